This design comes from an exercise in tuning for small area on the open sky130 flow, not from production work. RTL that was checked went through simulation tests only; none was proved equivalent to the original. Order is by start time. A run may have started before the one above it ended, and the first run may already hold edits. The series may have gaps, and a smaller design here may also do less where the tests do not look. The RTL of runs 2 to 6 was laid out without a check of its function. Power figures rest on the tool's default switching activity, not on a simulated workload.

<file path="flow/config.mk">
export PLATFORM = sky130hd
export DESIGN_NAME = dino_game_top
export DESIGN_NICKNAME = dino_game_top
export VERILOG_FILES = /design/flow/design.v
export SDC_FILE = /design/flow/constraint.sdc
export NUM_CORES = 4
export LEC_CHECK = 0
export CAP_MARGIN = 20
export CORE_MARGIN = 2
export CORE_UTILIZATION = 40
export SLEW_MARGIN = 20
</file>
<file path="flow/constraint.sdc">
create_clock -name core_clock -period 10.0 [get_ports {clk}]
set_input_delay 2.0000 -clock core_clock [delete_from_list [all_inputs] [get_ports {clk}]]
set_output_delay 2.0000 -clock core_clock [all_outputs]
set_load 0.01 [all_outputs]
</file>
<file path="flow/design.v">
module dino_game_top(
    input clk, rst,
    input jump, crouch,
    output [7:0] dinor,
    output [15:0] outc,
    output [6:0] HEX0, HEX1, HEX2, HEX3, HEX4, HEX5
);
    wire clkdiv, clkdis;
    wire endiv, endis;
    wire [2:0] dinonow;
    wire [4:0] xcoor;
    wire state, shape;
    wire [1:0] game_state;
    freqdiv_gen f1(.clk(clk), .rst(rst), .exp(32'd31), .out(clkdiv), .rise(endiv));
    freqdiv_gen f2(.clk(clk), .rst(rst), .exp(32'd3), .out(clkdis), .rise(endis));
    dinologic_core d1(.clk(clk), .en(endiv), .rst(rst), .jump(jump), .crouch(crouch), .sprite_id(dinonow));
    random_gen r1(.clk(clk), .en(endiv), .rst(rst), .out(state));
    obstacle_move m1(.clk(clk), .en(endiv), .rst(rst), .state(state), .game_state(game_state), .xcoor(xcoor), .shape(shape));
    display_combined display_unit(
        .clk(clk), .en(endis), .rst(rst),
        .crouch(crouch), .jump(jump),
        .dinonow(dinonow),
        .shape(shape),
        .xcoor(xcoor),
        .dinor(dinor),
        .outc(outc),
        .game_state(game_state)
    );
    score_counter my_score(
        .clk(clk),
        .rst(rst),
        .game_state(game_state),
        .jump(jump), .crouch(crouch),
        .hex0(HEX0), .hex1(HEX1), .hex2(HEX2), .hex3(HEX3), .hex4(HEX4), .hex5(HEX5)
    );
endmodule
module display_combined(
    input clk, en, rst, shape,
    input jump,
    input crouch,
    input [2:0] dinonow,
    input [4:0] xcoor,
    output reg [7:0] dinor,
    output reg [15:0] outc,
    output reg [1:0] game_state
);
    reg [2:0] row_idx;
    reg [15:0] dino_row_data;
    reg [15:0] obs_raw_data;
    reg [31:0] obs_shifted;
    wire [2:0] next_row = row_idx + 1;
    reg [23:0] blink_counter;
    reg blink_state;
    function [15:0] start_pattern;
        input [2:0] r;
        begin
            case (r)
                3'd1: start_pattern = 16'b0000000010000000;
                3'd2: start_pattern = 16'b0000000011000000;
                3'd3: start_pattern = 16'b0000000011100000;
                3'd4: start_pattern = 16'b0000000011000000;
                3'd5: start_pattern = 16'b0000000010000000;
                default: start_pattern = 16'b0000000000000000;
            endcase
        end
    endfunction
    function [15:0] end_pattern;
        input [2:0] r;
        begin
            case (r)
                3'd2: end_pattern = 16'b1110100010110000;
                3'd3: end_pattern = 16'b1000100110101000;
                3'd4: end_pattern = 16'b1110101010100100;
                3'd5: end_pattern = 16'b1000110010101000;
                3'd6: end_pattern = 16'b1110100010110000;
                default: end_pattern = 16'b0000000000000000;
            endcase
        end
    endfunction
    always @(*) begin
        case (dinonow)
            3'd0: case(next_row)
                3'd5: dino_row_data=16'b0001100000000000;
                3'd4: dino_row_data=16'b0001010000000000;
                3'd3: dino_row_data=16'b0101100000000000;
                3'd2: dino_row_data=16'b0111100000000000;
                3'd1: dino_row_data=16'b0011000000000000;
                3'd0: dino_row_data=16'b0010100000000000;
                default: dino_row_data=0; endcase
            3'd1: case(next_row)
                3'd5: dino_row_data=16'b0001100000000000;
                3'd4: dino_row_data=16'b0001010000000000;
                3'd3: dino_row_data=16'b0101100000000000;
                3'd2: dino_row_data=16'b0111100000000000;
                3'd1: dino_row_data=16'b0011000000000000;
                3'd0: dino_row_data=16'b0101000000000000;
                default: dino_row_data=0; endcase
            3'd2: case(next_row)
                3'd7: dino_row_data=16'b0100000000000000;
                3'd6: dino_row_data=16'b0010011000000000;
                3'd5: dino_row_data=16'b0011110100000000;
                3'd4: dino_row_data=16'b0001111000000000;
                3'd3: dino_row_data=16'b0001010000000000;
                default: dino_row_data=0; endcase
            3'd3: case(next_row)
                3'd7: dino_row_data=16'b0100000000000000;
                3'd6: dino_row_data=16'b0010011000000000;
                3'd5: dino_row_data=16'b0011110100000000;
                3'd4: dino_row_data=16'b0001111000000000;
                3'd3: dino_row_data=16'b0010001000000000;
                default: dino_row_data=0; endcase
            3'd4: case(next_row)
                3'd3: dino_row_data=16'b0100110000000000;
                3'd2: dino_row_data=16'b0111111000000000;
                3'd1: dino_row_data=16'b0011100000000000;
                3'd0: dino_row_data=16'b0010010000000000;
                default: dino_row_data=0; endcase
            3'd5: case(next_row)
                3'd3: dino_row_data=16'b0100110000000000;
                3'd2: dino_row_data=16'b0111111000000000;
                3'd1: dino_row_data=16'b0011100000000000;
                3'd0: dino_row_data=16'b0100100000000000;
                default: dino_row_data=0; endcase
            default: dino_row_data = 0;
        endcase
    end
    always @(*) begin
        if (shape == 0) begin  
            case (next_row)
                3'd2: obs_raw_data=16'b0000000000000101;
                3'd1: obs_raw_data=16'b0000000000001011;
                3'd0: obs_raw_data=16'b0000000000001001;
                default: obs_raw_data=0; endcase
        end else begin  
            case (next_row)
                3'd7: obs_raw_data=16'b0000000000000010;
                3'd6: obs_raw_data=16'b0000000000000110;
                3'd5: obs_raw_data=16'b0000000000010111;
                3'd4: obs_raw_data=16'b0000000000001110;
                default: obs_raw_data=0; endcase
        end
        obs_shifted = {16'b0, obs_raw_data} << xcoor;
    end
    always @(posedge clk or negedge rst) begin
        if (!rst) begin
            row_idx <= 0;
            dinor <= 8'hFE;
            outc <= 0;
            game_state <= 0;
            blink_counter <= 0;
            blink_state <= 0;
        end
        else if (en) begin
            row_idx <= next_row;
            dinor <= ~(8'b00000001 << next_row);
            if (blink_counter >= 40) begin
                blink_counter <= 0;
                blink_state <= ~blink_state;
            end
            else begin
                blink_counter <= blink_counter + 1;
            end
            case (game_state)
                2'd0: begin  
                    outc <= 16'b0;
                    if (!jump||!crouch) begin   
                        game_state <= 1;
                    end
                    else begin
                        if (blink_state) begin
                            outc <= start_pattern(row_idx);
                        end
                        else begin
                            outc <= 16'b0;
                        end
                    end
                end
                2'd1: begin  
                    if (dino_row_data & obs_shifted[31:16]) begin
                        game_state <= 2;  
                        outc <= dino_row_data | obs_shifted[31:16];
                    end else begin
                        outc <= dino_row_data | obs_shifted[31:16];
                    end
                end
                2'd2: begin  
                    outc <= 16'b0;
                    if (!jump||!crouch) begin   
                        game_state <= 0;
                    end
                    else begin
                        if (blink_state) begin
                            outc <= end_pattern(row_idx);
                        end
                        else begin
                            outc <= 16'b0;
                        end
                    end
                end
                default: begin
                    game_state <= 0;
                    outc <= 0;
                end
            endcase
        end
    end
endmodule
module freqdiv_gen(input clk, rst, input [31:0] exp, output reg out, output rise);
    reg [31:0] count;
    assign rise = (count == exp) && !out;
    always @(posedge clk or negedge rst) begin
        if (!rst)
            {count, out} <= 0;
        else if (count == exp) begin
            count <= 0; out <= ~out;
        end else
            count <= count + 1;
    end
endmodule
module dinologic_core(input clk, en, rst, jump, crouch, output reg [2:0] sprite_id);
    parameter RUN = 2'b00, JUMP = 2'b01, CROUCH = 2'b10;
    reg [1:0] state;
    reg anim_toggle;
    reg [6:0] holdt;
    reg [3:0] anim_cnt;
    always @(posedge clk or negedge rst) begin
        if (!rst) begin
            state <= RUN; anim_toggle <= 0; holdt <= 0; anim_cnt <= 0;
        end else if (en) begin
            if (anim_cnt < 4'd10) begin  
                anim_cnt <= anim_cnt + 1;
            end else begin
                anim_cnt <= 0;
                anim_toggle <= ~anim_toggle;
            end
            case (state)
                RUN: if (!jump)
                        state <= JUMP;
                    else if (!crouch)
                        state <= CROUCH;
                JUMP: if (holdt < 60)
                        holdt <= holdt + 1;
                    else begin
                        holdt <= 0; state <= RUN;
                    end
                CROUCH: if (crouch)
                        state <= RUN;
            endcase
        end
    end
    always @(*) begin
        case (state)
            RUN:    sprite_id = anim_toggle ? 3'd1 : 3'd0;
            JUMP:   sprite_id = anim_toggle ? 3'd3 : 3'd2;
            CROUCH: sprite_id = anim_toggle ? 3'd5 : 3'd4;
            default: sprite_id = 3'd0;
        endcase
    end
endmodule
module random_gen(input clk, en, rst, output reg out);
    reg [15:0] lfsr;
    wire feedback = lfsr[15] ^ lfsr[13] ^ lfsr[12] ^ lfsr[10];
    always @(posedge clk or negedge rst) begin
        if (!rst) begin
            lfsr <= 16'hACE1; out <= 0;
        end else if (en) begin
            lfsr <= {lfsr[14:0], feedback}; out <= lfsr[15];
        end
    end
endmodule
module obstacle_move(
    input clk, en, rst,
    input [1:0] game_state,
    input state,
    output reg [4:0] xcoor,
    output reg shape
);
    reg [2:0] delay;
    reg [31:0] start_delay_counter;
    reg delay_complete;
    always @(posedge clk or negedge rst) begin
        if (!rst) begin
            xcoor <= 0;
            shape <= 0;
            delay <= 0;
            start_delay_counter <= 0;
            delay_complete <= 0;
        end
        else if (en) begin
            case (game_state)
                2'd0: begin  
                    xcoor <= 0;
                    shape <= 0;
                    delay <= 0;
                    start_delay_counter <= 0;
                    delay_complete <= 0;
                end
                2'd1: begin  
                    if (!delay_complete) begin
                        if (start_delay_counter < 32'd120) begin
                            start_delay_counter <= start_delay_counter + 1;
                        end
                        else begin
                            delay_complete <= 1;
                            start_delay_counter <= 0;
                        end
                    end
                    else begin
                        if (delay < 3'd5)
                            delay <= delay + 1;
                        else begin
                            delay <= 0;
                            if (xcoor == 31) begin
                                xcoor <= 0;
                                shape <= state;
                            end else xcoor <= xcoor + 1;
                        end
                    end
                end
                2'd2: begin  
                    xcoor <= 0;
                end
                default: begin
                    xcoor <= 0;
                    shape <= 0;
                    delay <= 0;
                    start_delay_counter <= 0;
                    delay_complete <= 0;
                end
            endcase
        end
    end
endmodule
module score_counter(
    input clk,
    input rst, jump, crouch,
    input [1:0] game_state,  
    output [6:0] hex0,
    output [6:0] hex1,
    output [6:0] hex2,
    output [6:0] hex3,
    output [6:0] hex4,
    output [6:0] hex5
);
    parameter SCORE_SPEED = 9;
    reg [31:0] time_cnt;
    wire tick_score;
    always @(posedge clk or negedge rst) begin
        if(!rst) begin
            time_cnt <= 0;
        end
        else if (game_state == 2'd1) begin
            if(time_cnt >= SCORE_SPEED)
                time_cnt <= 0;
            else
                time_cnt <= time_cnt + 1;
        end
        else begin
            time_cnt <= 0;
        end
    end
    assign tick_score = (time_cnt == SCORE_SPEED);
    reg [3:0] digit0, digit1, digit2, digit3, digit4, digit5;
    always @(posedge clk or negedge rst) begin
        if(!rst) begin
            digit0 <= 0; digit1 <= 0; digit2 <= 0;
            digit3 <= 0; digit4 <= 0; digit5 <= 0;
        end
        else if (tick_score && (game_state == 2'd1)) begin
            if(digit0 == 4'd9) begin
                digit0 <= 0;
                if(digit1 == 4'd9) begin
                    digit1 <= 0;
                    if(digit2 == 4'd9) begin
                        digit2 <= 0;
                        if(digit3 == 4'd9) begin
                            digit3 <= 0;
                            if(digit4 == 4'd9) begin
                                digit4 <= 0;
                                if(digit5 == 4'd9) digit5 <= 0;
                                else digit5 <= digit5 + 1;
                            end else digit4 <= digit4 + 1;
                        end else digit3 <= digit3 + 1;
                    end else digit2 <= digit2 + 1;
                end else digit1 <= digit1 + 1;
            end else digit0 <= digit0 + 1;
        end
        else if ((game_state == 2'd0)||(game_state == 2'd2)) begin
            if(!jump||!crouch) begin
                digit0 <= 0; digit1 <= 0; digit2 <= 0;
                digit3 <= 0; digit4 <= 0; digit5 <= 0;
            end
        end
    end
    function [6:0] seg7_decoder;
        input [3:0] num;
        begin
            case(num)
                4'h0: seg7_decoder = 7'b1000000;
                4'h1: seg7_decoder = 7'b1111001;
                4'h2: seg7_decoder = 7'b0100100;
                4'h3: seg7_decoder = 7'b0110000;
                4'h4: seg7_decoder = 7'b0011001;
                4'h5: seg7_decoder = 7'b0010010;
                4'h6: seg7_decoder = 7'b0000010;
                4'h7: seg7_decoder = 7'b1111000;
                4'h8: seg7_decoder = 7'b0000000;
                4'h9: seg7_decoder = 7'b0010000;
                default: seg7_decoder = 7'b1111111;
            endcase
        end
    endfunction
    assign hex0 = seg7_decoder(digit0);
    assign hex1 = seg7_decoder(digit1);
    assign hex2 = seg7_decoder(digit2);
    assign hex3 = seg7_decoder(digit3);
    assign hex4 = seg7_decoder(digit4);
    assign hex5 = seg7_decoder(digit5);
endmodule
</file>
<file path="flow/run.sh">
#!/bin/bash
# synth_recipe.tcl (not shown) runs the flow's synth.tcl, then flattens the netlist and writes it again
# the make line also repeats each setting of config.mk as NAME=value (left out here)
make -C /OpenROAD-flow-scripts/flow DESIGN_CONFIG=/design/flow/config.mk WORK_HOME=/design/flow/orfs CLKGATE_MAP_FILE= SYNTH_SCRIPT=/design/flow/synth_recipe.tcl finish
</file>
==> Flow_metrics.wiki, run 1 <==
{| class="wikitable"
! Metric !! Value
|-
| Worst Hold Depth || 2
|-
| Total of max-cap violations || 0
|-
| Final number of hold-violating endpoints || 0
|-
| Number of synthesized flops with an enable pin || 0
|-
| Die area || 33900 um2
|-
| WHS Endpoint || r1.lfsr[6]
|-
| Total power after layout || 2.11 mW
|-
| Setup Fix Bufs, Post-CTS || 0
|-
| Fmax achieved || 0.228 GHz
|-
| Count leader, synth || dfrtp_1
|-
| Global routing usage summed across all routing layers || 16.3%
|-
| CTS tree || done
|-
| Flop and latch count out of synthesis || 249
|-
| Period utilisation layout || 43.8%
|-
| Setup Total Neg Slack || 0 ns
|-
| Vias in the first global route || 9561
|-
| Transition time at the pin with the least slew margin || 0.952 ns
|-
| Biggest area consumer among synthesized cells || dfrtp_1
|-
| Floorplan Core Area || 31700 um2
|-
| Per-cell via count in the routed design || 5.32
|-
| Netlist area before placement || 13000 um2
|-
| Horizontal die dimension || 184 um
|-
| Starting density of the core || 40.9%
|-
| Max H-tree Level || 1
|-
| Unrepaired setup endpoints after global routing || no
|-
| Cell count after placement || 1875
|-
| Peak fanout along the critical path || 7
|-
| Sum of overflow across all layers after global routing || 0
|-
| Final ANT Viol Nets || 0
|-
| HPWL reported at the end of detailed placement || 18.9 mm
|-
| Setup violations, final || 0
|-
| Async S/R FF share, synth || 100%
|-
| Share of Yosys cell area claimed by the top area cell type || 45.1%
|-
| Class of the most critical hold timing path || reg2reg
|-
| Final weighted congestion in routability-driven placement || 0.848
|-
| Clk sinks || 249
|-
| Initial antenna violation count || 0
|-
| Master cell of the clock root buffer || clkbuf_16
|-
| First-pass GRT wire length || 46.7 mm
|-
| Count of cell types in the netlist || 73
|-
| Remaining routing DRC violations || 0
|-
| Final period demand of the worst path || 4.38 ns
|-
| Max-Slew Margin vs Limit || 36.5%
|-
| Critical path data arrival time || 2.38 ns
|-
| Clk pin slew, worst setup/hold paths || 0.06 ns
|-
| Number of pins exceeding their max-slew limit in the final report || 0
|-
| Setup crit start kind || register
|-
| Average instance area after synthesis || 9.12 um2
|-
| Routed wire length || 27.3 mm
|-
| Path type of the worst setup path || reg2out
|-
| Finished Cell Area || 15100 um2
|-
| Antenna diode count || 0
|-
| Placement-stage cell area || 14100 um2
|-
| # nets final || 1563
|-
| Path depth of the worst reg2reg path || 9
|-
| Fraction of final layout cells with drive strength greater than 1 || 6.17%
|-
| Min-Delay Startpoint || r1.lfsr[5]
|-
| Total number of vias || 10200
|-
| Vertical extent of the die || 184 um
|-
| Cells after Synth || 1423
|-
| Result of the run || complete, no violations
|-
| Data required time of the critical path || 8.00 ns
|-
| Input/output buffers || 69
|-
| Fin cells || 1925
|-
| Starting DRC count in detailed routing || 668
|-
| Gates resized, CTS repair || 0
|-
| Area growth, synth to finish || 16.3%
|-
| Critical register-to-register path endpoint || display_unit.outc[15]
|-
| Peak ir drop on the vdd network || 0.118 mV
|-
| Element type at the critical path end || output port
|-
| Most used standard cells in the synthesized netlist || 234 x dfrtp_1, 193 x nand2_1, 174 x nor2_1
|-
| Power density cells || 140 nW/um2
|-
| Cts-stage hold buffer count || 0
|-
| Ys flop type || dfrtp_1
|-
| DR pass1 iterations || 5
|-
| Number of I/O pins || 70
|-
| Sequential cell area fraction in the yosys report || 48.2%
|-
| Clock buffers created by TritonCTS || 27
|-
| Launch instance of the worst register-to-register path || display_unit.row_idx[0]
|-
| WL/cell || 14.2 um
|-
| Register-to-register setup slack || 6.41 ns
|-
| Clock network latency to the later pin of the worst-skew pair || 0.55 ns
|-
| Ranking of synthesized cells by area || dfrtp_1 45%, nand2_1 5.6%, ha_1 5.5%
|-
| Count of yosys warnings during synthesis || 6
|-
| Maximum number of pins on one net before global-route repair || 171
|-
| Clock tree skew after final layout || 0.0152 ns
|-
| Row count || 65
|-
| Number of buffers on the longest clock path || 3
|-
| Leakage power || 6.79 nW
|}
-- power breakdown --
| group | switching [mW] | total (mW) | internal, mW |
|---|---|---|---|
| clock network | 0.405 | 1.04 | 0.632 |
| logic | 0.0339 | 0.0482 | 0.0143 |
| registers | 0.00396 | 1.02 | 1.02 |
| total | 0.443 | 2.11 | 1.66 |
-- worst max path at each step --
stage                                   from                  to  slack (ns)  depth (start not counted)
after floorplan                         jump  my_score.digit5[3]        6.40                          8
after global placement                  jump  my_score.digit5[3]        5.85                          8
after detailed placement                jump  my_score.digit5[3]        5.81                          8
after CTS                 my_score.digit4[1]             HEX4[3]        5.60                          6
after global routing      my_score.digit1[1]             HEX1[3]        5.46                          6
final                     my_score.digit4[1]             HEX4[3]        5.62                          6
-- flip-flops by register name, indices dropped and copies added, names as in the netlist, 3 cells and up --
register                    flops
f1.count                       32
f2.count                       32
m1.start_delay_counter         32
my_score.time_cnt              32
display_unit.blink_counter     24
display_unit.outc              16
r1.lfsr                        16
display_unit.dinor              8
d1.holdt                        7
m1.xcoor                        5
d1.anim_cnt                     4
my_score.digit0                 4
my_score.digit1                 4
my_score.digit2                 4
my_score.digit3                 4
my_score.digit4                 4
my_score.digit5                 4
display_unit.row_idx            3
m1.delay                        3
-- metal layers --
layer,track usage [%],routed length (um),vias up
met2,26.1,12200,217
met1,23.7,13400,4839
met5,0,0,-
li1,-,-,5137
met3,2.00,1160,46
met4,3.94,527,0
-- cell type report --
cell class	instances	area, um2
flip-flops and latches	249	6250
fillers	3036	16600
well taps	402	503
clock inverters	8	111
inverters	53	199
clock buffers	42	842
repair buffers	77	768
multi-input cells	1094	6410
-- cell usage in the layout, fill, tap and decap left out, drive strengths merged, types with 5 or more instances in the layout --
cell type	n
dfrtp	234
nand2	193
nor2	174
o21ai	96
a21oi	76
clkdlybuf4s50	68
ha	57
nand3	54
inv	54
xnor2	46
clkbuf	42
nor4	39
a31oi	35
xor2	30
nor3	29
conb	28
nand4	26
and3	20
nand2b	17
dfstp	15
nor2b	14
and2	13
o31ai	13
or2	13
buf	9
a41oi	8
o211ai	8
a22oi	7
and4	7
mux2i	6
or4	6
a21o	6
or3	5
a211oi	5
o21a	5
-- metrics by stage --
| step | hold slack (ns) | worst slack, ns | util (%) |
|---|---|---|---|
| after global routing | 0.481 | 5.46 | 47.6 |
| after CTS | 0.457 | 5.60 | 47.6 |
| after floorplan | 0.424 | 6.40 | - |
| after global placement | 0.439 | 5.85 | 44.5 |
| final | 0.451 | 5.62 | 47.6 |
| after detailed placement | 0.449 | 5.81 | 44.5 |
-- worst max-delay path, stage by stage (launching register included) --
cell	delay, ns
dfrtp_1	0.46
inv_1	0.15
ha_1	0.22
or2_2	0.27
a21oi_1	0.19
a31oi_1	0.06
clkdlybuf4s50_1	0.49
-- kinds of logic (layout without fill, tap and decap cells) --
| logic type | count (synthesis) | count (layout) | synth area share (%) |
|---|---|---|---|
| flops | 249 | 249 | 48.2 |
| simple gates | 626 | 626 | 22.9 |
| compound gates | 299 | 299 | 14.3 |
| xor+xnor | 76 | 76 | 5.13 |
| other cells | 1 | 28 | 0.0289 |
| mux | 8 | 8 | 0.637 |
| buf+inv | 107 | 180 | 3.31 |
| fa+ha+maj | 57 | 57 | 5.50 |
==> inputs of run 2 (changes only) <==
==> flow/design.v (replaced) <==
module dino_game_top(
    input clk, rst,
    input jump, crouch,
    output [7:0] dinor,
    output [15:0] outc,
    output [6:0] HEX0, HEX1, HEX2, HEX3, HEX4, HEX5
);
    reg [5:0] u;
    wire [2:0] row = u[5:3];
    wire scan  = (u[2:0] == 3'd7);      
    wire gsamp = (u == 6'd35);          
    wire gtick = (u == 6'd39);          
    always @(posedge clk or negedge rst)
        if (!rst) u <= 6'd4;
        else u <= u + 6'd1;
    assign dinor = ~(8'b00000001 << row);
    wire button = !jump || !crouch;
    reg [5:0] blink_cnt;
    reg blink;
    always @(posedge clk or negedge rst) begin
        if (!rst) begin
            blink_cnt <= 0; blink <= 0;
        end else if (scan) begin
            if (blink_cnt == 6'd40) begin
                blink_cnt <= 0; blink <= ~blink;
            end else
                blink_cnt <= blink_cnt + 6'd1;
        end
    end
    reg [5:0] h;
    reg [3:0] anim_cnt;
    reg anim;
    reg jp, cp;             
    wire notjump = &h[5:1];
    wire crouching = notjump & h[0];
    wire running = notjump & ~h[0];
    always @(posedge clk or negedge rst) begin
        if (!rst) begin
            jp <= 0; cp <= 0;
        end else if (gsamp) begin
            jp <= !jump; cp <= !crouch;
        end
    end
    always @(posedge clk or negedge rst) begin
        if (!rst) begin
            h <= 6'd62; anim_cnt <= 0; anim <= 0;
        end else if (gtick) begin
            if (anim_cnt == 4'd10) begin
                anim_cnt <= 0; anim <= ~anim;
            end else
                anim_cnt <= anim_cnt + 4'd1;
            if (running) begin
                if (jp) h <= 6'd0;
                else if (cp) h <= 6'd63;
            end else if (crouching) begin
                if (!cp) h <= 6'd62;
            end else begin
                if (h == 6'd60) h <= 6'd62;
                else h <= h + 6'd1;
            end
        end
    end
    reg [15:0] p;
    always @(posedge clk or negedge rst)
        if (!rst) p <= 16'h62B5;
        else p <= {p[14:0], p[15] ^ p[13] ^ p[12] ^ p[10]};
    reg [1:0] gsr;
    reg pat;
    reg [4:0] x;
    reg [2:0] d;
    reg f;
    reg shape;
    reg [15:0] dino_row;
    always @(*) begin
        case ({crouching, ~notjump, anim})
            3'b000: case (row)
                3'd5: dino_row=16'b0001100000000000;
                3'd4: dino_row=16'b0001010000000000;
                3'd3: dino_row=16'b0101100000000000;
                3'd2: dino_row=16'b0111100000000000;
                3'd1: dino_row=16'b0011000000000000;
                3'd0: dino_row=16'b0010100000000000;
                default: dino_row=0; endcase
            3'b001: case (row)
                3'd5: dino_row=16'b0001100000000000;
                3'd4: dino_row=16'b0001010000000000;
                3'd3: dino_row=16'b0101100000000000;
                3'd2: dino_row=16'b0111100000000000;
                3'd1: dino_row=16'b0011000000000000;
                3'd0: dino_row=16'b0101000000000000;
                default: dino_row=0; endcase
            3'b010: case (row)
                3'd7: dino_row=16'b0100000000000000;
                3'd6: dino_row=16'b0010011000000000;
                3'd5: dino_row=16'b0011110100000000;
                3'd4: dino_row=16'b0001111000000000;
                3'd3: dino_row=16'b0001010000000000;
                default: dino_row=0; endcase
            3'b011: case (row)
                3'd7: dino_row=16'b0100000000000000;
                3'd6: dino_row=16'b0010011000000000;
                3'd5: dino_row=16'b0011110100000000;
                3'd4: dino_row=16'b0001111000000000;
                3'd3: dino_row=16'b0010001000000000;
                default: dino_row=0; endcase
            3'b100: case (row)
                3'd3: dino_row=16'b0100110000000000;
                3'd2: dino_row=16'b0111111000000000;
                3'd1: dino_row=16'b0011100000000000;
                3'd0: dino_row=16'b0010010000000000;
                default: dino_row=0; endcase
            default: case (row)
                3'd3: dino_row=16'b0100110000000000;
                3'd2: dino_row=16'b0111111000000000;
                3'd1: dino_row=16'b0011100000000000;
                3'd0: dino_row=16'b0100100000000000;
                default: dino_row=0; endcase
        endcase
    end
    reg [4:0] obs_raw;
    always @(*) begin
        if (!f) obs_raw = 0;
        else if (shape == 0) begin  
            case (row)
                3'd2: obs_raw=5'b00101;
                3'd1: obs_raw=5'b01011;
                3'd0: obs_raw=5'b01001;
                default: obs_raw=0; endcase
        end else begin  
            case (row)
                3'd7: obs_raw=5'b00010;
                3'd6: obs_raw=5'b00110;
                3'd5: obs_raw=5'b10111;
                3'd4: obs_raw=5'b01110;
                default: obs_raw=0; endcase
        end
    end
    wire [31:0] obs_wide = {27'b0, obs_raw} << x;
    wire [15:0] obs_row = obs_wide[31:16];
    wire [15:0] game_row = dino_row | obs_row;
    wire coll = |(dino_row & obs_row);
    reg [15:0] start_row, end_row;
    always @(*) begin
        case (row)
            3'd2: start_row = 16'b0000000010000000;
            3'd3: start_row = 16'b0000000011000000;
            3'd4: start_row = 16'b0000000011100000;
            3'd5: start_row = 16'b0000000011000000;
            3'd6: start_row = 16'b0000000010000000;
            default: start_row = 16'b0000000000000000;
        endcase
        case (row)
            3'd3: end_row = 16'b1110100010110000;
            3'd4: end_row = 16'b1000100110101000;
            3'd5: end_row = 16'b1110101010100100;
            3'd6: end_row = 16'b1000110010101000;
            3'd7: end_row = 16'b1110100010110000;
            default: end_row = 16'b0000000000000000;
        endcase
    end
    assign outc = !pat ? 16'b0 :
                  gsr[1] ? end_row :
                  gsr[0] ? game_row : start_row;
    wire [1:0] gs = (gsr == 2'd1 && pat && coll) ? 2'd2 : gsr;
    wire gs_run = (gs == 2'd1);
    always @(posedge clk or negedge rst) begin
        if (!rst) begin
            gsr <= 0; pat <= 0;
        end else if (scan) begin
            case (gs)
                2'd1: begin gsr <= 2'd1; pat <= 1'b1; end
                2'd0: if (button) begin gsr <= 2'd1; pat <= 1'b0; end
                      else begin gsr <= 2'd0; pat <= blink; end
                default: if (button) begin gsr <= 2'd0; pat <= 1'b0; end
                      else begin gsr <= 2'd2; pat <= blink; end
            endcase
        end
    end
    always @(posedge clk or negedge rst) begin
        if (!rst) begin
            x <= 5'd11; d <= 3'd5; f <= 0; shape <= 0;
        end else if (gtick) begin
            case (gs)
                2'd0: begin
                    x <= 5'd11; d <= 3'd5; f <= 0; shape <= 0;
                end
                2'd1: begin
                    if (d != 3'd5)
                        d <= d + 3'd1;
                    else begin
                        d <= 0;
                        x <= x + 5'd1;
                        if (x == 5'd31) begin
                            f <= 1'b1;
                            if (f) shape <= p[15];
                        end
                    end
                end
                default: x <= 0;
            endcase
        end
    end
    reg [3:0] tc;
    always @(posedge clk or negedge rst) begin
        if (!rst) tc <= 0;
        else if (gs_run && tc != 4'd9) tc <= tc + 4'd1;
        else tc <= 0;
    end
    reg [3:0] digit0, digit1, digit2, digit3, digit4, digit5;
    always @(posedge clk or negedge rst) begin
        if (!rst) begin
            digit0 <= 0; digit1 <= 0; digit2 <= 0;
            digit3 <= 0; digit4 <= 0; digit5 <= 0;
        end else if (gs_run) begin
            if (tc == 4'd9) begin
                if (digit0 == 4'd9) begin
                    digit0 <= 0;
                    if (digit1 == 4'd9) begin
                        digit1 <= 0;
                        if (digit2 == 4'd9) begin
                            digit2 <= 0;
                            if (digit3 == 4'd9) begin
                                digit3 <= 0;
                                if (digit4 == 4'd9) begin
                                    digit4 <= 0;
                                    if (digit5 == 4'd9) digit5 <= 0;
                                    else digit5 <= digit5 + 4'd1;
                                end else digit4 <= digit4 + 4'd1;
                            end else digit3 <= digit3 + 4'd1;
                        end else digit2 <= digit2 + 4'd1;
                    end else digit1 <= digit1 + 4'd1;
                end else digit0 <= digit0 + 4'd1;
            end
        end else if (button) begin
            digit0 <= 0; digit1 <= 0; digit2 <= 0;
            digit3 <= 0; digit4 <= 0; digit5 <= 0;
        end
    end
    function [6:0] seg7;
        input [3:0] n;
        begin
            case (n)
                4'h0: seg7 = 7'b1000000;
                4'h1: seg7 = 7'b1111001;
                4'h2: seg7 = 7'b0100100;
                4'h3: seg7 = 7'b0110000;
                4'h4: seg7 = 7'b0011001;
                4'h5: seg7 = 7'b0010010;
                4'h6: seg7 = 7'b0000010;
                4'h7: seg7 = 7'b1111000;
                4'h8: seg7 = 7'b0000000;
                4'h9: seg7 = 7'b0010000;
                default: seg7 = 7'b1111111;
            endcase
        end
    endfunction
    assign HEX0 = seg7(digit0);
    assign HEX1 = seg7(digit1);
    assign HEX2 = seg7(digit2);
    assign HEX3 = seg7(digit3);
    assign HEX4 = seg7(digit4);
    assign HEX5 = seg7(digit5);
endmodule
==> Flow_metrics.wiki, run 2 <==
{| class="wikitable"
! Metric !! Value
|-
| Die area || 16900 um2 (-50%)
|-
| Ranking of synthesized cells by area || dfrtp_1 25%, ha_1 7.9%, dfstp_2 7.9%
|-
| Peak fanout along the critical path || 31 (+24)
|-
| Area growth, synth to finish || 17.0%
|-
| Row count || 46 (-29%)
|-
| Initial antenna violation count || 0 (unchanged)
|-
| Routed wire length || 17.0 mm (-38%)
|-
| Worst setup path startpoint || u[4]
|-
| Flop and latch count out of synthesis || 83 (-67%)
|-
| Setup Fix Bufs, Post-CTS || 0 (unchanged)
|-
| DR pass1 iterations || 5 (unchanged)
|-
| Netlist area before placement || 6350 um2 (-51%)
|-
| Remaining routing DRC violations || 0 (unchanged)
|-
| Most common cell after layout, fill and taps aside || nor2_1
|-
| Final number of hold-violating endpoints || 0 (unchanged)
|-
| Cts-stage hold buffer count || 0 (unchanged)
|-
| Horizontal die dimension || 130 um (-29%)
|-
| Ys flop type || dfrtp_1
|-
| Clk pin slew, worst setup/hold paths || 0.07 ns (about the same)
|-
| Area of combinational cells with multiple inputs || 3870 um2 (-40%)
|-
| Fmax achieved || 0.182 GHz (-20%)
|-
| Maximum number of pins on one net before global-route repair || 84 (-51%)
|-
| Class of the most critical hold timing path || reg2reg
|-
| Clk sinks || 83 (-67%)
|-
| Finished Cell Area || 7430 um2 (-51%)
|-
| Power density cells || 116 nW/um2 (-17%)
|-
| CTS tree || done
|-
| Sum of overflow across all layers after global routing || 0 (unchanged)
|-
| Biggest area consumer among synthesized cells || dfrtp_1
|-
| Vias in the first global route || 5512 (-42%)
|-
| Async S/R FF share, synth || 100% (unchanged)
|-
| # nets final || 879 (-44%)
|-
| Cells after Synth || 796 (-44%)
|-
| Fraction of final layout cells with drive strength greater than 1 || 7.74% (+1.6 points)
|-
| Setup violations, final || 0 (unchanged)
|-
| Critical register-to-register path endpoint || digit5[3]
|-
| Result of the run || complete, no violations
|-
| Main combinational cell family by area after synthesis || simple AND/OR/NAND/NOR gates
|-
| Path type of the worst setup path || reg2out
|-
| Global routing usage summed across all routing layers || 20.5% (+4.1 points)
|-
| Element type at the critical path end || output port
|-
| Count leader, synth || nor2_1
|-
| HPWL reported at the end of detailed placement || 12.6 mm (-33%)
|-
| Number of I/O pins || 70 (unchanged)
|-
| Final ANT Viol Nets || 0 (unchanged)
|-
| Peak ir drop on the vdd network || 0.0959 mV (-19%)
|-
| Vertical extent of the die || 130 um (-29%)
|-
| Final weighted congestion in routability-driven placement || 0.938 (+11%)
|-
| Reg with most FFs || p
|-
| Area occupied by registers || 2100 um2 (-66%)
|-
| Count of yosys warnings during synthesis || 1 (-5)
|-
| Leakage power || 3.02 nW (-56%)
|-
| Number of synthesized flops with an enable pin || 0 (unchanged)
|-
| Number of flip-flops in the largest register || 16
|-
| Starting DRC count in detailed routing || 475 (-29%)
|-
| Simple-gate share of the synthesized area || 25.3% (+2.3 points)
|-
| Max H-tree Level || 3 (+2)
|-
| Total number of vias || 5916 (-42%)
|-
| Fillcell total || 1499 (-51%)
|-
| Most frequent cells in the layout || 99 x nor2_1, 83 x nand2_1, 68 x clkdlybuf4s50_1, 66 x a21oi_1, 64 x dfrtp_1
|-
| Clock buffers created by TritonCTS || 9 (-67%)
|-
| Period utilisation layout || 55.0% (+11 points)
|-
| Compound-gate portion of the synthesized area || 24.3% (+10 points)
|-
| Clock tree skew after final layout || 0.0130 ns (-0.00220 ns)
|-
| Setup Total Neg Slack || 0 ns (unchanged)
|-
| Share of Yosys cell area claimed by the top area cell type || 25.2% (-20 points)
|-
| WL/cell || 16.1 um (+14%)
|-
| Gates resized, CTS repair || 0 (unchanged)
|-
| Master cell of the clock root buffer || clkbuf_16
|-
| Most used standard cells in the synthesized netlist || 99 x nor2_1, 83 x nand2_1, 66 x a21oi_1
|-
| Final period demand of the worst path || 5.50 ns (+1.12 ns)
|-
| Per-cell via count in the routed design || 5.60 (+5.3%)
|-
| Register-to-register setup slack || 5.94 ns (-0.47 ns)
|-
| Floorplan Core Area || 15700 um2 (-50%)
|-
| Total of max-cap violations || 0 (unchanged)
|-
| Arithmetic-cell share of the synthesized area counting full adders, half adders and majority gates || 7.89% (+2.4 points)
|-
| Xor and xnor fraction of the mapped netlist area || 2.48% (-2.6 points)
|-
| Critical path data arrival time || 3.50 ns (+1.12 ns)
|-
| Starting density of the core || 40.4% (-0.51 points)
|-
| Average instance area after synthesis || 7.97 um2 (-13%)
|-
| Last element of the critical path || outc[15]
|-
| Multiplexer share of the synthesized area || 0.986% (+0.35 points)
|-
| Input/output buffers || 69 (unchanged)
|-
| Number of pins exceeding their max-slew limit in the final report || 0 (unchanged)
|-
| Launch instance of the worst register-to-register path || u[5]
|-
| Sequential cell area fraction in the yosys report || 33.1% (-15 points)
|-
| Transition time at the pin with the least slew margin || 1.01 ns (+0.0594 ns)
|-
| Data required time of the critical path || 8.00 ns (about the same)
|-
| Placement-stage cell area || 7100 um2 (-50%)
|-
| Antenna diode count || 0 (unchanged)
|-
| Path depth of the worst reg2reg path || 10 (+1)
|-
| Max-Slew Margin vs Limit || 32.6% (-4.0 points)
|-
| Unrepaired setup endpoints after global routing || no
|-
| Setup crit start kind || register
|-
| Count of cell types in the netlist || 82 (+12%)
|-
| First-pass GRT wire length || 27.5 mm (-41%)
|-
| Clock network latency to the later pin of the worst-skew pair || 0.35 ns (-0.20 ns)
|-
| Number of buffers on the longest clock path || 2 (-1)
|}
run 2: cell count changes after synthesis, sizes merged, moves of 30 or more:
| cell | before | now |
|---|---|---|
| dfrtp | 234 | 64 |
| nand2 | 193 | 84 |
| nor2 | 174 | 99 |
| nor4 | 39 | 4 |
| o21ai | 96 | 66 |
| xnor2 | 46 | 9 |
run 2: power breakdown:
part / switching (mW) / total [mW] / internal [mW]
registers: 0.0204 / 0.371 / 0.351
clock network: 0.135 / 0.351 / 0.216
logic: 0.0680 / 0.137 / 0.0690
total: 0.224 / 0.859 / 0.636
run 2: per-stage QoR:
stage / cells / worst slack, ns / util [%] / total power [mW] / hold WS [ns]
after floorplan: 796 / 5.81 / - / 0.451 / 0.331
after global placement: 1040 / 4.98 / 45.2 / 0.510 / 0.337
after detailed placement: 1040 / 4.94 / 45.2 / 0.515 / 0.341
after CTS: 1056 / 4.55 / 47.2 / 0.871 / 0.356
after global routing: 1056 / 4.21 / 47.3 / 0.907 / 0.362
final: 1056 / 4.50 / 47.3 / 0.859 / 0.355
run 2: critical path, stage by stage, from the launching register on:
cell,delay (ns)
dfrtp_1,0.90
nor2b_1,0.33
a21oi_1,0.11
o22ai_1,0.40
o211ai_1,0.18
o22ai_1,0.18
and2_1,0.21
nand3_1,0.11
a21oi_1,0.17
clkdlybuf4s50_1,0.55
run 2: cell type report:
class | count | area share, %
tap | 216 | 3.64
timing repair buffer | 70 | 9.42
multi-input combinational | 627 | 52.1
inverter | 44 | 2.22
clock inverter | 4 | 0.741
sequential | 83 | 28.3
clock buffer | 12 | 3.59
run 2: cells by family (layout without fill, tap and decap cells):
family          Yosys count  count (layout)
compound gates          237             237
flops                    83              83
fa+ha+maj                40              40
buf+inv                  86             130
mux                       6               6
xor+xnor                 18              18
simple gates            326             326
run 2: metal layers:
metal	global-route usage [%]	vias to the layer above	wire [um]
li1	-	2906	-
met1	28.2	2791	7830
met2	32.4	186	7910
met5	0	-	0
met4	8.29	0	452
met3	3.12	33	788
run 2: worst min-delay path by stage:
stage / from / end / cells after the start
CTS: p[8] / p[9] / 0
global route: p[8] / p[9] / 0
floorplan: p[11] / p[12] / 0
global placement: p[11] / p[12] / 0
finish: p[8] / p[9] / 0
detailed placement: p[8] / p[9] / 0
==> inputs of run 3 (changes only) <==
--- a/flow/config.mk
+++ b/flow/config.mk
@@ -5,6 +5,7 @@
 export SDC_FILE = /design/flow/constraint.sdc
 export NUM_CORES = 4
 export LEC_CHECK = 0
+export ABC_AREA = 1
 export CAP_MARGIN = 20
 export CORE_MARGIN = 2
 export CORE_UTILIZATION = 40
==> Flow_metrics.wiki, run 3 <==
{| class="wikitable"
! Metric !! Value
|-
| Max-Slew Margin vs Limit || 50.8% (+18 points)
|-
| Power density cells || 150 nW/um2 (+30%)
|-
| Sequential cell area fraction in the yosys report || 34.4% (+1.3 points)
|-
| Cell seen most often among critical-path stages || inv_1
|-
| Most common cell after layout, fill and taps aside || nand2_1
|-
| Clock tree skew after final layout || 0.00689 ns (-0.00612 ns)
|-
| Critical path buffers and inverters || 4 (+3)
|-
| Async S/R FF share, synth || 100% (unchanged)
|-
| Gates resized, CTS repair || 0 (unchanged)
|-
| Count of yosys warnings during synthesis || 1 (unchanged)
|-
| Class of the most critical hold timing path || reg2reg
|-
| Number of flip-flops in the largest register || 16 (unchanged)
|-
| Fmax achieved || 0.209 GHz (+15%)
|-
| Sum of overflow across all layers after global routing || 0 (unchanged)
|-
| HPWL reported at the end of detailed placement || 11.2 mm (-11%)
|-
| Total number of vias || 5750 (-2.8%)
|-
| Peak fanout along the critical path || 5 (-84%)
|-
| Kind of cell with the highest combined delay on the critical path || buffers and inverters
|-
| Ranking of synthesized cells by area || dfrtp_1 26%, nand2_1 12%, ha_1 8.2%
|-
| Clk network pwr share || 30.9% (-9.9 points)
|-
| Setup Total Neg Slack || 0 ns (unchanged)
|-
| Number of pins exceeding their max-slew limit in the final report || 0 (unchanged)
|-
| Slowest cell on the critical path || clkdlybuf4s50_1
|-
| Count leader, synth || nand2_1
|-
| Data required time of the critical path || 8.00 ns (about the same)
|-
| Final period demand of the worst path || 4.79 ns (-0.709 ns)
|-
| # nets final || 948 (+7.8%)
|-
| Number of I/O pins || 70 (unchanged)
|-
| Cts-stage hold buffer count || 0 (unchanged)
|-
| Clk pin slew, worst setup/hold paths || 0.06 ns (about the same)
|-
| Clock buffers created by TritonCTS || 9 (unchanged)
|-
| Maximum number of pins on one net before global-route repair || 58 (-31%)
|-
| Metal2 WL || 6.89 mm (-13%)
|-
| Fraction of final layout cells with drive strength greater than 1 || 8.91% (+1.2 points)
|-
| Vertical extent of the die || 128 um (-1.8%)
|-
| Number of buffers on the longest clock path || 2 (unchanged)
|-
| Result of the run || complete, no violations
|-
| Count of cell types in the netlist || 49 (-40%)
|-
| Reg with most FFs || p
|-
| Remaining routing DRC violations || 0 (unchanged)
|-
| Routed wire length || 14.9 mm (-12%)
|-
| Biggest area consumer among synthesized cells || dfrtp_1
|-
| Internal power consumption || 0.743 mW (+17%)
|-
| Highest signal layer in the routed design || met4
|-
| Longest individual stage delay on the worst path || 0.61 ns (-0.29 ns)
|-
| Final ANT Viol Nets || 0 (unchanged)
|-
| Most used standard cells in the synthesized netlist || 192 x nand2_1, 92 x inv_1, 86 x nor2_1
|-
| Floorplan Core Area || 15100 um2 (-4.0%)
|-
| Path type of the worst setup path || reg2out
|-
| Peak ir drop on the vdd network || 0.153 mV (+59%)
|-
| Clk sinks || 83 (unchanged)
|-
| Reg power frac || 37.1% (-6.1 points)
|-
| Ys flop type || dfrtp_1
|-
| Routed length on met1 || 7.16 mm (-8.5%)
|-
| Antenna diode count || 0 (unchanged)
|-
| Post-Place Worst Slack || 5.56 ns (+0.616 ns)
|-
| Placement-stage cell area || 6930 um2 (-2.4%)
|-
| First-pass GRT wire length || 24.7 mm (-10%)
|-
| Finished Cell Area || 7230 um2 (-2.6%)
|-
| Setup Fix Bufs, Post-CTS || 0 (unchanged)
|-
| Element type at the critical path end || output port
|-
| Max H-tree Level || 3 (unchanged)
|-
| WL/cell || 13.5 um (-16%)
|-
| Vias in the first global route || 5105 (-7.4%)
|-
| Horizontal die dimension || 128 um (-1.8%)
|-
| Clock network latency to the later pin of the worst-skew pair || 0.34 ns (about the same)
|-
| Switching Fraction || 31.6% (+5.5 points)
|-
| Input/output buffers || 69 (unchanged)
|-
| Die area || 16300 um2 (-3.6%)
|-
| Unrepaired setup endpoints after global routing || no
|-
| Final weighted congestion in routability-driven placement || 0.924 (-1.5%)
|-
| Netlist area before placement || 6110 um2 (-3.7%)
|-
| CTS tree || done
|-
| Area growth, synth to finish || 18.3%
|-
| Final number of hold-violating endpoints || 0 (unchanged)
|-
| Setup crit start kind || register
|-
| Share of Yosys cell area claimed by the top area cell type || 26.2% (+0.97 points)
|-
| Transition time at the pin with the least slew margin || 0.738 ns (-0.273 ns)
|-
| Cells after Synth || 846 (+6.3%)
|-
| Per-cell via count in the routed design || 5.24 (-6.4%)
|-
| Critical path data arrival time || 2.79 ns (-0.71 ns)
|-
| Total of max-cap violations || 0 (unchanged)
|-
| Setup violations, final || 0 (unchanged)
|-
| Flop and latch count out of synthesis || 83 (unchanged)
|-
| Number of synthesized flops with an enable pin || 0 (unchanged)
|-
| Worst setup margin || 5.21 ns (+0.709 ns)
|-
| Global routing usage summed across all routing layers || 18.5% (-2.0 points)
|-
| Starting density of the core || 40.5% (+0.12 points)
|-
| Period utilisation layout || 47.9% (-7.1 points)
|-
| Average instance area after synthesis || 7.22 um2 (-9.4%)
|-
| Routed wire length on met3 || 649 um (-18%)
|-
| Relative contribution of combinational cells to total power || 32.0% (+16 points)
|-
| Row count || 45 (-2.2%)
|-
| Leakage power || 3.47 nW (+15%)
|-
| Most frequent cells in the layout || 192 x nand2_1, 92 x inv_1, 86 x nor2_1, 70 x o21ai_0, 68 x clkdlybuf4s50_1
|-
| Total power after layout || 1.09 mW (+26%)
|-
| DR pass1 iterations || 6 (+1)
|-
| Starting DRC count in detailed routing || 444 (-6.5%)
|-
| Master cell of the clock root buffer || clkbuf_16
|-
| Ordered list of cells on the worst path || inv_1 -> nor2_1 -> inv_1 -> nor2_1 -> inv_1 -> a2111oi_0 -> clkdlybuf4s50_1
|-
| Initial antenna violation count || 0 (unchanged)
|-
| Switching power of the nets || 0.343 mW (+53%)
|}
[run 3: final cells by class]
cell class	instances	area, um2
Sequential cell	83	2100
Clock inverter	4	51.3
Tap cell	188	235
Inverter	103	387
Fill cell	1511	7860
Clock buffer	12	246
Timing Repair Buffer	71	703
Multi-Input combinational cell	636	3510
[run 3: final timing paths]
kind	start	to	slack, ns	cells after the start
setup / recovery	gsr[0]	outc[0]	5.21	7
setup reg to reg	u[4]	digit2[3]	6.87	17
hold reg to reg	p[8]	p[9]	0.35	0
max in group asynchronous	rst	digit5[2]	7.39	2
hold / removal	p[8]	p[9]	0.35	0
min in group asynchronous	rst	h[0]	1.56	1
[run 3: routing by layer]
layer / up-vias / global-route usage (%)
met5: - / 0
met3: 15 / 3.18
li1: 2926 / -
met2: 139 / 29.7
met1: 2670 / 26.2
met4: 0 / 4.46
[run 3: kinds of logic after synthesis]
| group | synth area share [%] |
|---|---|
| buffers and inverters | 8.27 |
| flip-flops | 34.4 |
| XOR/XNOR | 2.72 |
| adder cells (fa/ha/maj) | 8.19 |
| AO/OA/AOI/OAI | 15.8 |
| AND/OR/NAND/NOR | 30.6 |
[run 3: metrics by stage]
stage                     std cells  util, %  hold slack [ns]
after floorplan                 846        -            0.331
after global placement         1081     45.9            0.333
after detailed placement       1081     45.9            0.343
after CTS                      1097     47.9            0.354
after global routing           1097     47.9            0.355
final                          1097     47.9            0.347
[run 3: power by group through the flow]
| stage | sequential [mW] | clock [mW] | combinational [mW] |
|---|---|---|---|
| after CTS | 0.401 | 0.346 | 0.352 |
| after global placement | 0.407 | 0 | 0.348 |
| final | 0.402 | 0.336 | 0.347 |
| after floorplan | 0.392 | 0 | 0.206 |
| after global routing | 0.407 | 0.360 | 0.393 |
| after detailed placement | 0.407 | 0 | 0.351 |
==> inputs of run 4 (changes only) <==
--- a/flow/config.mk
+++ b/flow/config.mk
@@ -6,7 +6,8 @@
 export NUM_CORES = 4
 export LEC_CHECK = 0
 export ABC_AREA = 1
+export ABC_CLOCK_PERIOD_IN_PS = 10000
 export CAP_MARGIN = 20
 export CORE_MARGIN = 2
-export CORE_UTILIZATION = 40
+export CORE_UTILIZATION = 50
 export SLEW_MARGIN = 20
==> Flow_metrics.wiki, run 4 <==
{| class="wikitable"
! Metric !! Value
|-
| Metal2 WL || 7.07 mm (+2.6%)
|-
| Starting density of the core || 51.1% (+11 points)
|-
| Finished Cell Area || 7180 um2 (-0.67%)
|-
| Die area || 13100 um2 (-19%)
|-
| First-pass GRT wire length || 24.9 mm (+0.64%)
|-
| Most common cell after layout, fill and taps aside || nand2_1
|-
| Path type of the worst setup path || reg2out
|-
| Power density cells || 153 nW/um2 (+1.7%)
|-
| Data required time of the critical path || 8.00 ns (about the same)
|-
| Final weighted congestion in routability-driven placement || 0.988 (+6.9%)
|-
| CTS tree || done
|-
| Max-Slew Margin vs Limit || 29.0% (-22 points)
|-
| Share of Yosys cell area claimed by the top area cell type || 26.2% (unchanged)
|-
| Total number of vias || 5877 (+2.2%)
|-
| Sequential cell area fraction in the yosys report || 34.4% (unchanged)
|-
| Leakage power || 3.47 nW (about the same)
|-
| Row count || 40 (-11%)
|-
| Total of max-cap violations || 0 (unchanged)
|-
| HPWL reported at the end of detailed placement || 11.3 mm (+1.0%)
|-
| Reg with most FFs || p
|-
| Number of flip-flops in the largest register || 16 (unchanged)
|-
| # nets final || 947 (-0.11%)
|-
| Biggest area consumer among synthesized cells || dfrtp_1
|-
| Number of buffers on the longest clock path || 2 (unchanged)
|-
| Max H-tree Level || 3 (unchanged)
|-
| Ys flop type || dfrtp_1
|-
| Result of the run || complete, no violations
|-
| Switching power of the nets || 0.358 mW (+4.4%)
|-
| Input/output buffers || 69 (unchanged)
|-
| Worst setup path startpoint || gsr[0]
|-
| Peak fanout along the critical path || 12 (+7)
|-
| Count of cell types in the netlist || 49 (unchanged)
|-
| Class of the most critical hold timing path || reg2reg
|-
| Routed length on met1 || 6.79 mm (-5.3%)
|-
| Setup crit start kind || register
|-
| Area growth, synth to finish || 17.5%
|-
| Flop and latch count out of synthesis || 83 (unchanged)
|-
| Gates resized, CTS repair || 0 (unchanged)
|-
| WL/cell || 14.2 um (+4.6%)
|-
| Number of synthesized flops with an enable pin || 0 (unchanged)
|-
| Clock buffers created by TritonCTS || 9 (unchanged)
|-
| Final period demand of the worst path || 5.58 ns (+0.787 ns)
|-
| Horizontal die dimension || 115 um (-10%)
|-
| Min-Delay Startpoint || p[3]
|-
| Launch instance of the worst register-to-register path || u[5]
|-
| Transition time at the pin with the least slew margin || 1.06 ns (+0.323 ns)
|-
| Slowest cell on the critical path || nor2_1
|-
| Setup violations, final || 0 (unchanged)
|-
| Setup Fix Bufs, Post-CTS || 0 (unchanged)
|-
| Cell seen most often among critical-path stages || inv_1
|-
| Most used standard cells in the synthesized netlist || 192 x nand2_1, 92 x inv_1, 86 x nor2_1
|-
| Routed wire length || 15.0 mm (+0.62%)
|-
| Sum of overflow across all layers after global routing || 0 (unchanged)
|-
| Unrepaired setup endpoints after global routing || no
|-
| Critical path data arrival time || 3.58 ns (+0.79 ns)
|-
| Average instance area after synthesis || 7.22 um2 (unchanged)
|-
| Reg power frac || 36.7% (-0.4 points)
|-
| Vertical extent of the die || 115 um (-10%)
|-
| Setup Total Neg Slack || 0 ns (unchanged)
|-
| Clock tree skew after final layout || 0.00551 ns (-0.00138 ns)
|-
| Vias in the first global route || 5302 (+3.9%)
|-
| Longest individual stage delay on the worst path || 0.81 ns (+0.20 ns)
|-
| Count of yosys warnings during synthesis || 1 (unchanged)
|-
| Remaining routing DRC violations || 0 (unchanged)
|-
| Final number of hold-violating endpoints || 0 (unchanged)
|-
| Clock network latency to the later pin of the worst-skew pair || 0.35 ns (about the same)
|-
| Final ANT Viol Nets || 0 (unchanged)
|-
| Fmax achieved || 0.179 GHz (-14%)
|-
| Clk sinks || 83 (unchanged)
|-
| Count leader, synth || nand2_1
|-
| Per-cell via count in the routed design || 5.57 (+6.3%)
|-
| Floorplan Core Area || 12000 um2 (-21%)
|-
| Global routing usage summed across all routing layers || 23.5% (+5.0 points)
|-
| Ordered list of cells on the worst path || inv_1 -> nor2_1 -> inv_1 -> nor2_1 -> inv_1 -> a2111oi_0 -> clkdlybuf4s50_1
|-
| Peak ir drop on the vdd network || 0.120 mV (-22%)
|-
| Clk pin slew, worst setup/hold paths || 0.07 ns (about the same)
|-
| Number of pins exceeding their max-slew limit in the final report || 0 (unchanged)
|-
| Switching Fraction || 32.6% (+1.0 points)
|-
| Cts-stage hold buffer count || 0 (unchanged)
|-
| Routed wire length on met3 || 716 um (+10%)
|-
| Highest signal layer in the routed design || met4
|-
| Most frequent cells in the layout || 192 x nand2_1, 92 x inv_1, 86 x nor2_1, 70 x o21ai_0, 68 x clkdlybuf4s50_1
|-
| Starting DRC count in detailed routing || 476 (+7.2%)
|-
| Maximum number of pins on one net before global-route repair || 53 (-8.6%)
|-
| Number of I/O pins || 70 (unchanged)
|-
| Initial antenna violation count || 0 (unchanged)
|-
| Internal power consumption || 0.739 mW (-0.50%)
|-
| Placement-stage cell area || 6870 um2 (-0.85%)
|-
| Element type at the critical path end || output port
|-
| Fraction of final layout cells with drive strength greater than 1 || 9.03% (+0.12 points)
|-
| Ranking of synthesized cells by area || dfrtp_1 26%, nand2_1 12%, ha_1 8.2%
|-
| Cells after Synth || 846 (unchanged)
|-
| Netlist area before placement || 6110 um2 (unchanged)
|-
| Relative contribution of combinational cells to total power || 31.8% (-0.2 points)
|-
| DR pass1 iterations || 5 (-1)
|-
| Async S/R FF share, synth || 100% (unchanged)
|-
| Master cell of the clock root buffer || clkbuf_16
|-
| Period utilisation layout || 55.8% (+7.9 points)
|-
| Clk network pwr share || 31.5% (+0.6 points)
|-
| Antenna diode count || 0 (unchanged)
|}
run 4: cell counts after synthesis:
No cell type changed its count.
run 4: worst max-delay path, delay by kind of cell, from the launching register on:
family	cells	cell delay, ns
flip-flops	1	0.42
AND/OR/NAND/NOR	2	1.31
buffers and inverters	4	1.11
AO/OA/AOI/OAI	1	0.38
run 4: power by group through the flow:
stage	logic, mW	registers, mW	clock network (mW)
2_1_floorplan	0.206	0.392	0
3_3_place_gp	0.344	0.405	0
3_5_place_dp	0.352	0.407	0
4_1_cts	0.353	0.402	0.352
5_1_grt	0.392	0.408	0.366
6_report	0.348	0.402	0.346
run 4: final timing paths:
| check | cells past startpoint | slack, ns | to |
|---|---|---|---|
| setup / recovery | 7 | 4.42 | outc[0] |
| hold / removal | 0 | 0.36 | p[4] |
| setup reg to reg | 17 | 6.80 | digit2[2] |
| hold reg to reg | 0 | 0.36 | p[4] |
| max in group asynchronous | 2 | 7.40 | blink_cnt[3] |
| min in group asynchronous | 1 | 1.59 | digit2[3] |
run 4: cells by family after synthesis:
logic type               share of synthesized area, %
XOR/XNOR                                         2.72
AO/OA/AOI/OAI                                    15.8
buffers and inverters                            8.27
AND/OR/NAND/NOR                                  30.6
flip-flops                                       34.4
adder cells (fa/ha/maj)                          8.19
run 4: area by class of cell:
cell class | instances | area, um2
Clock buffer | 9 | 225
Clock inverter | 7 | 82.6
Fill cell | 1058 | 4780
Inverter | 103 | 387
Multi-Input combinational cell | 636 | 3510
Sequential cell | 83 | 2100
Tap cell | 147 | 184
Timing Repair Buffer | 70 | 696
run 4: metal layers:
metal  GRT usage [%]  up-vias
met2            38.2      169
met3            4.92       31
met1            30.9     2772
li1                -     2905
met5               0        -
met4            8.86        0
run 4: through the flow:
| stage | power [mW] | setup WS (ns) | hold slack [ns] | utilization [%] | instances |
|---|---|---|---|---|---|
| floorplan | 0.598 | 5.78 | 0.331 | - | 846 |
| global placement | 0.750 | 4.85 | 0.342 | 57.5 | 1039 |
| detailed placement | 0.759 | 4.82 | 0.338 | 57.5 | 1039 |
| CTS | 1.11 | 4.44 | 0.360 | 60.0 | 1055 |
| global route | 1.17 | 4.21 | 0.361 | 60.0 | 1055 |
| finish | 1.10 | 4.42 | 0.358 | 60.0 | 1055 |
==> inputs of run 5 (changes only) <==
==> flow/flow/run.sh (new file) <==
#!/bin/bash
# Own flow: the standard ORFS layout (standard.sh), with these changes:
#  - no half/full-adder cell mapping in synthesis (abc maps the adders as gates);
#  - the port buffers are buf_1 cells;
#  - CTS uses clkbuf_8 buffers, larger sink clusters and no dummy loads.
set -euo pipefail
export ADDER_MAP_FILE=
export BUFFER_PORTS_ARGS="-buffer_cell sky130_fd_sc_hd__buf_1"
export CTS_ARGS="-sink_clustering_enable -repair_clock_nets -buf_list sky130_fd_sc_hd__clkbuf_8 -sink_clustering_size 25 -sink_clustering_max_diameter 60 -dont_use_dummy_load"
bash standard.sh > standard_flow.log 2>&1
==> flow/standard.sh (new file) <==
#!/bin/bash
# synth_recipe.tcl (not shown) runs the flow's synth.tcl, then flattens the netlist and writes it again
# the make line also repeats each setting of config.mk as NAME=value (left out here)
make -C /OpenROAD-flow-scripts/flow DESIGN_CONFIG=/design/flow/config.mk WORK_HOME=/design/flow/orfs CLKGATE_MAP_FILE= SYNTH_SCRIPT=/design/flow/synth_recipe.tcl "${@:-finish}"
--- a/flow/config.mk
+++ b/flow/config.mk
@@ -6,7 +6,6 @@
 export NUM_CORES = 4
 export LEC_CHECK = 0
 export ABC_AREA = 1
-export ABC_CLOCK_PERIOD_IN_PS = 10000
 export CAP_MARGIN = 20
 export CORE_MARGIN = 2
 export CORE_UTILIZATION = 50
removed: flow/run.sh
==> Flow_metrics.wiki, run 5 <==
{| class="wikitable"
! Metric !! Value
|-
| Remaining routing DRC violations || 0 (unchanged)
|-
| Most frequent cells in the layout || 184 x nand2_1, 103 x inv_1, 95 x nor2_1, 68 x buf_1
|-
| Critical path data arrival time || 2.90 ns (-0.68 ns)
|-
| Transition time at the pin with the least slew margin || 0.948 ns (-0.114 ns)
|-
| Switching Fraction || 35.4% (+2.8 points)
|-
| Routed wire length || 14.0 mm (-6.3%)
|-
| Switching power of the nets || 0.285 mW (-20%)
|-
| Clock network latency to the later pin of the worst-skew pair || 0.37 ns (+0.02 ns)
|-
| Critical register-to-register path endpoint || digit5[1]
|-
| Min-Delay Startpoint || p[1]
|-
| Setup violations, final || 0 (unchanged)
|-
| Max H-tree Level || 3 (unchanged)
|-
| Cell count after placement || 993 (-4.4%)
|-
| Input/output buffers || 69 (unchanged)
|-
| Setup crit start kind || register
|-
| Starting density of the core || 51.6% (+0.48 points)
|-
| # nets final || 868 (-8.3%)
|-
| Vias in the first global route || 4912 (-7.4%)
|-
| Horizontal die dimension || 110 um (-4.0%)
|-
| Maximum number of pins on one net before global-route repair || 75 (+42%)
|-
| Most used standard cells in the synthesized netlist || 184 x nand2_1, 103 x inv_1, 95 x nor2_1
|-
| Async S/R FF share, synth || 100% (unchanged)
|-
| Clk network pwr share || 23.3% (-8.2 points)
|-
| Total power after layout || 0.806 mW (-26%)
|-
| Fillcell total || 1089 (+2.9%)
|-
| Final number of hold-violating endpoints || 0 (unchanged)
|-
| Row count || 38 (-5.0%)
|-
| Setup Fix Bufs, Post-CTS || 0 (unchanged)
|-
| Number of buffers on the longest clock path || 2 (unchanged)
|-
| Average instance area after synthesis || 7.01 um2 (-3.0%)
|-
| Met2 demand-to-capacity share in global routing || 41.1% (+2.9 points)
|-
| Fmax achieved || 0.204 GHz (+14%)
|-
| Clk pin slew, worst setup/hold paths || 0.10 ns (+0.03 ns)
|-
| Global-route met1 utilization || 30.2% (-0.70 points)
|-
| Count of yosys warnings during synthesis || 1 (unchanged)
|-
| Cells after Synth || 801 (-5.3%)
|-
| Antenna diode count || 0 (unchanged)
|-
| Floorplan Core Area || 10900 um2 (-9.0%)
|-
| Sequential cell area fraction in the yosys report || 37.4% (+3.0 points)
|-
| WL/cell || 14.0 um (-1.4%)
|-
| Sum of overflow across all layers after global routing || 0 (unchanged)
|-
| Global-route track usage on met3 || 3.53% (-1.4 points)
|-
| Launch instance of the worst register-to-register path || u[4]
|-
| Count of cell types in the netlist || 45 (-8.2%)
|-
| Cts-stage hold buffer count || 0 (unchanged)
|-
| Clock tree skew after final layout || 0.0316 ns (+0.0261 ns)
|-
| Worst setup path startpoint || gsr[0]
|-
| Starting DRC count in detailed routing || 428 (-10%)
|-
| GR peak layer || met2
|-
| Final period demand of the worst path || 4.90 ns (-0.675 ns)
|-
| Final ANT Viol Nets || 0 (unchanged)
|-
| Initial antenna violation count || 0 (unchanged)
|-
| Fin cells || 1002 (-5.0%)
|-
| Per-cell via count in the routed design || 5.44 (-2.4%)
|-
| Leakage power || 2.92 nW (-16%)
|-
| Vertical extent of the die || 110 um (-4.0%)
|-
| Setup Total Neg Slack || 0 ns (unchanged)
|-
| Clock buffers created by TritonCTS || 9 (unchanged)
|-
| WHS Endpoint || p[2]
|-
| Flop and latch count out of synthesis || 83 (unchanged)
|-
| Global routing usage summed across all routing layers || 23.9% (+0.35 points)
|-
| Die area || 12100 um2 (-7.9%)
|-
| Result of the run || complete, no violations
|-
| Total number of vias || 5449 (-7.3%)
|-
| CTS tree || done
|-
| Reg with most FFs || p
|-
| Area growth, synth to finish || 8.04%
|-
| Netlist area before placement || 5620 um2 (-8.1%)
|-
| Number of flip-flops in the largest register || 16 (unchanged)
|-
| Unrepaired setup endpoints after global routing || no
|-
| Count leader, synth || nand2_1
|-
| Element type at the critical path end || output port
|-
| Gates resized, CTS repair || 0 (unchanged)
|-
| Period utilisation layout || 49.0% (-6.8 points)
|-
| HPWL reported at the end of detailed placement || 10.7 mm (-5.6%)
|-
| Number of pins exceeding their max-slew limit in the final report || 0 (unchanged)
|-
| Power density cells || 133 nW/um2 (-13%)
|-
| Total of max-cap violations || 0 (unchanged)
|-
| Fraction of final layout cells with drive strength greater than 1 || 9.28% (+0.25 points)
|-
| Max-Slew Margin vs Limit || 36.8% (+7.8 points)
|-
| Number of synthesized flops with an enable pin || 0 (unchanged)
|-
| Post-Place Worst Slack || 5.52 ns (+0.699 ns)
|-
| Master cell of the clock root buffer || clkbuf_8
|-
| Class of the most critical hold timing path || reg2reg
|-
| Biggest area consumer among synthesized cells || dfrtp_1
|-
| Worst Hold Depth || 0 (unchanged)
|-
| Worst setup margin || 5.10 ns (+0.675 ns)
|-
| Share of Yosys cell area claimed by the top area cell type || 28.5% (+2.3 points)
|-
| Peak fanout along the critical path || 11 (-1)
|-
| Data required time of the critical path || 8.00 ns (about the same)
|-
| Ranking of synthesized cells by area || dfrtp_1 29%, nand2_1 12%, dfstp_2 8.9%
|-
| Path type of the worst setup path || reg2out
|-
| Final weighted congestion in routability-driven placement || 0.908 (-8.0%)
|-
| Final core utilization || 55.7% (-4.3 points)
|-
| Number of I/O pins || 70 (unchanged)
|-
| First-pass GRT wire length || 22.7 mm (-8.7%)
|-
| Path depth of the worst reg2reg path || 18 (+1)
|-
| Clk sinks || 83 (unchanged)
|-
| Reg power frac || 47.9% (+11 points)
|-
| DR pass1 iterations || 6 (+1)
|-
| Register-to-register setup slack || 6.71 ns (-0.09 ns)
|-
| Most common cell after layout, fill and taps aside || nand2_1
|-
| Peak ir drop on the vdd network || 0.127 mV (+6.3%)
|-
| Internal power consumption || 0.521 mW (-29%)
|-
| Relative contribution of combinational cells to total power || 28.7% (-3.1 points)
|-
| Ys flop type || dfrtp_1
|}
## run 5: cells by family after synthesis
group | share of synthesized area (%)
simple gates | 34.6
compound gates | 15.1
xor+xnor | 3.12
flops | 37.4
buf+inv | 9.76
## run 5: power groups by stage
stage | registers (mW) | logic [mW] | clock network (mW)
after floorplan | 0.381 | 0.172 | 0
after global placement | 0.391 | 0.226 | 0
after detailed placement | 0.392 | 0.233 | 0
after CTS | 0.386 | 0.233 | 0.195
after global routing | 0.390 | 0.267 | 0.208
final | 0.386 | 0.232 | 0.188
## run 5: area by class of cell
| class | count | area, um2 | share of cell area, % |
|---|---|---|---|
| timing repair buffer | 70 | 270 | 4.45 |
| inverter | 114 | 430 | 7.09 |
| clock buffer | 9 | 124 | 2.04 |
| multi-input combinational | 586 | 2970 | 48.9 |
| sequential | 83 | 2100 | 34.6 |
| tap | 140 | 175 | 2.89 |
## run 5: per-stage QoR
step	cell area [um2]	hold WS, ns
CTS	6070	0.366
floorplan	5620	0.331
global route	6070	0.370
finish	6070	0.362
global placement	5940	0.337
detailed placement	5940	0.340
## run 5: worst max-delay path by stage
stage                    end
CTS                  outc[0]
global route         outc[0]
finish               outc[0]
detailed placement   outc[0]
floorplan           outc[11]
global placement     outc[0]
## run 5: routing by layer
metal	up-vias	routed length (um)
met4	0	300
met2	142	6960
met5	-	0
li1	2750	-
met3	27	599
met1	2530	6150
## run 5: worst max-delay path, stage by stage, from the launching register on
cell	delay, ns
dfrtp_1	0.48
inv_1	0.09
nor2_1	0.69
inv_1	0.23
nor2_1	0.41
inv_1	0.12
nor2_1	0.14
o21ai_0	0.10
a21oi_1	0.11
buf_1	0.16
==> inputs of run 6 (changes only) <==
==> flow/flow/run.sh (replaced) <==
#!/bin/bash
# Own flow: the standard ORFS layout (standard.sh), with these changes:
#  - synthesis: no half/full-adder cells (abc maps adders as plain gates), and
#    the final abc mapping uses flow/area.abc (area-oriented dch + map -a);
#    everything else, registers included, is the standard flow's synthesis script;
#  - the port buffers are buf_1 cells;
#  - CTS uses clkbuf_8 buffers, larger sink clusters and no dummy loads.
# Every tool's output goes to standard_flow.log here, and ORFS's own logs to orfs/logs.
set -euo pipefail
work=$PWD
export ADDER_MAP_FILE=
export BUFFER_PORTS_ARGS="-buffer_cell sky130_fd_sc_hd__buf_1"
export CTS_ARGS="-sink_clustering_enable -repair_clock_nets -buf_list sky130_fd_sc_hd__clkbuf_8 -sink_clustering_size 25 -sink_clustering_max_diameter 60 -dont_use_dummy_load"
export MY_ABC_SCRIPT=$work/flow/area.abc
cat > $work/own_synth.tcl <<EOT
# The standard flow's synthesis script, with abc's -script replaced by \$::env(MY_ABC_SCRIPT)
proc abc {args} {
  set i [lsearch -exact \$args -script]
  if { \$i >= 0 } {
    set args [lreplace \$args [expr {\$i + 1}] [expr {\$i + 1}] \$::env(MY_ABC_SCRIPT)]
  }
  yosys abc {*}\$args
}
source $work/synth_recipe.tcl
EOT
sed "s|SYNTH_SCRIPT=[^ ]*|SYNTH_SCRIPT=$work/own_synth.tcl|" standard.sh > own_standard.sh
grep -q "SYNTH_SCRIPT=$work/own_synth.tcl" own_standard.sh
bash own_standard.sh > standard_flow.log 2>&1
==> flow/flow/area.abc (new file) <==
strash
dc2
dch -f
map -a
strash
dc2
dch -f
map -a
topo
==> Flow_metrics.wiki, run 6 <==
{| class="wikitable"
! Metric !! Value
|-
| Clock buffers created by TritonCTS || 9 (unchanged)
|-
| Count of yosys warnings during synthesis || 1 (unchanged)
|-
| Global-route met1 utilization || 31.6% (+1.4 points)
|-
| Number of buffers on the longest clock path || 2 (unchanged)
|-
| Count leader, synth || nor2_1
|-
| Critical register-to-register path endpoint || digit5[2]
|-
| Number of pins exceeding their max-slew limit in the final report || 0 (unchanged)
|-
| Setup crit start kind || register
|-
| Per-cell via count in the routed design || 5.46 (+0.40%)
|-
| Number of flip-flops in the largest register || 16 (unchanged)
|-
| Global routing usage summed across all routing layers || 23.7% (-0.19 points)
|-
| WL/cell || 13.5 um (-3.7%)
|-
| Class of the most critical hold timing path || reg2reg
|-
| Fin cells || 909 (-9.3%)
|-
| Share of Yosys cell area claimed by the top area cell type || 32.6% (+4.0 points)
|-
| Data required time of the critical path || 10.24 ns (+2.24 ns)
|-
| Final period demand of the worst path || 6.25 ns (+1.35 ns)
|-
| Number of I/O pins || 70 (unchanged)
|-
| # nets final || 782 (-9.9%)
|-
| Count of cell types in the netlist || 30 (-33%)
|-
| Final number of hold-violating endpoints || 0 (unchanged)
|-
| DR pass1 iterations || 5 (-1)
|-
| First-pass GRT wire length || 20.2 mm (-11%)
|-
| Max H-tree Level || 3 (unchanged)
|-
| Setup Total Neg Slack || 0 ns (unchanged)
|-
| Result of the run || complete, no violations
|-
| Number of synthesized flops with an enable pin || 0 (unchanged)
|-
| Max-Slew Margin vs Limit || 37.0% (+0.18 points)
|-
| Unrepaired setup endpoints after global routing || no
|-
| Min-Delay Startpoint || p[1]
|-
| Fillcell total || 976 (-10%)
|-
| Area occupied by registers || 2100 um2 (unchanged)
|-
| Most frequent cells in the layout || 142 x nor2_1, 114 x clkinv_1, 101 x nand2_1, 77 x o21ai_0, 68 x buf_1
|-
| Initial antenna violation count || 0 (unchanged)
|-
| Period utilisation layout || 62.5% (+13 points)
|-
| Starting density of the core || 51.0% (-0.54 points)
|-
| Reg with most FFs || p
|-
| Cell seen most often among critical-path stages || clkinv_1
|-
| Horizontal die dimension || 103 um (-6.2%)
|-
| Transition time at the pin with the least slew margin || 0.945 ns (-0.00265 ns)
|-
| Vertical extent of the die || 103 um (-6.2%)
|-
| Fmax achieved || 0.160 GHz (-22%)
|-
| Netlist area before placement || 4920 um2 (-12%)
|-
| Clock network latency to the later pin of the worst-skew pair || 0.35 ns (-0.02 ns)
|-
| Area growth, synth to finish || 11.4%
|-
| Maximum number of pins on one net before global-route repair || 78 (+4.0%)
|-
| GR peak layer || met2
|-
| Setup Fix Bufs, Post-CTS || 0 (unchanged)
|-
| Most used standard cells in the synthesized netlist || 142 x nor2_1, 114 x clkinv_1, 101 x nand2_1
|-
| Biggest area consumer among synthesized cells || dfrtp_1
|-
| Vias in the first global route || 4457 (-9.3%)
|-
| Remaining routing DRC violations || 0 (unchanged)
|-
| Final weighted congestion in routability-driven placement || 0.973 (+7.2%)
|-
| Master cell of the clock root buffer || clkbuf_8
|-
| Cts-stage hold buffer count || 0 (unchanged)
|-
| Longest individual stage delay on the worst path || 0.54 ns (-0.15 ns)
|-
| Path depth of the worst reg2reg path || 30 (+12)
|-
| Flop and latch count out of synthesis || 83 (unchanged)
|-
| Slowest cell on the critical path || dfstp_2
|-
| Sum of overflow across all layers after global routing || 0 (unchanged)
|-
| Element type at the critical path end || register
|-
| Area of combinational cells with multiple inputs || 2390 um2 (-19%)
|-
| Async S/R FF share, synth || 100% (unchanged)
|-
| Floorplan Core Area || 9640 um2 (-11%)
|-
| Average instance area after synthesis || 7.06 um2 (+0.68%)
|-
| Clock tree skew after final layout || 0.0426 ns (+0.0110 ns)
|-
| Total number of vias || 4963 (-8.9%)
|-
| Starting DRC count in detailed routing || 264 (-38%)
|-
| Clk sinks || 83 (unchanged)
|-
| Peak fanout along the critical path || 14 (+3)
|-
| Ys flop type || dfrtp_1
|-
| Global-route track usage on met3 || 3.63% (+0.10 points)
|-
| Row count || 36 (-5.3%)
|-
| Path type of the worst setup path || reg2reg
|-
| Gates resized, CTS repair || 0 (unchanged)
|-
| Cell count after placement || 900 (-9.4%)
|-
| Final ANT Viol Nets || 0 (unchanged)
|-
| Most common cell after layout, fill and taps aside || nor2_1
|-
| Ranking of synthesized cells by area || dfrtp_1 33%, nor2_1 11%, dfstp_2 10%
|-
| Worst Hold Depth || 0 (unchanged)
|-
| Cells after Synth || 697 (-13%)
|-
| Fraction of final layout cells with drive strength greater than 1 || 4.51% (-4.8 points)
|-
| Die area || 10600 um2 (-12%)
|-
| Input/output buffers || 69 (unchanged)
|-
| Critical path data arrival time || 6.49 ns (+3.59 ns)
|-
| Total of max-cap violations || 0 (unchanged)
|-
| Met2 demand-to-capacity share in global routing || 40.1% (-0.99 points)
|-
| Setup violations, final || 0 (unchanged)
|-
| Antenna diode count || 0 (unchanged)
|-
| Register-to-register setup slack || 3.75 ns (-2.96 ns)
|-
| Sequential cell area fraction in the yosys report || 42.7% (+5.3 points)
|-
| CTS tree || done
|-
| Routed wire length || 12.2 mm (-13%)
|-
| WHS Endpoint || p[2]
|-
| Launch instance of the worst register-to-register path || h[2]
|-
| HPWL reported at the end of detailed placement || 9.33 mm (-13%)
|-
| Clk pin slew, worst setup/hold paths || 0.10 ns (about the same)
|}
run 6: changes by cell type in the layout (fill, tap and decap cells not counted), sizes merged, moves of 5 or more:
cell / change
o21ai: -10
a21oi: +27
a31oi: +5
nand2: -97
nand4: -20
nor3: +17
nor2: +34
inv: -111
clkinv: +111
nand3: -55
o211ai: -5
o22ai: +10
run 6: layout make-up:
type / count / share of cell area (%)
Tap cell: 133 / 3.04
Timing Repair Buffer: 70 / 4.93
Inverter: 114 / 7.81
Multi-Input combinational cell: 500 / 43.6
Clock buffer: 9 / 2.26
Sequential cell: 83 / 38.3
run 6: metal layers:
layer,share of wire (%),vias up,routed length [um]
met5,0,-,0
met4,1.5,0,181
met3,6.1,17,749
met2,49,162,5940
met1,44,2300,5370
li1,-,2484,-
run 6: worst max path at each step:
stage | start | end | slack, ns | cells after the start
floorplan | h[3] | digit5[2] | 4.98 | 30
global placement | h[3] | digit5[2] | 4.10 | 30
detailed placement | h[3] | digit5[2] | 3.83 | 30
CTS | h[3] | digit5[2] | 3.77 | 30
global route | u[3] | digit5[2] | 2.82 | 30
finish | h[2] | digit5[2] | 3.75 | 30
run 6: metrics by stage:
step	util [%]	hold slack (ns)	instance area (um2)	setup slack [ns]
2_1_floorplan	-	0.331	4920	4.98
3_3_place_gp	55.6	0.336	5360	4.10
3_5_place_dp	55.6	0.340	5360	3.83
4_1_cts	56.9	0.357	5480	3.77
5_1_grt	56.9	0.365	5480	2.82
6_report	56.9	0.349	5480	3.75
run 6: worst max-delay path: cells and delay by family (launching register included):
kind            cells  cell delay (ns)
simple gates       16             3.16
buf+inv             9             1.48
compound gates      5             0.97
flops               1             0.54
run 6: logic make-up (layout without fill, tap and decap cells):
logic type / after synthesis / in the layout / share of synthesized area (%)
and+or+nand+nor: 305 / 305 / 25.4
xor gates and xnor gates: 16 / 16 / 2.85
AOI/OAI and AO/OA: 179 / 179 / 20.4
DFF: 83 / 83 / 42.7
buffers and inverters: 114 / 193 / 8.70
Power of run 6 is not shown: the default activity estimate is doubtful for this run.
==> inputs of run 7 (changes only) <==
--- a/flow/design.v
+++ b/flow/design.v
@@ -21,7 +21,7 @@
         if (!rst) begin
             blink_cnt <= 0; blink <= 0;
         end else if (scan) begin
-            if (blink_cnt == 6'd40) begin
+            if (blink_cnt[5] & blink_cnt[3]) begin    
                 blink_cnt <= 0; blink <= ~blink;
             end else
                 blink_cnt <= blink_cnt + 6'd1;
@@ -34,18 +34,15 @@
     wire notjump = &h[5:1];
     wire crouching = notjump & h[0];
     wire running = notjump & ~h[0];
-    always @(posedge clk or negedge rst) begin
-        if (!rst) begin
-            jp <= 0; cp <= 0;
-        end else if (gsamp) begin
+    always @(posedge clk)
+        if (gsamp) begin
             jp <= !jump; cp <= !crouch;
         end
-    end
     always @(posedge clk or negedge rst) begin
         if (!rst) begin
             h <= 6'd62; anim_cnt <= 0; anim <= 0;
         end else if (gtick) begin
-            if (anim_cnt == 4'd10) begin
+            if (anim_cnt[3] & anim_cnt[1]) begin    
                 anim_cnt <= 0; anim <= ~anim;
             end else
                 anim_cnt <= anim_cnt + 4'd1;
@@ -55,7 +52,7 @@
             end else if (crouching) begin
                 if (!cp) h <= 6'd62;
             end else begin
-                if (h == 6'd60) h <= 6'd62;
+                if (&h[5:2]) h <= 6'd62;    
                 else h <= h + 6'd1;
             end
         end
@@ -185,7 +182,7 @@
                     x <= 5'd11; d <= 3'd5; f <= 0; shape <= 0;
                 end
                 2'd1: begin
-                    if (d != 3'd5)
+                    if (!(d[2] & d[0]))    
                         d <= d + 3'd1;
                     else begin
                         d <= 0;
@@ -201,29 +198,28 @@
         end
     end
     reg [3:0] tc;
-    always @(posedge clk or negedge rst) begin
-        if (!rst) tc <= 0;
-        else if (gs_run && tc != 4'd9) tc <= tc + 4'd1;
+    wire tc9 = tc[3] & tc[0];    
+    always @(posedge clk)
+        if (gs_run && !tc9) tc <= tc + 4'd1;
         else tc <= 0;
-    end
     reg [3:0] digit0, digit1, digit2, digit3, digit4, digit5;
     always @(posedge clk or negedge rst) begin
         if (!rst) begin
             digit0 <= 0; digit1 <= 0; digit2 <= 0;
             digit3 <= 0; digit4 <= 0; digit5 <= 0;
         end else if (gs_run) begin
-            if (tc == 4'd9) begin
-                if (digit0 == 4'd9) begin
+            if (tc9) begin
+                if (digit0[3] & digit0[0]) begin
                     digit0 <= 0;
-                    if (digit1 == 4'd9) begin
+                    if (digit1[3] & digit1[0]) begin
                         digit1 <= 0;
-                        if (digit2 == 4'd9) begin
+                        if (digit2[3] & digit2[0]) begin
                             digit2 <= 0;
-                            if (digit3 == 4'd9) begin
+                            if (digit3[3] & digit3[0]) begin
                                 digit3 <= 0;
-                                if (digit4 == 4'd9) begin
+                                if (digit4[3] & digit4[0]) begin
                                     digit4 <= 0;
-                                    if (digit5 == 4'd9) digit5 <= 0;
+                                    if (digit5[3] & digit5[0]) digit5 <= 0;
                                     else digit5 <= digit5 + 4'd1;
                                 end else digit4 <= digit4 + 4'd1;
                             end else digit3 <= digit3 + 4'd1;
@@ -250,7 +246,12 @@
                 4'h7: seg7 = 7'b1111000;
                 4'h8: seg7 = 7'b0000000;
                 4'h9: seg7 = 7'b0010000;
-                default: seg7 = 7'b1111111;
+                4'ha: seg7 = 7'b0000100;
+                4'hb: seg7 = 7'b0110000;
+                4'hc: seg7 = 7'b0010010;
+                4'hd: seg7 = 7'b0010010;
+                4'he: seg7 = 7'b0000010;
+                default: seg7 = 7'b1111000;
             endcase
         end
     endfunction
==> Flow_metrics.wiki, run 7 <==
{| class="wikitable"
! Metric !! Value
|-
| Result of the run || complete, no violations
|-
| Per-cell via count in the routed design || 5.47 (+0.16%)
|-
| Setup crit start kind || register
|-
| HPWL reported at the end of detailed placement || 8.66 mm (-7.2%)
|-
| Kind of cell with the highest combined delay on the critical path || simple AND/OR/NAND/NOR gates
|-
| Transition time at the pin with the least slew margin || 0.965 ns (+0.0205 ns)
|-
| Final number of hold-violating endpoints || 0 (unchanged)
|-
| Vertical extent of the die || 101 um (-2.6%)
|-
| Critical register-to-register path endpoint || digit5[2]
|-
| Global routing usage summed across all routing layers || 23.7% (+0.037 points)
|-
| Element type at the critical path end || register
|-
| Ys flop type || dfrtp_1
|-
| First-pass GRT wire length || 19.2 mm (-5.2%)
|-
| Share of Yosys cell area claimed by the top area cell type || 31.2% (-1.4 points)
|-
| Final weighted congestion in routability-driven placement || 0.934 (-4.0%)
|-
| Setup Total Neg Slack || 0 ns (unchanged)
|-
| Netlist area before placement || 4660 um2 (-5.3%)
|-
| Number of I/O pins || 70 (unchanged)
|-
| Worst Hold Depth || 0 (unchanged)
|-
| Maximum number of pins on one net before global-route repair || 78 (unchanged)
|-
| Remaining routing DRC violations || 0 (unchanged)
|-
| Fillcell total || 885 (-9.3%)
|-
| DR pass1 iterations || 5 (unchanged)
|-
| Fraction of final layout cells with drive strength greater than 1 || 3.98% (-0.53 points)
|-
| Most used standard cells in the synthesized netlist || 154 x nor2_1, 117 x clkinv_1, 75 x nand2_1
|-
| CTS tree || done
|-
| Path depth of the worst reg2reg path || 34 (+13%)
|-
| Area growth, synth to finish || 11.3%
|-
| Number of synthesized flops with an enable pin || 2 (+2)
|-
| Critical path buffers and inverters || 11 (+2)
|-
| Initial antenna violation count || 0 (unchanged)
|-
| Sum of overflow across all layers after global routing || 0 (unchanged)
|-
| Starting DRC count in detailed routing || 245 (-7.2%)
|-
| Critical path data arrival time || 7.97 ns (+1.48 ns)
|-
| Max H-tree Level || 3 (unchanged)
|-
| Path type of the worst setup path || reg2reg
|-
| Count of yosys warnings during synthesis || 1 (unchanged)
|-
| Row count || 35 (-2.8%)
|-
| Total number of vias || 4588 (-7.6%)
|-
| Slowest cell on the critical path || nor4_1
|-
| Cells after Synth || 650 (-6.7%)
|-
| Antenna diode count || 0 (unchanged)
|-
| Biggest area consumer among synthesized cells || dfrtp_1
|-
| Final period demand of the worst path || 7.72 ns (+1.47 ns)
|-
| Clock network latency to the later pin of the worst-skew pair || 0.34 ns (about the same)
|-
| Starting density of the core || 50.9% (-0.14 points)
|-
| Setup Fix Bufs, Post-CTS || 0 (unchanged)
|-
| Clock tree skew after final layout || 0.0329 ns (-0.00967 ns)
|-
| Number of pins exceeding their max-slew limit in the final report || 0 (unchanged)
|-
| Clk sinks || 83 (unchanged)
|-
| Clock buffers created by TritonCTS || 9 (unchanged)
|-
| Ranking of synthesized cells by area || dfrtp_1 31%, nor2_1 12%, dfstp_2 11%
|-
| Flop and latch count out of synthesis || 83 (unchanged)
|-
| Cell seen most often among critical-path stages || clkinv_1
|-
| Fmax achieved || 0.130 GHz (-19%)
|-
| Most common cell after layout, fill and taps aside || nor2_1
|-
| Routed wire length || 11.4 mm (-6.5%)
|-
| Count leader, synth || nor2_1
|-
| Die area || 10100 um2 (-5.1%)
|-
| Gates resized, CTS repair || 0 (unchanged)
|-
| Longest individual stage delay on the worst path || 0.74 ns (+0.20 ns)
|-
| Period utilisation layout || 77.2% (+15 points)
|-
| Final ANT Viol Nets || 0 (unchanged)
|-
| Sequential cell area fraction in the yosys report || 44.9% (+2.2 points)
|-
| # nets final || 734 (-6.1%)
|-
| Vias in the first global route || 4126 (-7.4%)
|-
| Unrepaired setup endpoints after global routing || no
|-
| Peak fanout along the critical path || 11 (-3)
|-
| Cts-stage hold buffer count || 0 (unchanged)
|-
| Master cell of the clock root buffer || clkbuf_8
|-
| Average instance area after synthesis || 7.17 um2 (+1.5%)
|-
| Floorplan Core Area || 9150 um2 (-5.0%)
|-
| Data required time of the critical path || 10.25 ns (about the same)
|-
| Horizontal die dimension || 101 um (-2.6%)
|-
| Min-Delay Startpoint || p[4]
|-
| Class of the most critical hold timing path || reg2reg
|-
| Launch instance of the worst register-to-register path || u[3]
|-
| WHS Endpoint || p[5]
|-
| Async S/R FF share, synth || 92.8% (-7.2 points)
|-
| Register-to-register setup slack || 2.28 ns (-1.47 ns)
|-
| Count of cell types in the netlist || 29 (-3.3%)
|-
| Input/output buffers || 69 (unchanged)
|-
| Total of max-cap violations || 0 (unchanged)
|-
| Number of flip-flops in the largest register || 16 (unchanged)
|-
| Reg with most FFs || p
|-
| Max-Slew Margin vs Limit || 35.0% (-2.0 points)
|-
| Number of buffers on the longest clock path || 2 (unchanged)
|-
| Setup violations, final || 0 (unchanged)
|-
| WL/cell || 13.6 um (+1.3%)
|-
| Clk pin slew, worst setup/hold paths || 0.09 ns (about the same)
|-
| Most frequent cells in the layout || 154 x nor2_1, 117 x clkinv_1, 75 x nand2_1, 68 x buf_1, 58 x dfrtp_1
|}
-- run 7: through the flow --
| stage | setup WS, ns | utilization, % | hold slack [ns] | area, um2 | instances |
|---|---|---|---|---|---|
| finish | 2.28 | 56.6 | 0.360 | 5180 | 839 |
| global route | 1.16 | 56.6 | 0.367 | 5180 | 839 |
| CTS | 2.45 | 56.6 | 0.361 | 5180 | 839 |
| detailed placement | 2.47 | 55.3 | 0.346 | 5060 | 830 |
| global placement | 2.98 | 55.3 | 0.336 | 5060 | 830 |
| floorplan | 4.10 | - | 0.331 | 4660 | 650 |
-- run 7: layout make-up --
type	instances	area, um2	area share [%]
clock buffer	9	124	2.39
inverter	117	439	8.47
multi-input combinational	450	2130	41.1
sequential	83	2090	40.3
tap	111	139	2.68
timing repair buffer	69	263	5.07
-- run 7: metal layers --
layer  track usage [%]  share of wire, %
met4              8.32               1.7
met5                 0                 0
met2              38.3                47
met3              3.12               5.0
met1              33.2                47
-- run 7: worst max path at each step --
stage,from,cells after the start,end
final,u[3],34,digit5[2]
after global routing,u[3],34,digit5[2]
after CTS,u[3],34,digit5[2]
after detailed placement,u[3],34,digit5[2]
after global placement,u[3],34,digit5[2]
after floorplan,u[3],34,digit5[2]
-- run 7: kinds of logic (layout without fill, tap and decap cells) --
group | after synthesis | in the layout | synth area share [%]
xor gates and xnor gates | 6 | 6 | 1.13
and+or+nand+nor | 285 | 285 | 24.7
buffers and inverters | 117 | 195 | 9.43
DFF | 83 | 83 | 44.9
AOI/OAI and AO/OA | 159 | 159 | 19.9
Power of run 7 is not shown: the default activity estimate is doubtful for this run.
==> inputs of run 8 (changes only) <==
--- a/flow/flow/run.sh
+++ b/flow/flow/run.sh
@@ -1,7 +1,7 @@
 #!/bin/bash
 # Own flow: the standard ORFS layout (standard.sh), with these changes:
 #  - synthesis: no half/full-adder cells (abc maps adders as plain gates), and
-#    the final abc mapping uses flow/area.abc (area-oriented dch + map -a);
+#    the final abc mapping uses flow/area.abc (area-oriented dch + amap);
 #    everything else, registers included, is the standard flow's synthesis script;
 #  - the port buffers are buf_1 cells;
 #  - CTS uses clkbuf_8 buffers, larger sink clusters and no dummy loads.
@@ -10,7 +10,7 @@
 work=$PWD
 export ADDER_MAP_FILE=
 export BUFFER_PORTS_ARGS="-buffer_cell sky130_fd_sc_hd__buf_1"
-export CTS_ARGS="-sink_clustering_enable -repair_clock_nets -buf_list sky130_fd_sc_hd__clkbuf_8 -sink_clustering_size 25 -sink_clustering_max_diameter 60 -dont_use_dummy_load"
+export CTS_ARGS="-sink_clustering_enable -repair_clock_nets -buf_list sky130_fd_sc_hd__clkbuf_8 -sink_clustering_size 40 -sink_clustering_max_diameter 100 -dont_use_dummy_load"
 export MY_ABC_SCRIPT=$work/flow/area.abc
 cat > $work/own_synth.tcl <<EOT
 # The standard flow's synthesis script, with abc's -script replaced by \$::env(MY_ABC_SCRIPT)
==> flow/flow/area.abc (replaced) <==
strash
dc2
dch -f
amap
mfs
strash
dc2
dch -f
amap
topo
==> Flow_metrics.wiki, run 8 <==
{| class="wikitable"
! Metric !! Value
|-
| Netlist area before placement || 4510 um2 (-3.3%)
|-
| Die area || 9790 um2 (-3.1%)
|-
| Peak ir drop on the vdd network || 0.134 mV
|-
| Antenna diode count || 0 (unchanged)
|-
| Critical register-to-register path endpoint || digit5[3]
|-
| Ys flop type || dfrtp_1
|-
| Launch instance of the worst register-to-register path || h[3]
|-
| Sequential cell area fraction in the yosys report || 46.4% (+1.5 points)
|-
| Fmax achieved || 0.148 GHz (+14%)
|-
| Master cell of the clock root buffer || clkbuf_8
|-
| Worst setup margin || 3.25 ns (+0.967 ns)
|-
| Starting density of the core || 51.7% (+0.78 points)
|-
| Clk sinks || 83 (unchanged)
|-
| Count of cell types in the netlist || 37 (+28%)
|-
| Max H-tree Level || 3 (unchanged)
|-
| Final number of hold-violating endpoints || 0 (unchanged)
|-
| Period utilisation layout || 67.5% (-9.7 points)
|-
| Worst Hold Depth || 0 (unchanged)
|-
| Ranking of synthesized cells by area || dfrtp_1 32%, nor2_1 12%, dfstp_2 11%
|-
| Row count || 34 (-2.9%)
|-
| Clock network latency to the later pin of the worst-skew pair || 0.34 ns (about the same)
|-
| Gates resized, CTS repair || 0 (unchanged)
|-
| Element type at the critical path end || register
|-
| Remaining routing DRC violations || 0 (unchanged)
|-
| Sum of overflow across all layers after global routing || 0 (unchanged)
|-
| Path depth of the worst reg2reg path || 21 (-38%)
|-
| Result of the run || complete, no violations
|-
| Class of the most critical hold timing path || reg2reg
|-
| Fraction of final layout cells with drive strength greater than 1 || 4.45% (+0.46 points)
|-
| Total of max-cap violations || 0 (unchanged)
|-
| Share of Yosys cell area claimed by the top area cell type || 32.2% (+1.0 points)
|-
| Transition time at the pin with the least slew margin || 0.946 ns (-0.0190 ns)
|-
| Number of synthesized flops with an enable pin || 2 (unchanged)
|-
| Reg power frac || 51.5%
|-
| Data required time of the critical path || 10.27 ns (+0.02 ns)
|-
| Async S/R FF share, synth || 92.8% (unchanged)
|-
| Longest individual stage delay on the worst path || 0.63 ns (-0.11 ns)
|-
| WL/cell || 13.9 um (+2.2%)
|-
| Number of pins exceeding their max-slew limit in the final report || 0 (unchanged)
|-
| Most frequent cells in the layout || 145 x nor2_1, 81 x clkinv_1, 68 x buf_1, 58 x dfrtp_1
|-
| Clock buffers created by TritonCTS || 9 (unchanged)
|-
| Clock tree skew after final layout || 0.0338 ns (+0.000917 ns)
|-
| Switching Fraction || 32.5%
|-
| Cts-stage hold buffer count || 0 (unchanged)
|-
| Min-Delay Startpoint || p[11]
|-
| WHS Endpoint || p[12]
|-
| Final weighted congestion in routability-driven placement || 0.974 (+4.2%)
|-
| Initial antenna violation count || 0 (unchanged)
|-
| Setup crit start kind || register
|-
| Number of flip-flops in the largest register || 16 (unchanged)
|-
| Clk pin slew, worst setup/hold paths || 0.09 ns (about the same)
|-
| Count leader, synth || nor2_1
|-
| Setup Fix Bufs, Post-CTS || 0 (unchanged)
|-
| Final core utilization || 57.7% (+1.0 points)
|-
| Final period demand of the worst path || 6.75 ns (-0.967 ns)
|-
| Cell seen most often among critical-path stages || nor2_1
|-
| Internal power consumption || 0.512 mW
|-
| Most common cell after layout, fill and taps aside || nor2_1
|-
| Vias in the first global route || 3960 (-4.0%)
|-
| Maximum number of pins on one net before global-route repair || 78 (unchanged)
|-
| Max-Slew Margin vs Limit || 36.9% (+1.9 points)
|-
| Per-cell via count in the routed design || 5.69 (+4.0%)
|-
| Input/output buffers || 69 (unchanged)
|-
| Setup violations, final || 0 (unchanged)
|-
| Total power after layout || 0.759 mW
|-
| Global routing usage summed across all routing layers || 22.4% (-1.3 points)
|-
| Leakage power || 1.85 nW
|-
| Area growth, synth to finish || 11.6%
|-
| Cells after Synth || 574 (-12%)
|-
| Final ANT Viol Nets || 0 (unchanged)
|-
| Floorplan Core Area || 8720 um2 (-4.7%)
|-
| Biggest area consumer among synthesized cells || dfrtp_1
|-
| Number of buffers on the longest clock path || 2 (unchanged)
|-
| Routed wire length || 10.6 mm (-7.4%)
|-
| Power density cells || 151 nW/um2
|-
| Critical path data arrival time || 7.02 ns (-0.95 ns)
|-
| Unrepaired setup endpoints after global routing || no
|-
| Ordered list of cells on the worst path || nand4_1 -> nor2_1 -> clkinv_1 -> nor2_1 -> clkinv_1 -> o31ai_1 -> o22ai_1 -> nor4_1 -> nor2_1 -> nor2_1 -> clkinv_1 -> nor3_1 -> and3_1 -> nor2_1 -> a211oi_1 -> o211ai_1 -> nor2_1 -> clkinv_1 -> nor3_1 -> o21ai_0 -> o22ai_1
|-
| # nets final || 658 (-10%)
|-
| Worst setup path startpoint || h[3]
|-
| Count of yosys warnings during synthesis || 1 (unchanged)
|-
| Peak fanout along the critical path || 13 (+2)
|-
| Setup Total Neg Slack || 0 ns (unchanged)
|-
| Reg with most FFs || p
|-
| Path type of the worst setup path || reg2reg
|-
| Vertical extent of the die || 98.9 um (-1.6%)
|-
| DR pass1 iterations || 5 (unchanged)
|-
| CTS tree || done
|-
| Most used standard cells in the synthesized netlist || 145 x nor2_1, 81 x clkinv_1, 58 x dfrtp_1
|-
| Average instance area after synthesis || 7.85 um2 (+9.6%)
|-
| Total number of vias || 4321 (-5.8%)
|-
| First-pass GRT wire length || 18.2 mm (-4.9%)
|-
| Register-to-register setup slack || 3.25 ns (+0.97 ns)
|-
| Clk network pwr share || 23.9%
|-
| Number of I/O pins || 70 (unchanged)
|-
| HPWL reported at the end of detailed placement || 8.01 mm (-7.5%)
|-
| Horizontal die dimension || 98.9 um (-1.6%)
|-
| Switching power of the nets || 0.246 mW
|-
| Relative contribution of combinational cells to total power || 24.6%
|-
| Starting DRC count in detailed routing || 266 (+8.6%)
|-
| Slowest cell on the critical path || a211oi_1
|-
| Post-Place Worst Slack || 3.30 ns (+0.834 ns)
|-
| Flop and latch count out of synthesis || 83 (unchanged)
|}
run 8: layer usage:
layer,wire [um],vias up,track usage (%),part of all wire [%]
met4,226,0,7.48,2.1
met1,4960,1997,31.9,47
met2,4820,132,35.3,45
met5,0,-,0,0
li1,-,2174,-,-
met3,585,18,3.62,5.5
run 8: cells by family after synthesis:
| group | count (synthesis) | synth area share (%) |
|---|---|---|
| and+or+nand+nor | 248 | 23.0 |
| AOI/OAI and AO/OA | 162 | 23.9 |
| DFF | 83 | 46.4 |
| buffers and inverters | 81 | 6.75 |
run 8: worst max-delay path by stage:
stage	slack [ns]	cells past startpoint	end
3_5_place_dp	3.30	21	digit5[3]
5_1_grt	2.45	21	digit5[3]
3_3_place_gp	3.52	21	digit5[3]
2_1_floorplan	4.72	21	digit5[2]
4_1_cts	3.24	21	digit5[3]
6_report	3.25	21	digit5[3]
run 8: power by group through the flow:
stage          combinational [mW]  sequential (mW)  clock, mW
6_report                    0.187            0.391      0.181
5_1_grt                     0.216            0.395      0.203
4_1_cts                     0.190            0.390      0.190
3_5_place_dp                0.189            0.396          0
3_3_place_gp                0.186            0.396          0
2_1_floorplan               0.133            0.389          0
run 8: layout make-up:
type                    count  area, um2
well taps                 108        135
multi-input cells         410       2110
repair buffers             69        263
inverters                  81        304
flip-flops and latches     83       2090
clock buffers               9        124
fillers                   848       3690
run 8: critical path: cells and delay by family, from the launching register on:
family / cells / cell delay (ns)
AND/OR/NAND/NOR: 11 / 3.14
AO/OA/AOI/OAI: 6 / 1.84
buffers and inverters: 4 / 1.13
flip-flops: 1 / 0.57
run 8: metrics by stage:
stage | cells | cell area [um2] | hold WS, ns
final | 760 | 5030 | 0.335
after global routing | 760 | 5030 | 0.344
after CTS | 760 | 5030 | 0.341
after detailed placement | 751 | 4900 | 0.340
after global placement | 751 | 4900 | 0.337
after floorplan | 574 | 4510 | 0.331
==> inputs of run 9 (changes only) <==
--- a/flow/flow/run.sh
+++ b/flow/flow/run.sh
@@ -1,16 +1,16 @@
 #!/bin/bash
 # Own flow: the standard ORFS layout (standard.sh), with these changes:
 #  - synthesis: no half/full-adder cells (abc maps adders as plain gates), and
-#    the final abc mapping uses flow/area.abc (area-oriented dch + amap);
+#    the final abc mapping uses flow/area.abc (deepsyn for 60 s, then dch + amap);
 #    everything else, registers included, is the standard flow's synthesis script;
 #  - the port buffers are buf_1 cells;
-#  - CTS uses clkbuf_8 buffers, larger sink clusters and no dummy loads.
+#  - CTS uses a clkbuf_8 root, clkbuf_4 buffers, larger sink clusters and no dummy loads.
 # Every tool's output goes to standard_flow.log here, and ORFS's own logs to orfs/logs.
 set -euo pipefail
 work=$PWD
 export ADDER_MAP_FILE=
 export BUFFER_PORTS_ARGS="-buffer_cell sky130_fd_sc_hd__buf_1"
-export CTS_ARGS="-sink_clustering_enable -repair_clock_nets -buf_list sky130_fd_sc_hd__clkbuf_8 -sink_clustering_size 40 -sink_clustering_max_diameter 100 -dont_use_dummy_load"
+export CTS_ARGS="-sink_clustering_enable -repair_clock_nets -root_buf sky130_fd_sc_hd__clkbuf_8 -buf_list sky130_fd_sc_hd__clkbuf_4 -sink_clustering_size 40 -sink_clustering_max_diameter 100 -dont_use_dummy_load"
 export MY_ABC_SCRIPT=$work/flow/area.abc
 cat > $work/own_synth.tcl <<EOT
 # The standard flow's synthesis script, with abc's -script replaced by \$::env(MY_ABC_SCRIPT)
==> flow/flow/area.abc (replaced) <==
strash
&get -n
&deepsyn -T 60
&put
dch -f
amap
strash
dch -f
amap
topo
==> Flow_metrics.wiki, run 9 <==
{| class="wikitable"
! Metric !! Value
|-
| Input/output buffers || 69 (unchanged)
|-
| Unrepaired setup endpoints after global routing || no
|-
| Flop and latch count out of synthesis || 83 (unchanged)
|-
| Slowest cell on the critical path || dfrtp_1
|-
| Antenna diode count || 0 (unchanged)
|-
| Path depth of the worst reg2reg path || 36 (+71%)
|-
| Path type of the worst setup path || reg2reg
|-
| Count leader, synth || nor2_1
|-
| Maximum number of pins on one net before global-route repair || 78 (unchanged)
|-
| Clock buffers created by TritonCTS || 9 (unchanged)
|-
| Setup Fix Bufs, Post-CTS || 0 (unchanged)
|-
| Clk network pwr share || 28.0% (+4.1 points)
|-
| Number of buffers on the longest clock path || 2 (unchanged)
|-
| Setup crit start kind || register
|-
| Transition time at the pin with the least slew margin || 0.973 ns (+0.0263 ns)
|-
| Final number of hold-violating endpoints || 0 (unchanged)
|-
| Vias in the first global route || 3698 (-6.6%)
|-
| Fmax achieved || 0.156 GHz (+5.6%)
|-
| Count of cell types in the netlist || 39 (+5.4%)
|-
| Row count || 33 (-2.9%)
|-
| Period utilisation layout || 64.0% (-3.6 points)
|-
| HPWL reported at the end of detailed placement || 7.99 mm (-0.23%)
|-
| Reg with most FFs || p
|-
| Cells after Synth || 536 (-6.6%)
|-
| Most used standard cells in the synthesized netlist || 112 x nor2_1, 79 x clkinv_1, 58 x dfrtp_1
|-
| Fillcell total || 797 (-6.0%)
|-
| Highest signal layer in the routed design || met4
|-
| Sequential cell area fraction in the yosys report || 49.0% (+2.7 points)
|-
| Last element of the critical path || digit5[2]
|-
| Data required time of the critical path || 10.20 ns (-0.07 ns)
|-
| Worst setup path startpoint || u[3]
|-
| Clock tree skew after final layout || 0.0292 ns (-0.00457 ns)
|-
| Clk pin slew, worst setup/hold paths || 0.09 ns (about the same)
|-
| Area growth, synth to finish || 12.3%
|-
| DR pass1 iterations || 5 (unchanged)
|-
| Ranking of synthesized cells by area || dfrtp_1 34%, dfstp_2 12%, nor2_1 9.9%
|-
| Critical register-to-register path endpoint || digit5[2]
|-
| Biggest area consumer among synthesized cells || dfrtp_1
|-
| Async S/R FF share, synth || 92.8% (unchanged)
|-
| Fraction of final layout cells with drive strength greater than 1 || 4.88% (+0.43 points)
|-
| First-pass GRT wire length || 16.9 mm (-7.1%)
|-
| Peak ir drop on the vdd network || 0.0756 mV (-43%)
|-
| Global routing usage summed across all routing layers || 23.5% (+1.1 points)
|-
| Metal2 WL || 4.97 mm (+3.1%)
|-
| Setup violations, final || 0 (unchanged)
|-
| WL/cell || 14.7 um (+5.2%)
|-
| Number of pins exceeding their max-slew limit in the final report || 0 (unchanged)
|-
| Element type at the critical path end || register
|-
| Max H-tree Level || 3 (unchanged)
|-
| Power density cells || 140 nW/um2 (-7.5%)
|-
| Vertical extent of the die || 96.3 um (-2.6%)
|-
| Most frequent cells in the layout || 112 x nor2_1, 79 x clkinv_1, 68 x buf_1, 58 x dfrtp_1, 53 x o21ai_0
|-
| Setup Total Neg Slack || 0 ns (unchanged)
|-
| Initial antenna violation count || 0 (unchanged)
|-
| Cts-stage hold buffer count || 0 (unchanged)
|-
| Number of synthesized flops with an enable pin || 2 (unchanged)
|-
| Internal power consumption || 0.473 mW (-7.7%)
|-
| Gates resized, CTS repair || 0 (unchanged)
|-
| Die area || 9280 um2 (-5.2%)
|-
| Critical path data arrival time || 6.59 ns (-0.43 ns)
|-
| Worst hold slack after final layout || 0.363 ns (+0.0283 ns)
|-
| Starting density of the core || 51.6% (-0.057 points)
|-
| Switching Fraction || 29.3% (-3.2 points)
|-
| Final ANT Viol Nets || 0 (unchanged)
|-
| Starting DRC count in detailed routing || 187 (-30%)
|-
| Average instance area after synthesis || 7.95 um2 (+1.3%)
|-
| Result of the run || complete, no violations
|-
| Final period demand of the worst path || 6.40 ns (-0.356 ns)
|-
| Most common cell after layout, fill and taps aside || nor2_1
|-
| Number of flip-flops in the largest register || 16 (unchanged)
|-
| Leakage power || 1.85 nW (+0.16%)
|-
| Peak fanout along the critical path || 10 (-3)
|-
| Total number of vias || 4088 (-5.4%)
|-
| Reg power frac || 55.3% (+3.8 points)
|-
| Switching power of the nets || 0.196 mW (-21%)
|-
| Ys flop type || dfrtp_1
|-
| Master cell of the clock root buffer || clkbuf_8
|-
| Per-cell via count in the routed design || 5.68 (-0.14%)
|-
| Logic depth of the worst path, buffers included || 36 (+71%)
|-
| Clock network latency to the later pin of the worst-skew pair || 0.34 ns (about the same)
|-
| Longest individual stage delay on the worst path || 0.51 ns (-0.12 ns)
|-
| Register-to-register setup slack || 3.60 ns (+0.36 ns)
|-
| CTS tree || done
|-
| # nets final || 621 (-5.6%)
|-
| Routed wire length on met3 || 617 um (+5.5%)
|-
| Class of the most critical hold timing path || reg2reg
|-
| Number of I/O pins || 70 (unchanged)
|-
| Relative contribution of combinational cells to total power || 16.7% (-7.9 points)
|-
| Routed wire length || 10.6 mm (-0.35%)
|-
| Kind of cell with the highest combined delay on the critical path || simple AND/OR/NAND/NOR gates
|-
| Launch instance of the worst register-to-register path || u[3]
|-
| Netlist area before placement || 4260 um2 (-5.4%)
|-
| Share of Yosys cell area claimed by the top area cell type || 34.0% (+1.8 points)
|-
| Horizontal die dimension || 96.3 um (-2.6%)
|-
| Max-Slew Margin vs Limit || 35.2% (-1.8 points)
|-
| Routed length on met1 || 4.72 mm (-4.8%)
|-
| Total of max-cap violations || 0 (unchanged)
|-
| Remaining routing DRC violations || 0 (unchanged)
|-
| Floorplan Core Area || 8260 um2 (-5.3%)
|-
| Cell seen most often among critical-path stages || nor2_1
|-
| Clk sinks || 83 (unchanged)
|-
| Critical path buffers and inverters || 8 (+4)
|-
| Sum of overflow across all layers after global routing || 0 (unchanged)
|-
| Count of yosys warnings during synthesis || 1 (unchanged)
|-
| Final weighted congestion in routability-driven placement || 0.945 (-3.0%)
|}
==> run 9: cell count changes after synthesis, moves of 5 or more <==
| cell | change |
|---|---|
| o21ai_0 | +17 |
| nor3_1 | -7 |
| a31oi_1 | -5 |
| nand3_1 | +11 |
| nor2_1 | -33 |
| a211oi_1 | -9 |
| o22a_1 | -9 |
| nand2_1 | +7 |
==> run 9: cell type report <==
type	instances	area [um2]	share of cell area, %
inverters	79	297	6.19
flip-flops and latches	83	2090	43.7
clock buffers	9	124	2.59
repair buffers	70	270	5.64
well taps	105	131	2.74
multi-input cells	374	1880	39.2
==> run 9: power groups by stage <==
stage / registers [mW] / logic, mW / clock network [mW]
global route: 0.372 / 0.130 / 0.205
finish: 0.370 / 0.112 / 0.187
detailed placement: 0.376 / 0.113 / 0
floorplan: 0.372 / 0.0760 / 0
CTS: 0.370 / 0.113 / 0.192
global placement: 0.375 / 0.111 / 0
==> run 9: worst min-delay path by stage <==
stage	from	end	slack (ns)	cells after the start
detailed placement	p[3]	p[4]	0.34	0
finish	p[11]	p[12]	0.36	0
floorplan	p[11]	p[12]	0.33	0
global placement	p[11]	p[12]	0.33	0
global route	p[3]	p[4]	0.37	0
CTS	p[11]	p[12]	0.36	0
==> run 9: routing by layer <==
metal / vias up / GRT usage [%]
li1: 2021 / -
met1: 1891 / 29.5
met2: 153 / 40.2
met3: 23 / 5.40
met4: 0 / 7.86
met5: - / 0
==> run 9: worst reg2reg max path: cells and delay by family (launching register included) <==
kind,cells,cell delay (ns)
AND/OR/NAND/NOR,18,2.91
AO/OA/AOI/OAI,10,1.81
buffers and inverters,8,1.01
flip-flops,1,0.51
==> run 9: cell families (layout without fill, tap and decap cells) <==
group                  count (synthesis)  after routing  share of synthesized area [%]
buffers and inverters                 79            158                           6.96
AO/OA/AOI/OAI                        142            142                           20.6
AND/OR/NAND/NOR                      232            232                           23.4
flip-flops                            83             83                           49.0
==> run 9: through the flow <==
| step | cells | util [%] | instance area [um2] | power (mW) | worst slack, ns |
|---|---|---|---|---|---|
| 6_report | 720 | 58.0 | 4790 | 0.668 | 3.60 |
| 5_1_grt | 720 | 58.0 | 4790 | 0.707 | 2.57 |
| 4_1_cts | 720 | 58.0 | 4790 | 0.675 | 3.67 |
| 3_5_place_dp | 711 | 56.5 | 4660 | 0.489 | 3.66 |
| 3_3_place_gp | 711 | 56.5 | 4660 | 0.485 | 3.97 |
| 2_1_floorplan | 536 | - | 4260 | 0.448 | 4.67 |

[re-timing with driven ports]
In the flow no input, the clock included, has a driving cell. The finished layouts below were timed again as built, in two steps.
Step 1 assumes that a clkbuf_16 drives the clock port and a buf_2 every other input.
Step 2 times the ports against the registers' clock, not the clock port: input delays grow and output delays shrink by t, the midpoint of the rising clock arrivals with the driver on.
a / b / c = no drivers / after step 1 / after step 2; a / b = the first two.
| run | t (ns) | slack for setup (ns) | clock arrival spread, ns |
|---|---|---|---|
| run 1 | 0.585 | 5.623 / 5.577 / 5.780 | 0.016 / 0.016 |
| run 2 | 0.376 | 4.502 / 4.466 / 4.841 | 0.013 / 0.013 |
| run 3 | 0.380 | 5.212 / 5.172 / 5.552 | 0.007 / 0.007 |
| run 4 | 0.387 | 4.425 / 4.385 / 4.772 | 0.006 / 0.006 |
| run 5 | 0.388 | 5.100 / 5.066 / 5.454 | 0.032 / 0.032 |
| run 6 | 0.359 | 3.751 / 3.751 / 3.751 | 0.043 / 0.043 |
| run 7 | 0.360 | 2.280 / 2.280 / 2.280 | 0.032 / 0.033 |
| run 8 | 0.358 | 3.247 / 3.247 / 3.247 | 0.034 / 0.034 |
| run 9 | 0.360 | 3.603 / 3.603 / 3.603 | 0.029 / 0.030 |
After both steps setup and hold are still met in every run listed.
